This is an optimization exercise on Yosys and OpenROAD, whose aim is small area, not a production implementation. The RTL was checked by simulation tests, not by an equivalence proof against the original design. The runs stand in the order in which they began. Some may have run side by side, so a run need not build on the results above it, and the first need not be the original design. The series may have gaps, and a smaller design here may also do less where the tests do not look. No driver is modelled on the clock port, so clock power and skew are understated where the tree is cut down; a real chip needs a root buffer or a tree. No activity file was given, so power comes from the tool's default toggle rates.

==> flow/design.v <==
`timescale 1ns / 1ps
module segdisplay(
    input [13:0] nb,
    input myclk,
    input rst,
	 output [7:0] seg,
	 output [3:0] an
    );
	 reg [1:0] muxcnt;
	 reg [3:0] anReg;
	 reg [7:0] SegReg;
	 reg [7:0] snb;
	always @(posedge myclk) 
	if(rst) begin
		muxcnt <= 2'b00;
	end
	else if(muxcnt == 2'b11) begin
		muxcnt <= 2'b00;
	end
	else begin
		muxcnt <= muxcnt + 1'b1;
	end
	always @(posedge myclk)	
	if(rst) begin
		anReg<=4'b1111;
		snb<=8'b11111111;
	end
	else
	case(muxcnt)
	2'b00 : begin
		anReg<=4'b0111;
		snb<=nb%10;
		end
	2'b01 : begin
		anReg<=4'b1110;
		snb<=(nb/10)%10;
		end
	2'b10 : begin
		anReg<=4'b1101;
		snb<=(nb/100)%10;
		end
	2'b11 : begin
		anReg<=4'b1011;
		snb<=(nb/1000)%10;
		end
		endcase
	always @(posedge myclk) 
	if(rst)
		SegReg <= 8'b11111111;
	else
   case (snb)
      4'b0000 : begin
						SegReg <= 8'b00000011;
               end
      4'b0001 : begin
                  SegReg <= 8'b10011111;
               end
      4'b0010 : begin
                  SegReg <= 8'b00100101;
               end
      4'b0011 : begin
                  SegReg <= 8'b00001101;
               end
      4'b0100 : begin
                  SegReg <= 8'b10011001; 
               end
      4'b0101 : begin
                  SegReg <= 8'b01001001;
               end
      4'b0110 : begin
                  SegReg <= 8'b01000001; 
               end
      4'b0111 : begin
                  SegReg <= 8'b00011111;
               end
      4'b1000 : begin
                  SegReg <= 8'b00000001;
               end
      4'b1001 : begin
                  SegReg <= 8'b00001001;
               end
      4'b1010 : begin
                  SegReg <= 8'b00010001;
               end
      4'b1011 : begin
                  SegReg <= 8'b11000001;
               end
      4'b1100 : begin
                  SegReg <= 8'b01100011;
               end
      4'b1101 : begin
                  SegReg <= 8'b10000101;
               end
      4'b1110 : begin
                  SegReg <= 8'b01100001;
               end
      4'b1111 : begin
                  SegReg <= 8'b01110001;
               end
      default: begin
                  SegReg <= 8'b11111111;
               end
   endcase
assign an = anReg;
assign seg = SegReg;
endmodule
==> flow/run.sh <==
#!/bin/bash
# synth_recipe.tcl (not shown) runs the flow's synth.tcl, then flattens the netlist and writes it again
# the make line also repeats each setting of config.mk as NAME=value (left out here)
make -C /OpenROAD-flow-scripts/flow DESIGN_CONFIG=/design/flow/config.mk WORK_HOME=/design/flow/orfs CLKGATE_MAP_FILE= SYNTH_SCRIPT=/design/flow/synth_recipe.tcl finish
==> flow/config.mk <==
export PLATFORM = sky130hd
export DESIGN_NAME = segdisplay
export DESIGN_NICKNAME = segdisplay
export VERILOG_FILES = /design/flow/design.v
export SDC_FILE = /design/flow/constraint.sdc
export NUM_CORES = 4
export LEC_CHECK = 0
export CAP_MARGIN = 20
export CORE_MARGIN = 2
export CORE_UTILIZATION = 40
export SLEW_MARGIN = 20
==> flow/constraint.sdc <==
create_clock -name core_clock -period 100.0 [get_ports {myclk}]
set_input_delay 20.0000 -clock core_clock [delete_from_list [all_inputs] [get_ports {myclk}]]
set_output_delay 20.0000 -clock core_clock [all_outputs]
set_load 0.01 [all_outputs]
==> results.py, run 1 <==
metrics = {
    "run_status": {
        "status": "no timing/DRC/antenna violations",
    },
    "timing": {
        "rsz0062_at_grt": "no",
        "setup_viol": 0,
        "finClkSkew_ns": 0.00842,
        "max_freq_mhz": 11.6,
        "hold_viol": 0,
        "max_slew.worst_pin.slew_ns": 0.997,
        "tns_ns": 0,
        "slew_viol_final": 0,
        "hold_slack_ns": 0.459,
        "relSlewSlack": 0.333,
        "min_period_over_period": 0.864,
        "finalCriticalPeriod_ns": 86.36,
    },
    "finish": {
        "multi_input_area_mm2": 0.0231,
        "layout.nets": 3680,
        "final_cell_mix": "nor2_1, nand2_1, a21oi_1, ha_1, o21ai_0",
        "fill_cells": 6285,
        "diodes": 0,
        "seqCellArea_um2": 420,
        "layout-drive-gt1-share": 0.121,
        "final_common_cell": "nor2_1",
        "area_delta_synth_final_pct": 3.09,
    },
    "hold_path": {
        "hold_class": "reg2reg",
        "min-delay-start": "snb[5]$_SDFF_PP1_",
    },
    "synthesis": {
        "yosysWarningCount": 1,
        "synth_xor_area_frac": 0.0820,
        "synth_edf_count": 0,
        "syn_area_mm2": 0.0245,
        "synth.distinct_cells": 185,
        "synth_compound_area_frac": 0.359,
        "yosys-mux-area-fraction": 0.0474,
        "syn_avg_cell_area_um2": 7.06,
        "synth_ff_type": "dfxtp_1",
        "yosys.area_share.simple": 0.330,
        "synthAdderAreaFrac": 0.120,
        "synth_top_family_by_area": "compound AO/OA/AOI/OAI gates",
        "yosys_register_bits": 21,
        "seq_area_frac_synth": 0.0171,
        "synthArstFlopShare": 0,
        "synth_cells": 3471,
    },
    "critical_path": {
        "cp_max_fo": 20,
        "slowest_delay_ns": 0.97,
        "cp.arrival_ns": 86.51,
        "required_ns": 100.15,
        "crit_buf_inv": 7,
        "startpoint": "nb[2]",
        "slowest_stage": "or4_1",
        "critPathTopFamily": "simple AND/OR/NAND/NOR gates",
        "crit_type": "in2reg",
        "startpoint_type": "input pin",
        "cp-end-kind": "register",
        "r2r-start": "muxcnt[0]$_SDFF_PP0_",
    },
    "floorplan": {
        "design.die.area_mm2": 0.0633,
        "row_count": 90,
        "ios": 28,
        "start_util": 0.405,
        "die_h_um": 252,
        "fp.dieW_um": 252,
        "core_region_area_mm2": 0.0605,
    },
    "clocking": {
        "holdBufCountCts": 0,
        "cts_resized": 0,
        "cts_sinks": 21,
        "clk_latency_ns": 0.26,
        "post_cts_buffers": 0,
        "htree_levels": 1,
        "clkSlewWorstSetupHoldPaths_ns": 0.06,
        "clock_path_buffers": 2,
        "cts_buffers": 3,
        "cts_tree": "yes",
        "cts_root_buf": "clkbuf_16",
    },
    "run": {
        "cap_violations": 0,
    },
    "detailed_routing": {
        "vias": 26092,
        "postRouteAntennaNets": 0,
        "drc": 0,
        "firstDrtPassIters": 5,
        "dr.first_iter.drc_count": 1997,
        "route.detailed.wl_per_inst_um": 17.9,
        "vias_per_cell": 6.19,
        "wl_um": 75200,
    },
    "global_route": {
        "grt_max_degree": 41,
        "antenna_found_initial": 0,
        "grt-ovfl-total": 0,
        "grt_pass1_vias": 23918,
        "grt_pass1_wl_um": 124000,
        "grt_use_total": 0.228,
    },
    "place": {
        "gp_congestion": 0.908,
        "hpwl_um": 61100,
        "port_buffers": 26,
    },
}
-- worst reg2reg max path, delay by kind of cell (launching register included) --
| kind | cells | cell delay [ns] |
|---|---|---|
| compound gates | 119 | 29.24 |
| fa+ha+maj | 30 | 9.48 |
| buf+inv | 7 | 1.99 |
| simple gates | 114 | 30.71 |
| xor+xnor | 1 | 0.28 |
| flops | 1 | 0.35 |
| mux | 5 | 1.96 |
-- Yosys cell counts, types with 18 or more instances --
cell / instances / area [µm²]
or3_1: 30 / 188
xnor2_1: 158 / 1380
a211oi_1: 55 / 413
nand4_1: 51 / 319
o211ai_1: 44 / 330
mux2_2: 29 / 327
nor2b_1: 31 / 194
a21boi_0: 19 / 143
nor3_1: 125 / 626
a21o_2: 22 / 193
and3_1: 30 / 188
clkbuf_1: 41 / 154
nor3_2: 20 / 200
a31oi_1: 46 / 288
o31ai_1: 36 / 270
nand3_1: 87 / 435
nand2b_1: 53 / 332
dfxtp_1: 21 / 420
ha_1: 232 / 2900
a21o_1: 65 / 488
mux2i_1: 59 / 591
or2_2: 42 / 263
o21a_1: 63 / 473
and2_1: 48 / 300
nor4_1: 20 / 125
o21bai_1: 21 / 158
buf_6: 33 / 372
xor2_1: 66 / 578
a21oi_1: 276 / 1380
and4_1: 18 / 158
inv_1: 93 / 349
o21ai_0: 194 / 971
nor2_1: 400 / 1500
o21ai_1: 32 / 160
nand2_1: 279 / 1050
-- logic make-up after synthesis --
| group | count (synthesis) |
|---|---|
| AND/OR/NAND/NOR | 1471 |
| AO/OA/AOI/OAI | 1216 |
| adder cells (fa/ha/maj) | 235 |
| XOR/XNOR | 227 |
| buffers and inverters | 196 |
| multiplexers | 103 |
| flip-flops | 21 |
| other | 2 |
-- area by class of cell --
cell class / instances / area share
sequential: 21 / 0.0166
inverter: 95 / 0.0142
timing repair buffer: 40 / 0.0145
clock buffer: 4 / 0.00312
tap: 782 / 0.0387
multi-input combinational: 3271 / 0.913
-- state kept, by name, indices dropped and copies added, names as in the netlist --
signal,count
snb,8
SegReg,7
anReg,4
muxcnt,2
-- path summary, 6_finish.rpt --
kind	endpoint	slack (ns)	cells past startpoint
worst min register to register	SegReg[4]$_SDFF_PP1_	0.46	1
worst min-delay path	SegReg[4]$_SDFF_PP1_	0.46	1
worst max register to register	snb[5]$_SDFF_PP1_	25.98	276
worst max-delay path	snb[5]$_SDFF_PP1_	13.64	255
-- metal layers --
layer | up-vias | track usage | share of wire
met4 | 0 | 0.0264 | 0.0093
met2 | 620 | 0.381 | 0.45
met5 | - | 0 | 0
met3 | 47 | 0.00794 | 0.038
met1 | 12246 | 0.333 | 0.50
li1 | 13179 | - | -
-- through the flow --
step	instances	cell area [µm²]	utilization	setup WS, ns
after floorplan	3488	24600	-	24.16
after global routing	4213	25300	0.418	7.81
after detailed placement	4209	25200	0.417	14.19
after CTS	4213	25300	0.418	14.27
after global placement	4209	25200	0.417	15.66
final	4213	25300	0.418	13.64
Power of run 1 is left out: the tool's default activity adds up to more than one toggle a clock period on the data nets, which glitch-free logic cannot reach.
==> run 2, diff against run 1 <==
==> flow/design.v (replaced) <==
`timescale 1ns / 1ps
module segdisplay(
    input [13:0] nb,
    input myclk,
    input rst,
    output [7:0] seg,
    output [3:0] an
    );
    localparam [15:0] TQ = 16'hefe0, T2 = 16'h1210, T1 = 16'h8d8c, T0 = 16'h854a;
    localparam [7:0] IQ = 8'he0, I2 = 8'h10, I1 = 8'h8c, I0 = 8'h4a;
    localparam [15:0] D0 = 16'hfc12, D1 = 16'hf060, D2 = 16'hfc04, D3 = 16'hf892, D4 = 16'hfeba, D5 = 16'hf88e, D6 = 16'hf883;
    wire [2:0] c0 = {nb[13], nb[12], nb[11]};
    wire q0 = IQ[c0];  wire [2:0] s0 = {I2[c0], I1[c0], I0[c0]};
    wire [3:0] c1 = {s0, nb[10]};
    wire q1 = TQ[c1];  wire [2:0] s1 = {T2[c1], T1[c1], T0[c1]};
    wire [3:0] c2 = {s1, nb[9]};
    wire q2 = TQ[c2];  wire [2:0] s2 = {T2[c2], T1[c2], T0[c2]};
    wire [3:0] c3 = {s2, nb[8]};
    wire q3 = TQ[c3];  wire [2:0] s3 = {T2[c3], T1[c3], T0[c3]};
    wire [3:0] c4 = {s3, nb[7]};
    wire q4 = TQ[c4];  wire [2:0] s4 = {T2[c4], T1[c4], T0[c4]};
    wire [3:0] c5 = {s4, nb[6]};
    wire q5 = TQ[c5];  wire [2:0] s5 = {T2[c5], T1[c5], T0[c5]};
    wire [3:0] c6 = {s5, nb[5]};
    wire q6 = TQ[c6];  wire [2:0] s6 = {T2[c6], T1[c6], T0[c6]};
    wire [3:0] c7 = {s6, nb[4]};
    wire q7 = TQ[c7];  wire [2:0] s7 = {T2[c7], T1[c7], T0[c7]};
    wire [3:0] c8 = {s7, nb[3]};
    wire q8 = TQ[c8];  wire [2:0] s8 = {T2[c8], T1[c8], T0[c8]};
    wire [3:0] c9 = {s8, nb[2]};
    wire q9 = TQ[c9];  wire [2:0] s9 = {T2[c9], T1[c9], T0[c9]};
    wire [3:0] c10 = {s9, nb[1]};
    wire q10 = TQ[c10];  wire [2:0] s10 = {T2[c10], T1[c10], T0[c10]};
    wire [2:0] c11 = {q0, q1, q2};
    wire q11 = IQ[c11];  wire [2:0] s11 = {I2[c11], I1[c11], I0[c11]};
    wire [3:0] c12 = {s11, q3};
    wire q12 = TQ[c12];  wire [2:0] s12 = {T2[c12], T1[c12], T0[c12]};
    wire [3:0] c13 = {s12, q4};
    wire q13 = TQ[c13];  wire [2:0] s13 = {T2[c13], T1[c13], T0[c13]};
    wire [3:0] c14 = {s13, q5};
    wire q14 = TQ[c14];  wire [2:0] s14 = {T2[c14], T1[c14], T0[c14]};
    wire [3:0] c15 = {s14, q6};
    wire q15 = TQ[c15];  wire [2:0] s15 = {T2[c15], T1[c15], T0[c15]};
    wire [3:0] c16 = {s15, q7};
    wire q16 = TQ[c16];  wire [2:0] s16 = {T2[c16], T1[c16], T0[c16]};
    wire [3:0] c17 = {s16, q8};
    wire q17 = TQ[c17];  wire [2:0] s17 = {T2[c17], T1[c17], T0[c17]};
    wire [3:0] c18 = {s17, q9};
    wire q18 = TQ[c18];  wire [2:0] s18 = {T2[c18], T1[c18], T0[c18]};
    wire [2:0] c19 = {q11, q12, q13};
    wire q19 = IQ[c19];  wire [2:0] s19 = {I2[c19], I1[c19], I0[c19]};
    wire [3:0] c20 = {s19, q14};
    wire q20 = TQ[c20];  wire [2:0] s20 = {T2[c20], T1[c20], T0[c20]};
    wire [3:0] c21 = {s20, q15};
    wire q21 = TQ[c21];  wire [2:0] s21 = {T2[c21], T1[c21], T0[c21]};
    wire [3:0] c22 = {s21, q16};
    wire q22 = TQ[c22];  wire [2:0] s22 = {T2[c22], T1[c22], T0[c22]};
    wire [3:0] c23 = {s22, q17};
    wire q23 = TQ[c23];  wire [2:0] s23 = {T2[c23], T1[c23], T0[c23]};
    wire [2:0] c24 = {q19, q20, q21};
    wire [2:0] s24 = {I2[c24], I1[c24], I0[c24]};
    wire [3:0] c25 = {s24, q22};
    wire q25 = TQ[c25];  wire [2:0] s25 = {T2[c25], T1[c25], T0[c25]};
    reg [3:0] an_r;    
    reg [3:0] d;       
    reg [3:0] pd;      
    reg [3:0] dig;
    always @(*) begin
        if (!an_r[3]) dig = {s18, q10};
        else if (!an_r[0]) dig = {s23, q18};
        else if (!an_r[1]) dig = {s25, q23};
        else dig = {s10, nb[0]};
    end
    always @(posedge myclk) begin
        if (rst) begin
            an_r <= 4'b1111;
        end else begin
            an_r <= {~(an_r[3] & an_r[1] & an_r[0]), an_r[1], an_r[0], an_r[3]};
        end
        d[3] <= rst ? 1'b1 : dig[3];
        pd[3] <= rst ? 1'b1 : d[3];
        d[2] <= rst ? 1'b1 : dig[2];
        pd[2] <= rst ? 1'b1 : d[2];
        d[1] <= dig[1];
        pd[1] <= d[1];
        d[0] <= dig[0];
        pd[0] <= d[0];
    end
    wire blank = pd[3] & pd[2];
    assign seg = {blank | D0[pd], blank | D1[pd], blank | D2[pd], blank | D3[pd], blank | D4[pd], blank | D5[pd], blank | D6[pd], 1'b1};
    assign an = an_r;
endmodule
--- a/flow/config.mk
+++ b/flow/config.mk
@@ -5,6 +5,7 @@
 export SDC_FILE = /design/flow/constraint.sdc
 export NUM_CORES = 4
 export LEC_CHECK = 0
+export ABC_AREA = 1
 export CAP_MARGIN = 20
 export CORE_MARGIN = 2
 export CORE_UTILIZATION = 40
==> results.py, run 2 <==
metrics = {
    "place": {
        "gp_congestion": 0.826,
        "port_buffers": 26,
        "hpwl_um": 4700,
    },
    "timing": {
        "tns_ns": 0,
        "setup_viol": 0,
        "finalCriticalPeriod_ns": 23.47,
        "min_period_over_period": 0.235,
        "slew_viol_final": 0,
        "finClkSkew_ns": 0.00173,
        "max_freq_mhz": 42.6,
        "rsz0062_at_grt": "no",
        "hold_slack_ns": 0.324,
        "hold_viol": 0,
    },
    "global_route": {
        "grt_use_total": 0.159,
        "grt_pass1_vias": 2524,
        "antenna_found_initial": 0,
        "grt_max_degree": 12,
        "grt_pass1_wl_um": 9960,
        "grt-ovfl-total": 0,
    },
    "floorplan": {
        "die_h_um": 84.1,
        "row_count": 29,
        "fp.dieW_um": 84.1,
        "start_util": 0.409,
        "design.die.area_mm2": 0.00707,
        "ios": 28,
        "core_region_area_mm2": 0.00628,
    },
    "finish": {
        "diodes": 0,
        "area_delta_synth_final_pct": 15.0,
        "layout-drive-gt1-share": 0.201,
        "multi_input_area_mm2": 0.00204,
        "fill_cells": 688,
        "final_common_cell": "nand2_1",
        "layout.nets": 530,
        "top_regs": "an_r: 4 flops, d: 4 flops, pd: 4 flops",
        "post-route-util": 0.470,
        "seqCellArea_um2": 240,
        "final_cell_mix": "nand2_1, nand3_1, inv_1, nand2_2, clkdlybuf4s50_1",
    },
    "critical_path": {
        "slowest_stage": "clkdlybuf4s50_1",
        "setup.worst_path.end": "d[2]$_SDFF_PP1_",
        "r2r-start": "an_r[0]$_SDFF_PP1_",
        "rr_worst_depth": 9,
        "crit_type": "in2reg",
        "cp_max_fo": 5,
        "rr_endpoint": "d[2]$_SDFF_PP1_",
        "slowest_delay_ns": 0.50,
        "cp-end-kind": "register",
        "startpoint_type": "input pin",
        "startpoint": "nb[12]",
        "r2r_slack_ns": 98.46,
        "required_ns": 100.13,
        "cp_common_cell": "nand2_1",
        "cp.arrival_ns": 23.60,
    },
    "power": {
        "p_leak_uw": 0.00175,
        "power_density_mw_per_mm2": 22.7,
        "power_uw": 67.1,
        "vdd_ir_drop_max_mv": 0.0134,
    },
    "clocking": {
        "cts_tree": "yes",
        "clk_latency_ns": 0.24,
        "clock_path_buffers": 2,
        "cts_buffers": 3,
        "cts_sinks": 12,
        "cts_resized": 0,
        "post_cts_buffers": 0,
        "holdBufCountCts": 0,
        "cts_root_buf": "clkbuf_8",
        "clkSlewWorstSetupHoldPaths_ns": 0.05,
        "htree_levels": 1,
    },
    "synthesis": {
        "synth_ff_type": "dfxtp_1",
        "syn_area_mm2": 0.00257,
        "synth_edf_count": 0,
        "synth_cells": 482,
        "synthArstFlopShare": 0,
        "yosys.cell_count.top_type": "nand2_1",
        "synth.distinct_cells": 33,
        "syn_avg_cell_area_um2": 5.32,
        "yosys_register_bits": 12,
        "seq_area_frac_synth": 0.0936,
        "synthDominantCellAreaShare": 0.281,
        "synth_top_cell_by_area": "nand2_1",
        "yosysWarningCount": 1,
        "synthTopCellsByArea": "nand2_1, nand2_2, nand3_1, dfxtp_1, inv_1",
        "ys_top_cells_by_count": "nand2_1, nand3_1, inv_1",
    },
    "detailed_routing": {
        "postRouteAntennaNets": 0,
        "firstDrtPassIters": 5,
        "vias_per_cell": 4.79,
        "wl_um": 5480,
        "dr.first_iter.drc_count": 119,
        "drc": 0,
        "route.detailed.wl_per_inst_um": 9.36,
        "vias": 2804,
    },
    "run_status": {
        "status": "no timing/DRC/antenna violations",
    },
    "run": {
        "cap_violations": 0,
    },
    "hold_path": {
        "hold_class": "reg2reg",
    },
}
## run 2: cell count changes in the layout (fill, tap and decap cells not counted), moves of 64 or more
cell and change:
nor2_1 -381, a21o_1 -64, ha_1 -225, nor3_1 -125
xor2_1 -66, xnor2_1 -157, o21ai_0 -184, nand2_1 -86
a21oi_1 -266
## run 2: area by class of cell
class / instances / area share
multi-input cells: 396 / 0.690
well taps: 77 / 0.0326
inverters: 70 / 0.0890
clock buffers: 4 / 0.0187
flip-flops and latches: 12 / 0.0814
repair buffers: 26 / 0.0882
## run 2: worst min path at each step
stage                         end          from  cells past startpoint  slack (ns)
floorplan           pd[0]$_DFF_P_  d[0]$_DFF_P_                      0        0.31
global placement    pd[0]$_DFF_P_  d[0]$_DFF_P_                      0        0.31
detailed placement  pd[1]$_DFF_P_  d[1]$_DFF_P_                      0        0.31
CTS                 pd[1]$_DFF_P_  d[1]$_DFF_P_                      0        0.32
global route        pd[1]$_DFF_P_  d[1]$_DFF_P_                      0        0.34
finish              pd[1]$_DFF_P_  d[1]$_DFF_P_                      0        0.32
## run 2: power by group
| part | switching [µW] | internal, µW | total [µW] |
|---|---|---|---|
| Combinational | 35.5 | 19.4 | 55.0 |
| Clock | 1.66 | 3.47 | 5.13 |
| Sequential | 0.926 | 6.04 | 6.97 |
## run 2: logic make-up (layout without fill, tap and decap cells)
logic type	Yosys count	after routing	synth area share
xor gates and xnor gates	1	1	0.00341
adders and majority gates	5	5	0.0244
buffers and inverters	74	100	0.113
and+or+nand+nor	354	354	0.671
DFF	12	12	0.0936
other	1	1	0.00146
AOI/OAI and AO/OA	35	35	0.0931
## run 2: metrics by stage
step	worst slack (ns)	area, µm²	cells
detailed placement	76.31	2900	581
global placement	76.33	2900	581
finish	76.53	2950	585
global route	76.04	2950	585
floorplan	77.28	2570	482
CTS	76.55	2950	585
## run 2: layer usage
metal	global-route usage	share of wire
met2	0.266	0.42
met5	0	0
met4	0.0176	0.0013
met1	0.223	0.54
met3	0.0208	0.041
## run 2: worst max-delay path, delay by kind of cell
family,cells,cell delay (ns)
and+or+nand+nor,31,2.80
buffers and inverters,6,0.79
==> run 3, diff against run 2 <==
==> flow/flow/run.sh (new file) <==
#!/bin/bash
# Layout flow: the standard flow, except that the ABC step of synthesis
# uses an area-oriented script (abc.script) instead of ORFS's delay-oriented one.
set -euo pipefail
here=$(pwd)
export MY_FLOW_DIR=$here/flow
export MY_ABC_SCRIPT=$here/flow/abc.script
bash standard.sh SYNTH_SCRIPT=$here/flow/synth.tcl finish > $here/standard.log 2>&1
==> flow/flow/abc.script (new file) <==
strash
&get -n
&deepsyn -T 60
&put
dch
amap
topo
stime -c
==> flow/flow/synth.tcl (new file) <==
# The standard flow's synthesis (synth_recipe.tcl), with ABC run on flow/abc.script
proc abc {args} {
  set i [lsearch -exact $args -script]
  if { $i >= 0 } { lset args [expr {$i + 1}] $::env(MY_ABC_SCRIPT) }
  puts "abc with area script: $args"
  yosys abc {*}$args
}
source $::env(MY_FLOW_DIR)/../synth_recipe.tcl
==> flow/standard.sh (new file) <==
#!/bin/bash
# synth_recipe.tcl (not shown) runs the flow's synth.tcl, then flattens the netlist and writes it again
# the make line also repeats each setting of config.mk as NAME=value (left out here)
make -C /OpenROAD-flow-scripts/flow DESIGN_CONFIG=/design/flow/config.mk WORK_HOME=/design/flow/orfs CLKGATE_MAP_FILE= SYNTH_SCRIPT=/design/flow/synth_recipe.tcl "${@:-finish}"
removed: flow/run.sh
==> results.py, run 3 <==
metrics = {
    "critical_path": {
        "crit_type": "in2reg",
        "slowest_stage": "clkdlybuf4s50_1",
        "required_ns": 100.15,
        "slowest_delay_ns": 0.50,
        "r2r-start": "an_r[1]$_SDFF_PP1_",
        "cp_common_cell": "nor2_1",
        "cp-end-kind": "register",
        "cp.arrival_ns": 28.46,
        "startpoint": "nb[12]",
        "startpoint_type": "input pin",
        "cp_max_fo": 5,
    },
    "detailed_routing": {
        "dr.first_iter.drc_count": 82,
        "drc": 0,
        "postRouteAntennaNets": 0,
        "wl_um": 3550,
        "firstDrtPassIters": 4,
        "vias": 1814,
        "vias_per_cell": 5.26,
        "route.detailed.wl_per_inst_um": 10.3,
    },
    "run_status": {
        "status": "no timing/DRC/antenna violations",
    },
    "floorplan": {
        "design.die.area_mm2": 0.00435,
        "die_h_um": 66.0,
        "start_util": 0.417,
        "row_count": 22,
        "ios": 28,
        "fp.dieW_um": 66.0,
        "core_region_area_mm2": 0.00369,
    },
    "clocking": {
        "clkSlewWorstSetupHoldPaths_ns": 0.05,
        "htree_levels": 1,
        "clock_path_buffers": 2,
        "cts_sinks": 12,
        "cts_resized": 0,
        "post_cts_buffers": 0,
        "cts_tree": "yes",
        "holdBufCountCts": 0,
        "cts_buffers": 3,
        "cts_root_buf": "clkbuf_8",
        "clk_latency_ns": 0.23,
    },
    "hold_path": {
        "hold_class": "reg2reg",
        "min-delay-start": "d[0]$_DFF_P_",
    },
    "place": {
        "hpwl_um": 3010,
        "port_buffers": 26,
        "pre_cts_slack_ns": 71.57,
        "gp_congestion": 0.789,
    },
    "timing": {
        "hold_viol": 0,
        "finClkSkew_ns": 0.00258,
        "setup_viol": 0,
        "relSlewSlack": 0.666,
        "max_freq_mhz": 35.3,
        "fin_ws_ns": 71.70,
        "finalCriticalPeriod_ns": 28.30,
        "min_period_over_period": 0.283,
        "max_slew.worst_pin.slew_ns": 0.499,
        "rsz0062_at_grt": "no",
        "slew_viol_final": 0,
        "tns_ns": 0,
    },
    "finish": {
        "layout.nets": 320,
        "post-route-util": 0.513,
        "diodes": 0,
        "top_regs": "an_r: 4 flops, d: 4 flops, pd: 4 flops",
        "final_cell_mix": "nor2_1, clkinv_1, o21ai_0, clkdlybuf4s50_1, nand2_1",
        "final_common_cell": "nor2_1",
        "layout-drive-gt1-share": 0.0101,
        "area_delta_synth_final_pct": 23.0,
    },
    "synthesis": {
        "synth.distinct_cells": 31,
        "syn_area_mm2": 0.00154,
        "synth_cells": 269,
        "synthTopCellsByArea": "nor2_1, dfxtp_1, o21ai_0, clkinv_1, a21oi_1",
        "yosys.cell_count.top_type": "nor2_1",
        "ys_top_cells_by_count": "nor2_1, clkinv_1, o21ai_0",
        "synthDominantCellAreaShare": 0.166,
        "yosysWarningCount": 1,
        "synth_top_cell_by_area": "nor2_1",
        "seq_area_frac_synth": 0.156,
        "synth_edf_count": 0,
        "yosys_register_bits": 12,
        "syn_avg_cell_area_um2": 5.71,
        "synthArstFlopShare": 0,
        "synth_ff_type": "dfxtp_1",
    },
    "global_route": {
        "grt_pass1_vias": 1586,
        "antenna_found_initial": 0,
        "grt_pass1_wl_um": 6490,
        "grt_max_degree": 12,
        "grt-ovfl-total": 0,
        "grt_use_total": 0.182,
    },
    "power": {
        "power_uw": 53.2,
        "vdd_ir_drop_max_mv": 0.0108,
        "power_density_mw_per_mm2": 28.2,
        "p_leak_uw": 0.000705,
    },
    "run": {
        "cap_violations": 0,
    },
}
[run 3: final timing paths]
path	depth (start not counted)	end	slack (ns)
min reg2reg	0	pd[0]$_DFF_P_	0.32
max	43	d[1]$_DFF_P_	71.70
min	0	pd[0]$_DFF_P_	0.32
max reg2reg	7	d[1]$_DFF_P_	98.07
[run 3: cell families after synthesis]
kind of cell    count (synthesis)  synth area share
buf+inv                        42             0.105
fa+ha+maj                       5            0.0407
simple gates                  108             0.289
other cells                     1           0.00244
flops                          12             0.156
compound gates                101             0.406
[run 3: layer usage]
layer | up-vias | GRT usage | part of all wire
li1 | 1011 | - | -
met1 | 777 | 0.265 | 0.55
met2 | 26 | 0.284 | 0.41
met3 | 0 | 0.0409 | 0.035
met4 | 0 | 0.0179 | 0
met5 | - | 0 | 0
[run 3: area by class of cell]
type	count	area, µm²
inverter	41	154
clock buffer	3	41.3
timing repair buffer	26	260
multi-input combinational	215	1130
fill	404	1800
tap	48	60.1
sequential	12	240
[run 3: worst max-delay path: cells and delay by family]
| family | cells | cell delay [ns] |
|---|---|---|
| AOI/OAI and AO/OA | 21 | 5.28 |
| buffers and inverters | 9 | 1.62 |
| and+or+nand+nor | 13 | 1.55 |
[run 3: stage by stage]
step	instances	hold WS [ns]	area, µm²
floorplan	269	0.310	1540
global placement	342	0.311	1850
detailed placement	342	0.315	1850
CTS	345	0.326	1890
global route	345	0.341	1890
finish	345	0.325	1890
[run 3: power breakdown]
| part | switching (µW) | internal (µW) | leakage, µW |
|---|---|---|---|
| registers | 1.10 | 6.27 | 0.000100 |
| clock network | 1.54 | 2.63 | 0.0000216 |
| logic | 25.3 | 16.5 | 0.000584 |
==> run 4, diff against run 3 <==
--- a/flow/design.v
+++ b/flow/design.v
@@ -6,9 +6,9 @@
     output [7:0] seg,
     output [3:0] an
     );
-    localparam [15:0] TQ = 16'hefe0, T2 = 16'h1210, T1 = 16'h8d8c, T0 = 16'h854a;
-    localparam [7:0] IQ = 8'he0, I2 = 8'h10, I1 = 8'h8c, I0 = 8'h4a;
-    localparam [15:0] D0 = 16'hfc12, D1 = 16'hf060, D2 = 16'hfc04, D3 = 16'hf892, D4 = 16'hfeba, D5 = 16'hf88e, D6 = 16'hf883;
+    localparam [15:0] TQ = 16'hbb33, T2 = 16'h6606, T1 = 16'hee66, T0 = 16'h80f7;
+    localparam [7:0] IQ = 8'he0, I2 = 8'h94, I1 = 8'hb5, I0 = 8'he7;
+    localparam [15:0] D0 = 16'h4fb0, D1 = 16'h8f01, D2 = 16'h0f04, D3 = 16'h4fb2, D4 = 16'hefaa, D5 = 16'h0fae, D6 = 16'h0ff2;
     wire [2:0] c0 = {nb[13], nb[12], nb[11]};
     wire q0 = IQ[c0];  wire [2:0] s0 = {I2[c0], I1[c0], I0[c0]};
     wire [3:0] c1 = {s0, nb[10]};
@@ -79,14 +79,14 @@
         end
         d[3] <= rst ? 1'b1 : dig[3];
         pd[3] <= rst ? 1'b1 : d[3];
-        d[2] <= rst ? 1'b1 : dig[2];
-        pd[2] <= rst ? 1'b1 : d[2];
+        d[2] <= rst ? 1'b0 : dig[2];
+        pd[2] <= rst ? 1'b0 : d[2];
         d[1] <= dig[1];
         pd[1] <= d[1];
         d[0] <= dig[0];
         pd[0] <= d[0];
     end
-    wire blank = pd[3] & pd[2];
+    wire blank = pd[3] & ~pd[2];
     assign seg = {blank | D0[pd], blank | D1[pd], blank | D2[pd], blank | D3[pd], blank | D4[pd], blank | D5[pd], blank | D6[pd], 1'b1};
     assign an = an_r;
 endmodule
==> flow/flow/run.sh (replaced) <==
#!/bin/bash
# Layout flow: the standard flow (standard.sh) with these changes:
#  - synthesis runs the standard flow's own script, but ABC maps with an area-oriented
#    script (flow/abc.script) and Yosys's adder extraction is off;
#  - ports are buffered with the smallest buffer (buf_1).
# The full output goes to standard.log; ORFS keeps each step's log in orfs/logs.
set -euo pipefail
here=$(pwd)
export MY_FLOW_DIR=$here/flow
export MY_ABC_SCRIPT=$here/flow/abc.script
bash standard.sh SYNTH_SCRIPT=$here/flow/synth.tcl ADDER_MAP_FILE= \
  "BUFFER_PORTS_ARGS=-buffer_cell sky130_fd_sc_hd__buf_1" finish > $here/standard.log 2>&1
--- a/flow/config.mk
+++ b/flow/config.mk
@@ -9,4 +9,5 @@
 export CAP_MARGIN = 20
 export CORE_MARGIN = 2
 export CORE_UTILIZATION = 40
+export CTS_BUF_LIST = sky130_fd_sc_hd__clkbuf_4
 export SLEW_MARGIN = 20
==> results.py, run 4 <==
metrics = {
    "finish": {
        "diodes": 0,
        "layout.nets": 304,
        "layout-drive-gt1-share": 0.0105,
        "layout.cells.non_filler": 333,
        "fill_cells": 376,
        "top_regs": "an_r: 4 flops, d: 4 flops, pd: 4 flops",
        "seqCellArea_um2": 240,
        "area_delta_synth_final_pct": 12.6,
        "multi_input_area_um2": 991,
        "final_common_cell": "nor2_1",
        "final_cell_mix": "nor2_1, clkinv_1, o21ai_0, a21oi_1, buf_1",
    },
    "global_route": {
        "met1_usage": 0.212,
        "grt_pass1_vias": 1330,
        "grt-ovfl-total": 0,
        "grt_max_degree": 12,
        "grt_pass1_wl_um": 5130,
        "busiest_layer": "met2",
        "grt_util_met3": 0.0432,
        "met2_usage": 0.237,
        "grt_use_total": 0.152,
        "antenna_found_initial": 0,
    },
    "synthesis": {
        "synthDominantCellAreaShare": 0.203,
        "yosys-mux-area-fraction": 0,
        "synthArstFlopShare": 0,
        "synth_compound_area_frac": 0.380,
        "synthAdderAreaFrac": 0,
        "synthTopCellsByArea": "nor2_1, dfxtp_1, o21ai_0, clkinv_1, a21oi_1",
        "yosys.area_share.simple": 0.332,
        "synth_top_cell_by_area": "nor2_1",
        "synth_top_family_by_area": "compound AO/OA/AOI/OAI gates",
        "synth_cells": 258,
        "syn_area_mm2": 0.00139,
        "synth.distinct_cells": 24,
        "ys_top_cells_by_count": "nor2_1, clkinv_1, o21ai_0",
        "yosys.cell_count.top_type": "nor2_1",
        "synth_edf_count": 0,
        "seq_area_frac_synth": 0.173,
        "synth_xor_area_frac": 0,
        "yosysWarningCount": 1,
        "synth_ff_type": "dfxtp_1",
        "syn_avg_cell_area_um2": 5.37,
        "yosys_register_bits": 12,
    },
    "critical_path": {
        "slowest_stage": "o21ai_0",
        "rr_endpoint": "d[3]$_SDFF_PP1_",
        "cp-end-kind": "register",
        "cp.arrival_ns": 25.60,
        "cp_common_cell": "nor2_1",
        "r2r_slack_ns": 98.23,
        "startpoint_type": "input pin",
        "r2r-start": "an_r[0]$_SDFF_PP1_",
        "required_ns": 100.18,
        "slowest_delay_ns": 0.32,
        "crit_type": "in2reg",
        "cp_max_fo": 4,
        "setup.worst_path.end": "d[2]$_SDFF_PP0_",
        "startpoint": "nb[13]",
        "rr_worst_depth": 5,
    },
    "clocking": {
        "cts_resized": 0,
        "clk_latency_ns": 0.26,
        "cts_root_buf": "clkbuf_4",
        "cts_buffers": 3,
        "holdBufCountCts": 0,
        "htree_levels": 1,
        "cts_sinks": 12,
        "clkSlewWorstSetupHoldPaths_ns": 0.07,
        "cts_tree": "yes",
        "clock_path_buffers": 2,
        "post_cts_buffers": 0,
    },
    "detailed_routing": {
        "vias": 1658,
        "vias_per_cell": 4.98,
        "wl_um": 2910,
        "firstDrtPassIters": 4,
        "postRouteAntennaNets": 0,
        "dr.first_iter.drc_count": 119,
        "route.detailed.wl_per_inst_um": 8.74,
        "drc": 0,
    },
    "place": {
        "gp_congestion": 0.803,
        "place_inst": 329,
        "hpwl_um": 2490,
        "pre_cts_slack_ns": 74.39,
        "port_buffers": 26,
    },
    "timing": {
        "max_freq_mhz": 39.3,
        "finalCriticalPeriod_ns": 25.42,
        "tns_ns": 0,
        "rsz0062_at_grt": "no",
        "fin_ws_ns": 74.58,
        "slew_viol_final": 0,
        "finClkSkew_ns": 0.000536,
        "setup_viol": 0,
        "min_period_over_period": 0.254,
        "hold_viol": 0,
    },
    "floorplan": {
        "core_region_area_mm2": 0.00334,
        "design.die.area_mm2": 0.00395,
        "start_util": 0.415,
        "ios": 28,
        "row_count": 21,
        "fp.dieW_um": 62.8,
        "die_h_um": 62.8,
    },
    "power": {
        "power_density_mw_per_mm2": 27.0,
        "switching_power_uw": 23.3,
        "clockPowerShare": 0.069,
        "p_leak_uw": 0.000554,
        "p_seq_frac": 0.170,
        "p_comb_frac": 0.761,
        "internal_power_uw": 18.8,
        "switching_share": 0.554,
        "vdd_ir_drop_max_mv": 0.0124,
    },
    "hold_path": {
        "hold_class": "reg2reg",
    },
    "run_status": {
        "status": "no timing/DRC/antenna violations",
    },
    "run": {
        "cap_violations": 0,
    },
}
[run 4: critical path: cells and delay by family]
family                 cells  cell delay (ns)
buffers and inverters      5             0.57
AOI/OAI and AO/OA         15             2.74
and+or+nand+nor           17             2.29
[run 4: cell type report]
type / count / share of cell area
clock buffer: 3 / 0.0144
sequential: 12 / 0.154
tap: 46 / 0.0369
multi-input combinational: 206 / 0.636
timing repair buffer: 26 / 0.0626
clock inverter: 1 / 0.00241
inverter: 39 / 0.0939
[run 4: per-layer routing]
layer,vias up,wire length (µm),part of all wire
li1,937,-,-
met5,-,0,0
met3,2,129,0.044
met4,0,8,0.0028
met1,686,1600,0.55
met2,33,1170,0.40
[run 4: power groups by stage]
stage               Sequential, µW  Clock (µW)  Combinational (µW)
floorplan                     7.09           0                25.8
global placement              7.25           0                31.8
detailed placement            7.26           0                31.6
CTS                           7.15        3.07                31.8
global route                  7.31        3.39                37.0
finish                        7.14        2.89                32.0
[run 4: cell families after synthesis]
kind of cell,count (synthesis)
AO/OA/AOI/OAI,93
buffers and inverters,40
flip-flops,12
other,1
AND/OR/NAND/NOR,112
[run 4: metrics by stage]
stage / util / hold slack (ns) / power (µW) / area (µm²)
finish: 0.467 / 0.329 / 42.1 / 1560
global route: 0.467 / 0.339 / 47.7 / 1560
CTS: 0.467 / 0.332 / 42.0 / 1560
detailed placement: 0.459 / 0.315 / 38.8 / 1530
global placement: 0.459 / 0.310 / 39.1 / 1530
floorplan: - / 0.310 / 32.9 / 1390
[run 4: worst min-delay path by stage]
stage | depth (start not counted) | to | start
2_1_floorplan | 0 | pd[0]$_DFF_P_ | d[0]$_DFF_P_
3_3_place_gp | 0 | pd[0]$_DFF_P_ | d[0]$_DFF_P_
3_5_place_dp | 0 | pd[0]$_DFF_P_ | d[0]$_DFF_P_
4_1_cts | 0 | pd[0]$_DFF_P_ | d[0]$_DFF_P_
5_1_grt | 0 | pd[1]$_DFF_P_ | d[1]$_DFF_P_
6_report | 0 | pd[0]$_DFF_P_ | d[0]$_DFF_P_
==> run 5, diff against run 4 <==
--- a/flow/design.v
+++ b/flow/design.v
@@ -6,9 +6,9 @@
     output [7:0] seg,
     output [3:0] an
     );
-    localparam [15:0] TQ = 16'hbb33, T2 = 16'h6606, T1 = 16'hee66, T0 = 16'h80f7;
-    localparam [7:0] IQ = 8'he0, I2 = 8'h94, I1 = 8'hb5, I0 = 8'he7;
-    localparam [15:0] D0 = 16'h4fb0, D1 = 16'h8f01, D2 = 16'h0f04, D3 = 16'h4fb2, D4 = 16'hefaa, D5 = 16'h0fae, D6 = 16'h0ff2;
+    localparam [15:0] TQ = 16'h0a0f, T2 = 16'h7272, T1 = 16'hee11, T0 = 16'hff19;
+    localparam [7:0] IQ = 8'he0, I2 = 8'ha5, I1 = 8'h63, I0 = 8'h73;
+    localparam [15:0] D0 = 16'hb130, D1 = 16'h3231, D2 = 16'h3070, D3 = 16'hb132, D4 = 16'hbbba, D5 = 16'hb0f2, D6 = 16'hf032;
     wire [2:0] c0 = {nb[13], nb[12], nb[11]};
     wire q0 = IQ[c0];  wire [2:0] s0 = {I2[c0], I1[c0], I0[c0]};
     wire [3:0] c1 = {s0, nb[10]};
@@ -59,34 +59,32 @@
     wire q23 = TQ[c23];  wire [2:0] s23 = {T2[c23], T1[c23], T0[c23]};
     wire [2:0] c24 = {q19, q20, q21};
     wire [2:0] s24 = {I2[c24], I1[c24], I0[c24]};
-    wire [3:0] c25 = {s24, q22};
-    wire q25 = TQ[c25];  wire [2:0] s25 = {T2[c25], T1[c25], T0[c25]};
-    reg [3:0] an_r;    
+    reg [2:0] ph;
+    wire [3:0] an_r = {~(ph[2] & ph[1]), ~(ph[2] & ~ph[1] & ~ph[0]), ~(ph[1] & ph[0]), ~(ph[2] & ph[0])};
     reg [3:0] d;       
     reg [3:0] pd;      
-    reg [3:0] dig;
+    reg [4:0] sel;    
     always @(*) begin
-        if (!an_r[3]) dig = {s18, q10};
-        else if (!an_r[0]) dig = {s23, q18};
-        else if (!an_r[1]) dig = {s25, q23};
-        else dig = {s10, nb[0]};
+        if (!an_r[3]) sel = {s17, q9, q10};
+        else if (!an_r[0]) sel = {s22, q17, q18};
+        else if (!an_r[1]) sel = {s24, q22, q23};
+        else sel = {s9, nb[1], nb[0]};
     end
+    wire [3:0] cs = sel[4:1];
+    wire [3:0] dig = {T2[cs], T1[cs], T0[cs], sel[0]};
     always @(posedge myclk) begin
-        if (rst) begin
-            an_r <= 4'b1111;
-        end else begin
-            an_r <= {~(an_r[3] & an_r[1] & an_r[0]), an_r[1], an_r[0], an_r[3]};
-        end
-        d[3] <= rst ? 1'b1 : dig[3];
-        pd[3] <= rst ? 1'b1 : d[3];
-        d[2] <= rst ? 1'b0 : dig[2];
-        pd[2] <= rst ? 1'b0 : d[2];
-        d[1] <= dig[1];
-        pd[1] <= d[1];
+        if (rst) ph <= 3'b000;
+        else ph <= {~(ph[2] & ph[0]), ~ph[1], ph[2] & (ph[1] | ph[0])};
+        d[3] <= dig[3];
+        pd[3] <= d[3];
+        d[2] <= rst ? 1'b1 : dig[2];
+        pd[2] <= rst ? 1'b1 : d[2];
+        d[1] <= rst ? 1'b0 : dig[1];
+        pd[1] <= rst ? 1'b0 : d[1];
         d[0] <= dig[0];
         pd[0] <= d[0];
     end
-    wire blank = pd[3] & ~pd[2];
+    wire blank = pd[2] & ~pd[1];
     assign seg = {blank | D0[pd], blank | D1[pd], blank | D2[pd], blank | D3[pd], blank | D4[pd], blank | D5[pd], blank | D6[pd], 1'b1};
     assign an = an_r;
 endmodule
==> flow/flow/abc.script (replaced) <==
strash
&get -n
&deepsyn -T 20
&put
dch
amap
mfs3 -ae -R 4
topo
stime -c
--- a/flow/config.mk
+++ b/flow/config.mk
@@ -10,4 +10,6 @@
 export CORE_MARGIN = 2
 export CORE_UTILIZATION = 40
 export CTS_BUF_LIST = sky130_fd_sc_hd__clkbuf_4
+export CTS_CLUSTER_DIAMETER = 200
+export CTS_CLUSTER_SIZE = 30
 export SLEW_MARGIN = 20
==> results.py, run 5 <==
metrics = {
    "clocking": {
        "cts_buffers": 3,
        "cts_sinks": 11,
        "cts_root_buf": "clkbuf_4",
        "htree_levels": 1,
        "cts_resized": 0,
        "clk_latency_ns": 0.26,
        "cts_tree": "yes",
        "post_cts_buffers": 0,
        "holdBufCountCts": 0,
        "clkSlewWorstSetupHoldPaths_ns": 0.07,
        "clock_path_buffers": 2,
    },
    "finish": {
        "final_cell_mix": "nor2_1, o21ai_0, buf_1, nand2_1, a21oi_1",
        "layout-drive-gt1-share": 0.0157,
        "final_common_cell": "nor2_1",
        "top_regs": "d: 4 flops, pd: 4 flops, ph: 3 flops",
        "area_delta_synth_final_pct": 13.4,
        "diodes": 0,
        "layout.cells.non_filler": 299,
        "layout.nets": 272,
    },
    "critical_path": {
        "cp_max_fo": 6,
        "cp_common_cell": "o21ai_0",
        "critPathTopFamily": "compound AO/OA/AOI/OAI gates",
        "crit_buf_inv": 2,
        "cp-end-kind": "register",
        "crit_type": "in2reg",
        "slowest_stage": "a2111oi_1",
        "rr_worst_depth": 10,
        "r2r_slack_ns": 97.98,
        "cp.arrival_ns": 26.96,
        "setup.worst_path.end": "d[1]$_SDFF_PP0_",
        "crit_cells": 38,
        "rr_endpoint": "d[1]$_SDFF_PP0_",
        "r2r-start": "ph[1]$_SDFF_PP0_",
        "required_ns": 100.20,
        "startpoint_type": "input pin",
        "startpoint": "nb[12]",
        "slowest_delay_ns": 0.71,
    },
    "floorplan": {
        "ios": 28,
        "die_h_um": 61.3,
        "fp.dieW_um": 61.3,
        "core_region_area_mm2": 0.00308,
        "start_util": 0.427,
        "design.die.area_mm2": 0.00376,
        "row_count": 20,
    },
    "global_route": {
        "grt_use_total": 0.162,
        "antenna_found_initial": 0,
        "grt_pass1_vias": 1217,
        "grt_pass1_wl_um": 4760,
        "grt-ovfl-total": 0,
        "grt_max_degree": 10,
    },
    "timing": {
        "max_slew.worst_pin.slew_ns": 0.791,
        "min_period_over_period": 0.268,
        "relSlewSlack": 0.471,
        "slew_viol_final": 0,
        "rsz0062_at_grt": "no",
        "finClkSkew_ns": 0.00651,
        "finalCriticalPeriod_ns": 26.75,
        "tns_ns": 0,
        "max_freq_mhz": 37.4,
        "hold_slack_ns": 0.327,
        "setup_viol": 0,
        "hold_viol": 0,
    },
    "synthesis": {
        "seq_area_frac_synth": 0.168,
        "synth_cells": 226,
        "syn_avg_cell_area_um2": 5.81,
        "ys_top_cells_by_count": "nor2_1, o21ai_0, nand2_1",
        "synth.distinct_cells": 31,
        "synth_top_cell_by_area": "dfxtp_1",
        "synthTopCellsByArea": "dfxtp_1, nor2_1, o21ai_0, nand2_1, a21oi_1",
        "yosys_register_bits": 11,
        "syn_area_mm2": 0.00131,
        "yosysWarningCount": 1,
        "synthArstFlopShare": 0,
        "synthDominantCellAreaShare": 0.168,
        "synth_edf_count": 0,
        "yosys.cell_count.top_type": "nor2_1",
        "synth_ff_type": "dfxtp_1",
    },
    "detailed_routing": {
        "vias_per_cell": 5.08,
        "route.detailed.wl_per_inst_um": 9.26,
        "drc": 0,
        "wl_um": 2770,
        "postRouteAntennaNets": 0,
        "firstDrtPassIters": 4,
        "vias": 1520,
        "dr.first_iter.drc_count": 49,
    },
    "place": {
        "hpwl_um": 2350,
        "place_inst": 295,
        "port_buffers": 26,
        "gp_congestion": 0.844,
    },
    "hold_path": {
        "min-delay-start": "d[3]$_DFF_P_",
        "hold_class": "reg2reg",
    },
    "power": {
        "power_density_mw_per_mm2": 20.5,
        "p_leak_uw": 0.000550,
        "vdd_ir_drop_max_mv": 0.00841,
    },
    "run_status": {
        "status": "no timing/DRC/antenna violations",
    },
    "run": {
        "cap_violations": 0,
    },
}
-- run 5: changes by cell type in the layout (fill, tap and decap cells not counted), moves of 4 or more --
| cell | before | now |
|---|---|---|
| nand2b_1 | 2 | 8 |
| a21oi_1 | 28 | 17 |
| and2_0 | 0 | 4 |
| nand2_1 | 20 | 24 |
| o22ai_1 | 8 | 3 |
| o22a_1 | 0 | 4 |
| clkinv_1 | 40 | 14 |
| o21ai_0 | 39 | 35 |
| nor3_1 | 2 | 7 |
| nor2_1 | 75 | 56 |
-- run 5: cell type report --
type | count | area [µm²]
well taps | 44 | 55.1
fillers | 353 | 1590
flip-flops and latches | 11 | 220
clock buffers | 4 | 30.0
inverters | 14 | 52.6
multi-input cells | 200 | 1030
repair buffers | 26 | 97.6
-- run 5: stage by stage --
| stage | cell area (µm²) | power, µW | worst slack, ns | utilization |
|---|---|---|---|---|
| 2_1_floorplan | 1310 | 23.2 | 74.13 | - |
| 3_3_place_gp | 1460 | 27.3 | 73.01 | 0.474 |
| 3_5_place_dp | 1460 | 27.3 | 72.83 | 0.474 |
| 4_1_cts | 1490 | 30.5 | 73.07 | 0.484 |
| 5_1_grt | 1490 | 34.1 | 72.07 | 0.484 |
| 6_report | 1490 | 30.5 | 73.25 | 0.484 |
-- run 5: worst min-delay path by stage --
stage | slack, ns | cells past startpoint | to
6_report | 0.33 | 0 | pd[3]$_DFF_P_
5_1_grt | 0.33 | 0 | pd[3]$_DFF_P_
4_1_cts | 0.33 | 0 | pd[3]$_DFF_P_
3_5_place_dp | 0.31 | 0 | pd[3]$_DFF_P_
3_3_place_gp | 0.31 | 0 | pd[3]$_DFF_P_
2_1_floorplan | 0.31 | 0 | pd[0]$_DFF_P_
-- run 5: logic make-up (layout without fill, tap and decap cells) --
| family | Yosys count | count (layout) | synth area share |
|---|---|---|---|
| compound gates | 84 | 84 | 0.394 |
| buf+inv | 15 | 44 | 0.0457 |
| flops | 11 | 11 | 0.168 |
| mux | 1 | 1 | 0.00762 |
| other cells | 1 | 1 | 0.00285 |
| simple gates | 114 | 114 | 0.382 |
-- run 5: worst reg2reg max path: stages, from the launching register on --
cell      delay [ns]
dfxtp_1         0.37
and2_0          0.21
clkinv_1        0.25
o31ai_1         0.35
o22a_1          0.19
o22ai_1         0.10
nor2_1          0.15
clkinv_1        0.08
a21oi_1         0.13
nor2_1          0.05
nor2_1          0.08
-- run 5: per-layer routing --
layer	wire (µm)	part of all wire	up-vias	global-route usage
li1	-	-	862	-
met1	1620	0.58	633	0.243
met2	1040	0.38	25	0.252
met3	107	0.039	0	0.0378
met4	0	0	0	0
met5	0	0	-	0
-- run 5: report_power, final --
part	switching, µW	internal, µW
clock	1.34	1.81
combinational	13.6	7.88
sequential	0.483	5.44
total	15.4	15.1
==> run 6, diff against run 5 <==
==> flow/flow/run.sh (replaced) <==
#!/bin/bash
# Layout flow: the standard flow (standard.sh) with these changes:
#  - synthesis runs the standard flow's own script, but ABC maps with an area-oriented
#    script (flow/abc.script) and Yosys's adder extraction is off;
#  - ports are buffered with the smallest buffer (buf_1);
#  - the clock tree uses clkbuf_2 and no dummy loads.
# The full output goes to standard.log; ORFS keeps each step's log in orfs/logs.
set -euo pipefail
here=$(pwd)
export MY_FLOW_DIR=$here/flow
export MY_ABC_SCRIPT=$here/flow/abc.script
bash standard.sh SYNTH_SCRIPT=$here/flow/synth.tcl ADDER_MAP_FILE= \
  "BUFFER_PORTS_ARGS=-buffer_cell sky130_fd_sc_hd__buf_1" \
  "CTS_ARGS=-sink_clustering_enable -repair_clock_nets -dont_use_dummy_load -sink_clustering_size 30 -sink_clustering_max_diameter 200 -buf_list sky130_fd_sc_hd__clkbuf_2" \
  finish > $here/standard.log 2>&1
--- a/flow/config.mk
+++ b/flow/config.mk
@@ -9,7 +9,4 @@
 export CAP_MARGIN = 20
 export CORE_MARGIN = 2
 export CORE_UTILIZATION = 40
-export CTS_BUF_LIST = sky130_fd_sc_hd__clkbuf_4
-export CTS_CLUSTER_DIAMETER = 200
-export CTS_CLUSTER_SIZE = 30
 export SLEW_MARGIN = 20
==> results.py, run 6 <==
metrics = {
    "run_status": {
        "status": "no timing/DRC/antenna violations",
    },
    "timing": {
        "tns_ns": 0,
        "min_period_over_period": 0.268,
        "max_slew.worst_pin.slew_ns": 0.791,
        "hold_slack_ns": 0.335,
        "relSlewSlack": 0.471,
        "finClkSkew_ns": 0.00359,
        "max_freq_mhz": 37.3,
        "hold_viol": 0,
        "finalCriticalPeriod_ns": 26.78,
        "setup_viol": 0,
        "slew_viol_final": 0,
        "rsz0062_at_grt": "no",
    },
    "floorplan": {
        "row_count": 20,
        "core_region_area_mm2": 0.00308,
        "die_h_um": 61.3,
        "start_util": 0.427,
        "fp.dieW_um": 61.3,
        "design.die.area_mm2": 0.00376,
        "ios": 28,
    },
    "synthesis": {
        "ys_top_cells_by_count": "nor2_1, o21ai_0, nand2_1",
        "seq_area_frac_synth": 0.168,
        "yosys_register_bits": 11,
        "synth_ff_type": "dfxtp_1",
        "syn_area_mm2": 0.00131,
        "synth_cells": 226,
        "synthTopCellsByArea": "dfxtp_1, nor2_1, o21ai_0, nand2_1, a21oi_1",
        "yosys.cell_count.top_type": "nor2_1",
        "synth.distinct_cells": 31,
        "synthDominantCellAreaShare": 0.168,
        "yosysWarningCount": 1,
        "synthArstFlopShare": 0,
        "synth_edf_count": 0,
        "synth_top_cell_by_area": "dfxtp_1",
        "syn_avg_cell_area_um2": 5.81,
    },
    "run": {
        "cap_violations": 0,
    },
    "clocking": {
        "cts_sinks": 11,
        "cts_buffers": 3,
        "post_cts_buffers": 0,
        "cts_tree": "yes",
        "clkSlewWorstSetupHoldPaths_ns": 0.09,
        "clock_path_buffers": 2,
        "cts_root_buf": "clkbuf_2",
        "clk_latency_ns": 0.24,
        "holdBufCountCts": 0,
        "htree_levels": 1,
        "cts_resized": 0,
    },
    "finish": {
        "top_regs": "d: 4 flops, pd: 4 flops, ph: 3 flops",
        "layout.nets": 272,
        "final_common_cell": "nor2_1",
        "final_cell_mix": "nor2_1, o21ai_0, buf_1, nand2_1, a21oi_1",
        "design_area_mm2": 0.00148,
        "diodes": 0,
        "layout-drive-gt1-share": 0.0118,
        "area_delta_synth_final_pct": 12.3,
    },
    "critical_path": {
        "slowest_delay_ns": 0.71,
        "slowest_stage": "a2111oi_1",
        "crit_type": "in2reg",
        "startpoint_type": "input pin",
        "cp-end-kind": "register",
        "required_ns": 100.18,
        "cp.arrival_ns": 26.96,
        "cp_common_cell": "o21ai_0",
        "cp_max_fo": 6,
        "critPathTopFamily": "compound AO/OA/AOI/OAI gates",
        "crit_buf_inv": 2,
    },
    "place": {
        "port_buffers": 26,
        "gp_congestion": 0.844,
        "hpwl_um": 2350,
        "placed_cell_area_mm2": 0.00146,
    },
    "detailed_routing": {
        "drc": 0,
        "dr.first_iter.drc_count": 39,
        "firstDrtPassIters": 4,
        "postRouteAntennaNets": 0,
        "wl_um": 2750,
        "route.detailed.wl_per_inst_um": 9.24,
        "vias_per_cell": 5.10,
        "vias": 1519,
    },
    "hold_path": {
        "hold_class": "reg2reg",
    },
    "global_route": {
        "grt-ovfl-total": 0,
        "antenna_found_initial": 0,
        "grt_use_total": 0.162,
        "grt_pass1_wl_um": 4760,
        "grt_max_degree": 10,
        "grt_pass1_vias": 1217,
    },
    "power": {
        "vdd_ir_drop_max_mv": 0.00839,
        "power_density_mw_per_mm2": 19.9,
        "p_leak_uw": 0.000544,
    },
}
[run 6: layout make-up]
cell class | instances | area, µm²
fill | 355 | 1600
tap | 44 | 55.1
multi-input combinational | 200 | 1030
clock buffer | 3 | 15.0
inverter | 14 | 52.6
timing repair buffer | 26 | 97.6
sequential | 11 | 220
[run 6: power breakdown]
part / total (µW) / switching [µW] / internal, µW
logic: 21.4 / 13.6 / 7.88
clock network: 2.04 / 1.22 / 0.819
registers: 5.92 / 0.480 / 5.44
total: 29.4 / 15.3 / 14.1
[run 6: cells by family (layout without fill, tap and decap cells)]
| group | Yosys count | after routing | share of synthesized area |
|---|---|---|---|
| AOI/OAI and AO/OA | 84 | 84 | 0.394 |
| muxes | 1 | 1 | 0.00762 |
| other | 1 | 1 | 0.00285 |
| and+or+nand+nor | 114 | 114 | 0.382 |
| buffers and inverters | 15 | 43 | 0.0457 |
| DFF | 11 | 11 | 0.168 |
[run 6: path summary, 6_finish.rpt]
kind / from / endpoint / slack, ns / depth (start not counted)
max: nb[12] / d[1]$_SDFF_PP0_ / 73.22 / 38
min: d[3]$_DFF_P_ / pd[3]$_DFF_P_ / 0.33 / 0
max reg2reg: ph[1]$_SDFF_PP0_ / d[1]$_SDFF_PP0_ / 97.98 / 10
min reg2reg: d[3]$_DFF_P_ / pd[3]$_DFF_P_ / 0.33 / 0
[run 6: metrics by stage]
stage          utilization  std cells  power (µW)  worst slack (ns)
2_1_floorplan            -        226        23.2             74.13
3_3_place_gp         0.474        295        27.3             73.01
3_5_place_dp         0.474        295        27.3             72.83
4_1_cts              0.479        298        29.4             73.06
5_1_grt              0.479        298        33.0             72.06
6_report             0.479        298        29.4             73.22
[run 6: per-layer routing]
metal	up-vias	part of all wire	global-route usage
met3	0	0.041	0.0378
met2	26	0.38	0.252
met5	-	0	0
li1	861	-	-
met4	0	0	0
met1	632	0.58	0.243
==> run 7, diff against run 6 <==
--- a/flow/design.v
+++ b/flow/design.v
@@ -7,8 +7,9 @@
     output [3:0] an
     );
     localparam [15:0] TQ = 16'h0a0f, T2 = 16'h7272, T1 = 16'hee11, T0 = 16'hff19;
+    localparam [15:0] K2 = 16'h5f5a, K1 = 16'h0072, K0 = 16'ha54b;
     localparam [7:0] IQ = 8'he0, I2 = 8'ha5, I1 = 8'h63, I0 = 8'h73;
-    localparam [15:0] D0 = 16'hb130, D1 = 16'h3231, D2 = 16'h3070, D3 = 16'hb132, D4 = 16'hbbba, D5 = 16'hb0f2, D6 = 16'hf032;
+    localparam [15:0] D0 = 16'h7270, D1 = 16'hb031, D2 = 16'h30f4, D3 = 16'h7272, D4 = 16'hfafa, D5 = 16'h32fe, D6 = 16'h3332;
     wire [2:0] c0 = {nb[13], nb[12], nb[11]};
     wire q0 = IQ[c0];  wire [2:0] s0 = {I2[c0], I1[c0], I0[c0]};
     wire [3:0] c1 = {s0, nb[10]};
@@ -71,16 +72,17 @@
         else sel = {s9, nb[1], nb[0]};
     end
     wire [3:0] cs = sel[4:1];
-    wire [3:0] dig = {T2[cs], T1[cs], T0[cs], sel[0]};
+    wire [3:0] dig = {K2[cs], K1[cs], K0[cs], sel[0]};
+    wire clr = rst | (ph == 3'b000);
     always @(posedge myclk) begin
         if (rst) ph <= 3'b000;
         else ph <= {~(ph[2] & ph[0]), ~ph[1], ph[2] & (ph[1] | ph[0])};
         d[3] <= dig[3];
         pd[3] <= d[3];
-        d[2] <= rst ? 1'b1 : dig[2];
-        pd[2] <= rst ? 1'b1 : d[2];
-        d[1] <= rst ? 1'b0 : dig[1];
-        pd[1] <= rst ? 1'b0 : d[1];
+        d[2] <= dig[2];
+        pd[2] <= clr ? 1'b1 : d[2];
+        d[1] <= dig[1];
+        pd[1] <= clr ? 1'b0 : d[1];
         d[0] <= dig[0];
         pd[0] <= d[0];
     end
==> results.py, run 7 <==
metrics = {
    "run_status": {
        "status": "no timing/DRC/antenna violations",
    },
    "critical_path": {
        "required_ns": 100.11,
        "cp-end-kind": "register",
        "crit_type": "in2reg",
        "slowest_delay_ns": 0.40,
        "cp_common_cell": "o21ai_0",
        "cp.arrival_ns": 25.44,
        "startpoint_type": "input pin",
        "cp_max_fo": 5,
        "slowest_stage": "o32ai_1",
    },
    "clocking": {
        "holdBufCountCts": 0,
        "cts_resized": 0,
        "cts_buffers": 3,
        "htree_levels": 1,
        "clkSlewWorstSetupHoldPaths_ns": 0.09,
        "clk_latency_ns": 0.25,
        "post_cts_buffers": 0,
        "cts_tree": "yes",
        "cts_sinks": 11,
        "cts_root_buf": "clkbuf_2",
        "clock_path_buffers": 2,
    },
    "detailed_routing": {
        "firstDrtPassIters": 4,
        "route.detailed.wl_per_inst_um": 9.27,
        "vias": 1521,
        "dr.first_iter.drc_count": 99,
        "vias_per_cell": 5.14,
        "postRouteAntennaNets": 0,
        "drc": 0,
        "wl_um": 2740,
    },
    "floorplan": {
        "start_util": 0.419,
        "core_region_area_mm2": 0.00303,
        "row_count": 20,
        "design.die.area_mm2": 0.00364,
        "ios": 28,
        "fp.dieW_um": 60.3,
        "die_h_um": 60.3,
    },
    "timing": {
        "min_period_over_period": 0.253,
        "tns_ns": 0,
        "rsz0062_at_grt": "no",
        "hold_slack_ns": 0.334,
        "setup_viol": 0,
        "fin_ws_ns": 74.67,
        "max_freq_mhz": 39.5,
        "slew_viol_final": 0,
        "hold_viol": 0,
        "finClkSkew_ns": 0.0113,
        "finalCriticalPeriod_ns": 25.33,
    },
    "place": {
        "gp_congestion": 0.837,
        "port_buffers": 26,
        "hpwl_um": 2390,
        "pre_cts_slack_ns": 74.40,
        "place_inst": 293,
    },
    "power": {
        "vdd_ir_drop_max_mv": 0.00730,
        "power_density_mw_per_mm2": 18.6,
        "p_leak_uw": 0.000512,
    },
    "synthesis": {
        "synth_edf_count": 0,
        "yosysWarningCount": 1,
        "synth_cells": 224,
        "syn_avg_cell_area_um2": 5.66,
        "synthArstFlopShare": 0,
        "synth_top_cell_by_area": "nor2_1",
        "yosys_register_bits": 11,
        "seq_area_frac_synth": 0.174,
        "synthTopCellsByArea": "nor2_1, dfxtp_1, o21ai_0, o21a_1, nand2_1",
        "syn_area_mm2": 0.00127,
        "synth_ff_type": "dfxtp_1",
        "synthDominantCellAreaShare": 0.175,
        "yosys.cell_count.top_type": "nor2_1",
        "ys_top_cells_by_count": "nor2_1, o21ai_0, nand2_1",
        "synth.distinct_cells": 30,
    },
    "finish": {
        "layout-drive-gt1-share": 0.0119,
        "top_regs": "d: 4 flops, pd: 4 flops, ph: 3 flops",
        "area_delta_synth_final_pct": 12.6,
        "final_common_cell": "nor2_1",
        "diodes": 0,
        "layout.cells.non_filler": 296,
        "fill_cells": 356,
        "seqCellArea_um2": 220,
        "final_cell_mix": "nor2_1, o21ai_0, buf_1, nand2_1, nor3_1",
        "layout.nets": 270,
        "multi_input_area_um2": 988,
    },
    "global_route": {
        "grt_pass1_vias": 1251,
        "busiest_layer": "met2",
        "grt_max_degree": 9,
        "grt-ovfl-total": 0,
        "met2_usage": 0.270,
        "antenna_found_initial": 0,
        "grt_pass1_wl_um": 4790,
        "grt_util_met3": 0.0390,
        "met1_usage": 0.233,
        "grt_use_total": 0.166,
    },
    "hold_path": {
        "hold_class": "reg2reg",
    },
    "run": {
        "cap_violations": 0,
    },
}
==> run 7: cell types whose count changed in the layout (fill, tap and decap cells not counted), moves of 3 or more <==
cell,delta
a21oi_1,-3
nand2b_1,-5
nor2_1,+3
nor3_1,+10
o21a_1,+9
o22a_1,-3
or2_0,-3
==> run 7: critical path: cells and delay by family <==
family                 cells  cell delay, ns
and+or+nand+nor           13            1.69
AOI/OAI and AO/OA         15            3.00
buffers and inverters      6            0.74
==> run 7: power breakdown <==
group,switching (µW),internal (µW)
Clock,1.25,0.818
Sequential,0.582,5.45
Combinational,11.8,6.68
==> run 7: kinds of logic after synthesis <==
logic type      share of synthesized area
compound gates                      0.384
buf+inv                            0.0473
simple gates                        0.392
other cells                       0.00296
flops                               0.174
==> run 7: area by class of cell <==
| class | count | share of cell area |
|---|---|---|
| Clock buffer | 3 | 0.0105 |
| Inverter | 14 | 0.0368 |
| Multi-Input combinational cell | 198 | 0.692 |
| Sequential cell | 11 | 0.154 |
| Tap cell | 44 | 0.0385 |
| Timing Repair Buffer | 26 | 0.0683 |
==> run 7: layer usage <==
layer / vias up / wire, µm
li1: 847 / -
met1: 636 / 1410
met2: 38 / 1170
met3: 0 / 165
met4: 0 / 0
met5: - / 0
==> run 7: stage by stage <==
stage	instance area, µm²	utilization	total power [µW]
floorplan	1270	-	20.9
global route	1430	0.472	30.0
detailed placement	1410	0.467	24.6
global placement	1410	0.467	24.5
finish	1430	0.472	26.6
CTS	1430	0.472	26.8
==> run 7: worst paths after layout <==
path,start,endpoint,slack (ns),depth (start not counted)
worst max-delay path,nb[11],d[1]$_DFF_P_,74.67,34
worst min-delay path,d[0]$_DFF_P_,pd[0]$_DFF_P_,0.33,0
worst max register to register,ph[1]$_SDFF_PP0_,d[1]$_DFF_P_,97.68,11
worst min register to register,d[0]$_DFF_P_,pd[0]$_DFF_P_,0.33,0
==> run 8, diff against run 7 <==
--- a/flow/design.v
+++ b/flow/design.v
@@ -73,16 +73,15 @@
     end
     wire [3:0] cs = sel[4:1];
     wire [3:0] dig = {K2[cs], K1[cs], K0[cs], sel[0]};
-    wire clr = rst | (ph == 3'b000);
     always @(posedge myclk) begin
         if (rst) ph <= 3'b000;
         else ph <= {~(ph[2] & ph[0]), ~ph[1], ph[2] & (ph[1] | ph[0])};
         d[3] <= dig[3];
         pd[3] <= d[3];
-        d[2] <= dig[2];
-        pd[2] <= clr ? 1'b1 : d[2];
-        d[1] <= dig[1];
-        pd[1] <= clr ? 1'b0 : d[1];
+        d[2] <= rst ? 1'b1 : dig[2];
+        pd[2] <= rst ? 1'b1 : d[2];
+        d[1] <= rst ? 1'b0 : dig[1];
+        pd[1] <= rst ? 1'b0 : d[1];
         d[0] <= dig[0];
         pd[0] <= d[0];
     end
==> flow/flow/run.sh (replaced) <==
#!/bin/bash
# Layout flow: the standard flow (standard.sh) with these changes:
#  - synthesis runs the standard flow's own script, but ABC maps with an area-oriented
#    script (flow/abc.script.in) and Yosys's adder extraction is off; the
#    script's random seed is chosen by synthesizing with each of several seeds
#    (in separate ORFS work folders trial<seed>/) and keeping the smallest;
#  - ports are buffered with the smallest buffer (buf_1);
#  - the clock tree uses clkbuf_2 and no dummy loads.
# Each run's output goes to its own log: trial<seed>.log, standard.log;
# ORFS keeps each step's log in orfs/logs (and trial<seed>/logs).
set -euo pipefail
here=$(pwd)
export MY_FLOW_DIR=$here/flow
common=(SYNTH_SCRIPT=$here/flow/synth.tcl ADDER_MAP_FILE=
  "BUFFER_PORTS_ARGS=-buffer_cell sky130_fd_sc_hd__buf_1"
  "CTS_ARGS=-sink_clustering_enable -repair_clock_nets -dont_use_dummy_load -sink_clustering_size 30 -sink_clustering_max_diameter 200 -buf_list sky130_fd_sc_hd__clkbuf_2")
seeds="0 1 2 3 4 5 6 7"
trial() {
  local s=$1
  sed "s/@SEED@/$s/" $here/flow/abc.script.in > $here/abc_s$s.script
  MY_ABC_SCRIPT=$here/abc_s$s.script bash standard.sh "${common[@]}" \
    WORK_HOME=$here/trial$s synth > $here/trial$s.log 2>&1 || true
}
n=0
for s in $seeds; do
  trial $s &
  n=$((n + 1))
  if [ $((n % 4)) -eq 0 ]; then wait; fi
done
wait
best=""; best_area=""
for s in $seeds; do
  f=$here/trial$s/reports/sky130hd/segdisplay/base/synth_stat.txt
  [ -f "$f" ] || continue
  a=$(grep "Chip area for module" "$f" | tail -1 | awk '{print $NF}')
  echo "seed $s: synthesized area $a" >> $here/seeds.log
  if [ -z "$best" ] || awk -v a="$a" -v b="$best_area" 'BEGIN { exit !(a < b) }'; then
    best=$s; best_area=$a
  fi
done
[ -n "$best" ] || best=0
echo "chosen seed $best ($best_area)" >> $here/seeds.log
MY_ABC_SCRIPT=$here/abc_s$best.script bash standard.sh "${common[@]}" finish > $here/standard.log 2>&1
==> flow/flow/abc.script.in (new file) <==
strash
&get -n
&deepsyn -J 30 -T 300 -S @SEED@
&put
dch
amap
mfs3 -ae -R 4
topo
stime -c
removed: flow/flow/abc.script
==> results.py, run 8 <==
metrics = {
    "run_status": {
        "status": "no timing/DRC/antenna violations",
    },
    "timing": {
        "min_period_over_period": 0.251,
        "slew_viol_final": 0,
        "rsz0062_at_grt": "no",
        "tns_ns": 0,
        "hold_viol": 0,
        "fin_ws_ns": 74.94,
        "setup_viol": 0,
        "finClkSkew_ns": 0.0184,
        "max_freq_mhz": 39.9,
        "finalCriticalPeriod_ns": 25.06,
    },
    "critical_path": {
        "crit_type": "in2reg",
        "cp_common_cell": "nor2_1",
        "slowest_stage": "a211oi_1",
        "rr_endpoint": "d[1]$_SDFF_PP0_",
        "slowest_delay_ns": 0.36,
        "startpoint": "nb[11]",
        "cp-end-kind": "register",
        "cp_max_fo": 5,
        "r2r-start": "ph[1]$_SDFF_PP0_",
        "required_ns": 100.18,
        "cp.arrival_ns": 25.23,
        "setup.worst_path.end": "d[1]$_SDFF_PP0_",
        "startpoint_type": "input pin",
        "rr_worst_depth": 10,
        "r2r_slack_ns": 97.79,
    },
    "floorplan": {
        "core_region_area_mm2": 0.00300,
        "row_count": 20,
        "fp.dieW_um": 59.8,
        "design.die.area_mm2": 0.00357,
        "start_util": 0.414,
        "die_h_um": 59.8,
        "ios": 28,
    },
    "clocking": {
        "clock_path_buffers": 2,
        "clkSlewWorstSetupHoldPaths_ns": 0.10,
        "clk_latency_ns": 0.25,
        "cts_sinks": 11,
        "cts_root_buf": "clkbuf_2",
        "cts_tree": "yes",
        "cts_resized": 0,
        "cts_buffers": 3,
        "htree_levels": 1,
        "holdBufCountCts": 0,
        "post_cts_buffers": 0,
    },
    "synthesis": {
        "synth.distinct_cells": 26,
        "syn_avg_cell_area_um2": 5.76,
        "synthDominantCellAreaShare": 0.177,
        "synthTopCellsByArea": "dfxtp_1, nor2_1, o21ai_0, o21a_1, nand2_1",
        "yosysWarningCount": 1,
        "syn_area_mm2": 0.00124,
        "ys_top_cells_by_count": "nor2_1, o21ai_0, nand2_1",
        "synth_top_family_by_area": "compound AO/OA/AOI/OAI gates",
        "synth_top_cell_by_area": "dfxtp_1",
        "synth_xor_area_frac": 0,
        "seq_area_frac_synth": 0.177,
        "yosys-mux-area-fraction": 0,
        "synth_ff_type": "dfxtp_1",
        "synthArstFlopShare": 0,
        "yosys_register_bits": 11,
        "synthAdderAreaFrac": 0,
        "synth_cells": 216,
        "synth_edf_count": 0,
        "yosys.cell_count.top_type": "nor2_1",
        "synth_compound_area_frac": 0.396,
        "yosys.area_share.simple": 0.390,
    },
    "finish": {
        "diodes": 0,
        "top_regs": "d: 4 flops, pd: 4 flops, ph: 3 flops",
        "layout.cells.non_filler": 277,
        "layout.nets": 262,
        "multi_input_area_um2": 982,
        "final_common_cell": "nor2_1",
        "seqCellArea_um2": 220,
        "final_cell_mix": "nor2_1, o21ai_0, nand2_1, buf_1, nor3_1",
        "fill_cells": 338,
        "layout-drive-gt1-share": 0.0123,
        "area_delta_synth_final_pct": 11.8,
    },
    "power": {
        "p_leak_uw": 0.000488,
        "vdd_ir_drop_max_mv": 0.00677,
        "power_density_mw_per_mm2": 18.9,
    },
    "global_route": {
        "busiest_layer": "met1",
        "grt_util_met3": 0.0390,
        "met2_usage": 0.228,
        "met1_usage": 0.244,
        "grt-ovfl-total": 0,
        "grt_use_total": 0.159,
        "grt_pass1_wl_um": 4590,
        "grt_pass1_vias": 1158,
        "grt_max_degree": 8,
        "antenna_found_initial": 0,
    },
    "place": {
        "gp_congestion": 0.861,
        "pre_cts_slack_ns": 74.67,
        "port_buffers": 26,
        "hpwl_um": 2250,
        "place_inst": 274,
    },
    "hold_path": {
        "hold_class": "reg2reg",
    },
    "detailed_routing": {
        "route.detailed.wl_per_inst_um": 9.43,
        "firstDrtPassIters": 4,
        "vias": 1462,
        "drc": 0,
        "wl_um": 2610,
        "vias_per_cell": 5.28,
        "dr.first_iter.drc_count": 68,
        "postRouteAntennaNets": 0,
    },
    "run": {
        "cap_violations": 0,
    },
}
run 8: how the worst min path moves through the flow:
stage | endpoint | cells after the start | slack (ns) | startpoint
after global placement | pd[3]$_DFF_P_ | 0 | 0.31 | d[3]$_DFF_P_
after CTS | pd[0]$_DFF_P_ | 0 | 0.33 | d[0]$_DFF_P_
after detailed placement | pd[0]$_DFF_P_ | 0 | 0.31 | d[0]$_DFF_P_
after global routing | pd[0]$_DFF_P_ | 0 | 0.34 | d[0]$_DFF_P_
after floorplan | pd[0]$_DFF_P_ | 0 | 0.31 | d[0]$_DFF_P_
final | pd[0]$_DFF_P_ | 0 | 0.33 | d[0]$_DFF_P_
run 8: layout make-up:
type / instances / share of cell area
inverter: 9 / 0.0243
multi-input combinational: 195 / 0.707
sequential: 11 / 0.158
timing repair buffer: 26 / 0.0702
tap: 33 / 0.0297
clock buffer: 3 / 0.0108
run 8: cells by family after synthesis:
family,after synthesis
buffers and inverters,10
other,1
AND/OR/NAND/NOR,112
AO/OA/AOI/OAI,82
flip-flops,11
run 8: report_power, final:
group          switching, µW  internal [µW]
Combinational           11.8           6.58
Clock                   1.25          0.818
Sequential             0.516           5.27
run 8: worst max-delay path: cells and delay by family:
kind                   cells  cell delay, ns
AOI/OAI and AO/OA         12            2.51
and+or+nand+nor           18            2.43
buffers and inverters      3            0.30
run 8: routing by layer:
metal,up-vias,routed length (µm),share of wire
met5,-,0,0
met4,0,0,0
met3,0,150,0.057
met2,37,1020,0.39
met1,591,1450,0.55
li1,834,-,-
run 8: metrics by stage:
step | hold WS (ns) | power, µW | util | cell area (µm²)
floorplan | 0.310 | 20.6 | - | 1240
global placement | 0.310 | 24.0 | 0.458 | 1380
detailed placement | 0.312 | 24.1 | 0.458 | 1380
CTS | 0.331 | 26.2 | 0.463 | 1390
global route | 0.335 | 29.5 | 0.463 | 1390
finish | 0.331 | 26.2 | 0.463 | 1390
==> run 9, diff against run 8 <==
==> flow/flow/run.sh (replaced) <==
#!/bin/bash
# Layout flow: the standard flow (standard.sh) with these changes:
#  - synthesis runs the standard flow's own script, but ABC maps with an area-oriented
#    script (flow/abc.script) and Yosys's adder extraction is off;
#  - ports are buffered with the smallest buffer (buf_1);
#  - the clock tree uses clkbuf_2 and no dummy loads.
# The full output goes to standard.log; ORFS keeps each step's log in orfs/logs.
set -euo pipefail
here=$(pwd)
export MY_FLOW_DIR=$here/flow
export MY_ABC_SCRIPT=$here/flow/abc.script
bash standard.sh SYNTH_SCRIPT=$here/flow/synth.tcl ADDER_MAP_FILE= \
  "BUFFER_PORTS_ARGS=-buffer_cell sky130_fd_sc_hd__buf_1" \
  "CTS_ARGS=-sink_clustering_enable -repair_clock_nets -dont_use_dummy_load -sink_clustering_size 30 -sink_clustering_max_diameter 200 -buf_list sky130_fd_sc_hd__clkbuf_2" \
  finish > $here/standard.log 2>&1
==> flow/flow/abc.script (new file) <==
strash
&get -n
&deepsyn -J 30 -T 300
&put
dch
amap
mfs3 -ae -R 4
topo
stime -c
removed: flow/flow/abc.script.in
==> results.py, run 9 <==
metrics = {
    "floorplan": {
        "start_util": 0.414,
        "fp.dieW_um": 59.8,
        "die_h_um": 59.8,
        "core_region_area_mm2": 0.00300,
        "ios": 28,
        "design.die.area_mm2": 0.00357,
        "row_count": 20,
    },
    "timing": {
        "finClkSkew_ns": 0.0184,
        "hold_viol": 0,
        "max_freq_mhz": 39.9,
        "min_period_over_period": 0.251,
        "rsz0062_at_grt": "no",
        "slew_viol_final": 0,
        "setup_viol": 0,
        "fin_ws_ns": 74.94,
        "tns_ns": 0,
        "finalCriticalPeriod_ns": 25.06,
        "hold_slack_ns": 0.331,
    },
    "finish": {
        "layout-drive-gt1-share": 0.0123,
        "layout.cells.non_filler": 277,
        "final_cell_mix": "nor2_1, o21ai_0, nand2_1, buf_1, nor3_1",
        "fill_cells": 338,
        "layout.nets": 262,
        "final_common_cell": "nor2_1",
        "diodes": 0,
        "area_delta_synth_final_pct": 11.8,
        "top_regs": "d: 4 flops, pd: 4 flops, ph: 3 flops",
    },
    "clocking": {
        "clkSlewWorstSetupHoldPaths_ns": 0.10,
        "post_cts_buffers": 0,
        "holdBufCountCts": 0,
        "clock_path_buffers": 2,
        "cts_root_buf": "clkbuf_2",
        "cts_resized": 0,
        "cts_tree": "yes",
        "cts_buffers": 3,
        "clk_latency_ns": 0.25,
        "cts_sinks": 11,
        "htree_levels": 1,
    },
    "power": {
        "switching_power_uw": 13.6,
        "clockPowerShare": 0.079,
        "p_seq_frac": 0.220,
        "power_density_mw_per_mm2": 18.9,
        "switching_share": 0.517,
        "p_leak_uw": 0.000488,
        "p_comb_frac": 0.700,
        "vdd_ir_drop_max_mv": 0.00677,
        "power_uw": 26.2,
        "internal_power_uw": 12.7,
    },
    "synthesis": {
        "synthTopCellsByArea": "dfxtp_1, nor2_1, o21ai_0, o21a_1, nand2_1",
        "yosysWarningCount": 1,
        "synth_top_cell_by_area": "dfxtp_1",
        "synth_cells": 216,
        "syn_area_mm2": 0.00124,
        "synth_edf_count": 0,
        "syn_avg_cell_area_um2": 5.76,
        "synthDominantCellAreaShare": 0.177,
        "ys_top_cells_by_count": "nor2_1, o21ai_0, nand2_1",
        "yosys.cell_count.top_type": "nor2_1",
        "synth_ff_type": "dfxtp_1",
        "yosys_register_bits": 11,
        "synth.distinct_cells": 26,
        "seq_area_frac_synth": 0.177,
        "synthArstFlopShare": 0,
    },
    "place": {
        "port_buffers": 26,
        "gp_congestion": 0.861,
        "hpwl_um": 2250,
        "pre_cts_slack_ns": 74.67,
        "place_inst": 274,
    },
    "global_route": {
        "grt_pass1_wl_um": 4590,
        "antenna_found_initial": 0,
        "grt_use_total": 0.159,
        "grt-ovfl-total": 0,
        "grt_max_degree": 8,
        "grt_pass1_vias": 1158,
    },
    "detailed_routing": {
        "dr.first_iter.drc_count": 68,
        "vias_per_cell": 5.28,
        "route.detailed.wl_per_inst_um": 9.43,
        "vias": 1462,
        "firstDrtPassIters": 4,
        "postRouteAntennaNets": 0,
        "drc": 0,
        "wl_um": 2610,
    },
    "hold_path": {
        "min_path_cells": 0,
        "hold_class": "reg2reg",
    },
    "critical_path": {
        "slowest_delay_ns": 0.36,
        "startpoint_type": "input pin",
        "rr_worst_depth": 10,
        "cp-end-kind": "register",
        "cp_common_cell": "nor2_1",
        "r2r_slack_ns": 97.79,
        "cp_max_fo": 5,
        "slowest_stage": "a211oi_1",
        "cp.arrival_ns": 25.23,
        "required_ns": 100.18,
        "crit_type": "in2reg",
    },
    "run": {
        "cap_violations": 0,
    },
    "run_status": {
        "status": "no timing/DRC/antenna violations",
    },
}
-- run 9: path summary, 6_finish.rpt --
check / from / end
min: d[0]$_DFF_P_ / pd[0]$_DFF_P_
min reg2reg: d[0]$_DFF_P_ / pd[0]$_DFF_P_
max reg2reg: ph[1]$_SDFF_PP0_ / d[1]$_SDFF_PP0_
max: nb[11] / d[1]$_SDFF_PP0_
-- run 9: power groups by stage --
stage                     Sequential (µW)  Combinational, µW  Clock [µW]
after global placement               5.89               18.1           0
final                                5.78               18.4        2.07
after CTS                            5.79               18.2        2.18
after floorplan                      5.76               14.8           0
after detailed placement             5.89               18.2           0
after global routing                 5.91               21.2        2.36
-- run 9: layout make-up --
type	count	area (µm²)	area share
inverter	9	33.8	0.0243
clock buffer	3	15.0	0.0108
tap	33	41.3	0.0297
multi-input combinational	195	982	0.707
sequential	11	220	0.158
timing repair buffer	26	97.6	0.0702
-- run 9: worst max-delay path, delay by kind of cell --
| kind | cells | cell delay, ns |
|---|---|---|
| and+or+nand+nor | 18 | 2.43 |
| buffers and inverters | 3 | 0.30 |
| AOI/OAI and AO/OA | 12 | 2.51 |
-- run 9: layer usage --
layer / up-vias / global-route usage / routed length, µm
met3: 0 / 0.0390 / 150
met5: - / 0 / 0
met1: 591 / 0.244 / 1450
met4: 0 / 0.0190 / 0
li1: 834 / - / -
met2: 37 / 0.228 / 1020
-- run 9: metrics by stage --
stage           util  instance area (µm²)
2_1_floorplan      -                 1240
4_1_cts        0.463                 1390
3_5_place_dp   0.458                 1380
5_1_grt        0.463                 1390
6_report       0.463                 1390
3_3_place_gp   0.458                 1380
-- run 9: kinds of logic after synthesis --
| group | after synthesis | synth area share |
|---|---|---|
| AO/OA/AOI/OAI | 82 | 0.396 |
| buffers and inverters | 10 | 0.0332 |
| flip-flops | 11 | 0.177 |
| other | 1 | 0.00302 |
| AND/OR/NAND/NOR | 112 | 0.390 |
==> run 10, diff against run 9 <==
--- a/flow/design.v
+++ b/flow/design.v
@@ -6,10 +6,10 @@
     output [7:0] seg,
     output [3:0] an
     );
-    localparam [15:0] TQ = 16'h0a0f, T2 = 16'h7272, T1 = 16'hee11, T0 = 16'hff19;
-    localparam [15:0] K2 = 16'h5f5a, K1 = 16'h0072, K0 = 16'ha54b;
-    localparam [7:0] IQ = 8'he0, I2 = 8'ha5, I1 = 8'h63, I0 = 8'h73;
-    localparam [15:0] D0 = 16'h7270, D1 = 16'hb031, D2 = 16'h30f4, D3 = 16'h7272, D4 = 16'hfafa, D5 = 16'h32fe, D6 = 16'h3332;
+    localparam [15:0] TQ = 16'he0e0, T2 = 16'h804c, T1 = 16'h93cc, T0 = 16'h50fa;
+    localparam [15:0] K2 = 16'h8c04, K1 = 16'hb5b5, K0 = 16'hd796;
+    localparam [7:0] IQ = 8'he0, I2 = 8'h8c, I1 = 8'h9c, I0 = 8'h5a;
+    localparam [15:0] D0 = 16'h7720, D1 = 16'hb301, D2 = 16'h3f04, D3 = 16'h7722, D4 = 16'hffaa, D5 = 16'h3f2e, D6 = 16'h3332;
     wire [2:0] c0 = {nb[13], nb[12], nb[11]};
     wire q0 = IQ[c0];  wire [2:0] s0 = {I2[c0], I1[c0], I0[c0]};
     wire [3:0] c1 = {s0, nb[10]};
@@ -61,31 +61,33 @@
     wire [2:0] c24 = {q19, q20, q21};
     wire [2:0] s24 = {I2[c24], I1[c24], I0[c24]};
     reg [2:0] ph;
-    wire [3:0] an_r = {~(ph[2] & ph[1]), ~(ph[2] & ~ph[1] & ~ph[0]), ~(ph[1] & ph[0]), ~(ph[2] & ph[0])};
+    wire [3:0] an_r = {~(~ph[1] & ph[0]), ~(ph[2] & ~ph[1] & ~ph[0]), ~(ph[1] & ph[0]), ~(ph[1] & ~ph[0])};
     reg [3:0] d;       
     reg [3:0] pd;      
     reg [4:0] sel;    
     always @(*) begin
-        if (!an_r[3]) sel = {s17, q9, q10};
-        else if (!an_r[0]) sel = {s22, q17, q18};
-        else if (!an_r[1]) sel = {s24, q22, q23};
-        else sel = {s9, nb[1], nb[0]};
+        case (ph[1:0])
+            2'd1: sel = {s17, q9, q10};
+            2'd2: sel = {s22, q17, q18};
+            2'd3: sel = {s24, q22, q23};
+            default: sel = {s9, nb[1], nb[0]};
+        endcase
     end
     wire [3:0] cs = sel[4:1];
     wire [3:0] dig = {K2[cs], K1[cs], K0[cs], sel[0]};
     always @(posedge myclk) begin
         if (rst) ph <= 3'b000;
-        else ph <= {~(ph[2] & ph[0]), ~ph[1], ph[2] & (ph[1] | ph[0])};
-        d[3] <= dig[3];
-        pd[3] <= d[3];
-        d[2] <= rst ? 1'b1 : dig[2];
-        pd[2] <= rst ? 1'b1 : d[2];
+        else ph <= {ph[1] & ph[0], ph[1:0] + 2'd1};
+        d[3] <= rst ? 1'b1 : dig[3];
+        pd[3] <= rst ? 1'b1 : d[3];
+        d[2] <= dig[2];
+        pd[2] <= d[2];
         d[1] <= rst ? 1'b0 : dig[1];
         pd[1] <= rst ? 1'b0 : d[1];
         d[0] <= dig[0];
         pd[0] <= d[0];
     end
-    wire blank = pd[2] & ~pd[1];
+    wire blank = pd[3] & ~pd[1];
     assign seg = {blank | D0[pd], blank | D1[pd], blank | D2[pd], blank | D3[pd], blank | D4[pd], blank | D5[pd], blank | D6[pd], 1'b1};
     assign an = an_r;
 endmodule
==> results.py, run 10 <==
metrics = {
    "run_status": {
        "status": "no timing/DRC/antenna violations",
    },
    "clocking": {
        "htree_levels": 1,
        "cts_sinks": 11,
        "clock_path_buffers": 2,
        "cts_tree": "yes",
        "cts_buffers": 3,
        "clk_latency_ns": 0.25,
        "holdBufCountCts": 0,
        "cts_resized": 0,
        "post_cts_buffers": 0,
        "cts_root_buf": "clkbuf_2",
        "clkSlewWorstSetupHoldPaths_ns": 0.09,
    },
    "power": {
        "p_comb_frac": 0.684,
        "internal_power_uw": 12.9,
        "switching_share": 0.511,
        "p_seq_frac": 0.236,
        "power_density_mw_per_mm2": 19.1,
        "p_leak_uw": 0.000492,
        "vdd_ir_drop_max_mv": 0.00717,
        "switching_power_uw": 13.5,
        "clockPowerShare": 0.080,
    },
    "place": {
        "gp_congestion": 0.827,
        "placed_cell_area_mm2": 0.00137,
        "hpwl_um": 2310,
        "port_buffers": 26,
        "pre_cts_slack_ns": 75.18,
    },
    "global_route": {
        "busiest_layer": "met1",
        "antenna_found_initial": 0,
        "met2_usage": 0.246,
        "grt_pass1_wl_um": 4700,
        "grt_pass1_vias": 1173,
        "grt_util_met3": 0.0393,
        "grt-ovfl-total": 0,
        "grt_max_degree": 8,
        "grt_use_total": 0.164,
        "met1_usage": 0.247,
    },
    "synthesis": {
        "syn_avg_cell_area_um2": 5.52,
        "yosys-mux-area-fraction": 0,
        "yosys.area_share.simple": 0.394,
        "yosysWarningCount": 1,
        "synth_top_family_by_area": "simple AND/OR/NAND/NOR gates",
        "syn_area_mm2": 0.00124,
        "synthArstFlopShare": 0,
        "yosys_register_bits": 11,
        "synth.distinct_cells": 27,
        "ys_top_cells_by_count": "nor2_1, o21ai_0, nand2_1",
        "seq_area_frac_synth": 0.178,
        "synth_xor_area_frac": 0,
        "synth_cells": 224,
        "synth_top_cell_by_area": "nor2_1",
        "synth_compound_area_frac": 0.361,
        "synth_edf_count": 0,
        "synthAdderAreaFrac": 0,
        "synth_ff_type": "dfxtp_1",
        "synthDominantCellAreaShare": 0.188,
        "synthTopCellsByArea": "nor2_1, dfxtp_1, o21ai_0, nand2_1, clkinv_1",
        "yosys.cell_count.top_type": "nor2_1",
    },
    "floorplan": {
        "core_region_area_mm2": 0.00300,
        "design.die.area_mm2": 0.00355,
        "row_count": 20,
        "die_h_um": 59.6,
        "start_util": 0.412,
        "fp.dieW_um": 59.6,
        "ios": 28,
    },
    "hold_path": {
        "hold_class": "reg2reg",
    },
    "detailed_routing": {
        "wl_um": 2710,
        "firstDrtPassIters": 4,
        "vias": 1461,
        "dr.first_iter.drc_count": 67,
        "drc": 0,
        "vias_per_cell": 5.13,
        "postRouteAntennaNets": 0,
        "route.detailed.wl_per_inst_um": 9.52,
    },
    "finish": {
        "layout.nets": 270,
        "diodes": 0,
        "layout-drive-gt1-share": 0.0119,
        "final_cell_mix": "nor2_1, o21ai_0, nand2_1, buf_1, clkinv_1",
        "top_regs": "d: 4 flops, pd: 4 flops, ph: 3 flops",
        "design_area_mm2": 0.00138,
        "area_delta_synth_final_pct": 11.8,
        "final_common_cell": "nor2_1",
    },
    "timing": {
        "hold_slack_ns": 0.329,
        "finClkSkew_ns": 0.00344,
        "finalCriticalPeriod_ns": 24.59,
        "max_freq_mhz": 40.7,
        "fin_ws_ns": 75.41,
        "hold_viol": 0,
        "rsz0062_at_grt": "no",
        "setup_viol": 0,
        "tns_ns": 0,
        "min_period_over_period": 0.246,
        "slew_viol_final": 0,
    },
    "critical_path": {
        "cp.arrival_ns": 24.75,
        "startpoint_type": "input pin",
        "crit_buf_inv": 4,
        "cp-end-kind": "register",
        "cp_max_fo": 4,
        "critPathTopFamily": "compound AO/OA/AOI/OAI gates",
        "required_ns": 100.16,
        "cp_common_cell": "o21ai_0",
        "slowest_delay_ns": 0.41,
        "slowest_stage": "or3_1",
        "crit_type": "in2reg",
    },
    "run": {
        "cap_violations": 0,
    },
}
run 10: changes by cell type after synthesis, moves of 2 or more:
cell      delta
and2_0       -3
or2_0        -3
clkinv_1    +10
o21a_1       -6
nor2_1      +10
a21oi_1      +2
o211ai_1     -3
nor3_1       -2
a211oi_1     -2
run 10: metrics by stage:
stage	std cells	utilization	power, µW
final	285	0.461	26.4
after global routing	285	0.461	29.5
after CTS	285	0.461	26.5
after detailed placement	282	0.456	24.2
after global placement	282	0.456	24.1
after floorplan	224	-	20.6
run 10: cells by family (layout without fill, tap and decap cells):
logic type / count (synthesis) / after routing
compound gates: 76 / 76
buf+inv: 20 / 48
other cells: 1 / 1
flops: 11 / 11
simple gates: 116 / 116
run 10: routing by layer:
layer / part of all wire / vias up
li1: - / 841
met3: 0.052 / 0
met5: 0 / -
met2: 0.38 / 29
met4: 0 / 0
met1: 0.57 / 591
run 10: path summary, 6_finish.rpt:
| kind | slack [ns] | startpoint | endpoint | depth (start not counted) |
|---|---|---|---|---|
| setup / recovery | 75.41 | nb[12] | d[1]$_SDFF_PP0_ | 29 |
| hold / removal | 0.33 | d[2]$_DFF_P_ | pd[2]$_DFF_P_ | 0 |
| setup reg to reg | 97.98 | ph[0]$_SDFF_PP0_ | d[3]$_SDFF_PP1_ | 7 |
| hold reg to reg | 0.33 | d[2]$_DFF_P_ | pd[2]$_DFF_P_ | 0 |
run 10: power by group through the flow:
stage	Combinational [µW]	Clock, µW	Sequential (µW)
after floorplan	14.4	0	6.20
after global placement	17.8	0	6.33
after detailed placement	17.9	0	6.33
after CTS	18.0	2.30	6.23
after global routing	20.7	2.45	6.38
final	18.1	2.11	6.23
run 10: cell type report:
type | instances | area, µm²
Inverter | 19 | 71.3
Tap cell | 33 | 41.3
Timing Repair Buffer | 26 | 97.6
Fill cell | 348 | 1620
Sequential cell | 11 | 220
Clock buffer | 3 | 15.0
Multi-Input combinational cell | 193 | 938
==> run 11, diff against run 10 <==
--- a/flow/design.v
+++ b/flow/design.v
@@ -61,23 +61,23 @@
     wire [2:0] c24 = {q19, q20, q21};
     wire [2:0] s24 = {I2[c24], I1[c24], I0[c24]};
     reg [2:0] ph;
-    wire [3:0] an_r = {~(~ph[1] & ph[0]), ~(ph[2] & ~ph[1] & ~ph[0]), ~(ph[1] & ph[0]), ~(ph[1] & ~ph[0])};
+    localparam [7:0] A3 = 8'hfa, A2 = 8'h77, A1 = 8'h5f, A0 = 8'h3f;    
+    localparam [7:0] N2 = 8'h55, N1 = 8'h3f, N0 = 8'hf0;    
+    wire [3:0] an_r = {A3[ph], A2[ph], A1[ph], A0[ph]};
     reg [3:0] d;       
     reg [3:0] pd;      
     reg [4:0] sel;    
     always @(*) begin
-        case (ph[1:0])
-            2'd1: sel = {s17, q9, q10};
-            2'd2: sel = {s22, q17, q18};
-            2'd3: sel = {s24, q22, q23};
-            default: sel = {s9, nb[1], nb[0]};
-        endcase
+        if (!an_r[3]) sel = {s17, q9, q10};
+        else if (!an_r[0]) sel = {s22, q17, q18};
+        else if (!an_r[1]) sel = {s24, q22, q23};
+        else sel = {s9, nb[1], nb[0]};
     end
     wire [3:0] cs = sel[4:1];
     wire [3:0] dig = {K2[cs], K1[cs], K0[cs], sel[0]};
     always @(posedge myclk) begin
-        if (rst) ph <= 3'b000;
-        else ph <= {ph[1] & ph[0], ph[1:0] + 2'd1};
+        if (rst) ph <= 3'b001;
+        else ph <= {N2[ph], N1[ph], N0[ph]};
         d[3] <= rst ? 1'b1 : dig[3];
         pd[3] <= rst ? 1'b1 : d[3];
         d[2] <= dig[2];
==> results.py, run 11 <==
metrics = {
    "run_status": {
        "status": "no timing/DRC/antenna violations",
    },
    "floorplan": {
        "ios": 28,
        "die_h_um": 59.5,
        "start_util": 0.413,
        "fp.dieW_um": 59.5,
        "core_region_area_mm2": 0.00298,
        "row_count": 20,
        "design.die.area_mm2": 0.00353,
    },
    "critical_path": {
        "startpoint_type": "input pin",
        "slowest_stage": "a21boi_0",
        "cp.arrival_ns": 24.81,
        "cp_max_fo": 5,
        "crit_type": "in2reg",
        "cp-end-kind": "register",
        "rr_worst_depth": 9,
        "required_ns": 100.13,
        "slowest_delay_ns": 0.35,
        "rr_endpoint": "d[1]$_SDFF_PP0_",
        "r2r_slack_ns": 98.09,
        "r2r-start": "ph[0]$_SDFF_PP1_",
        "cp_common_cell": "nor2_1",
    },
    "synthesis": {
        "syn_avg_cell_area_um2": 5.62,
        "synth_cells": 219,
        "synth.distinct_cells": 27,
        "yosysWarningCount": 1,
        "synthArstFlopShare": 0,
        "seq_area_frac_synth": 0.179,
        "synth_top_cell_by_area": "nor2_1",
        "ys_top_cells_by_count": "nor2_1, o21ai_0, nand2_1",
        "yosys.cell_count.top_type": "nor2_1",
        "yosys_register_bits": 11,
        "syn_area_mm2": 0.00123,
        "synthDominantCellAreaShare": 0.195,
        "synthTopCellsByArea": "nor2_1, dfxtp_1, o21ai_0, nand2_1, o21a_1",
        "synth_edf_count": 0,
        "synth_ff_type": "dfxtp_1",
    },
    "place": {
        "pre_cts_slack_ns": 75.06,
        "hpwl_um": 2260,
        "gp_congestion": 0.815,
        "place_inst": 277,
        "port_buffers": 26,
    },
    "detailed_routing": {
        "firstDrtPassIters": 4,
        "vias_per_cell": 5.34,
        "drc": 0,
        "route.detailed.wl_per_inst_um": 9.49,
        "wl_um": 2660,
        "postRouteAntennaNets": 0,
        "dr.first_iter.drc_count": 71,
        "vias": 1496,
    },
    "hold_path": {
        "min-delay-start": "d[2]$_DFF_P_",
        "min_delay_worst_endpoint": "pd[2]$_DFF_P_",
        "hold_class": "reg2reg",
        "min_path_cells": 0,
    },
    "timing": {
        "slew_viol_final": 0,
        "setup_viol": 0,
        "finClkSkew_ns": 0.00347,
        "max_freq_mhz": 40.5,
        "fin_ws_ns": 75.32,
        "hold_viol": 0,
        "tns_ns": 0,
        "min_period_over_period": 0.247,
        "finalCriticalPeriod_ns": 24.68,
        "rsz0062_at_grt": "no",
    },
    "clocking": {
        "cts_resized": 0,
        "cts_sinks": 11,
        "clk_latency_ns": 0.25,
        "cts_root_buf": "clkbuf_2",
        "post_cts_buffers": 0,
        "clkSlewWorstSetupHoldPaths_ns": 0.09,
        "clock_path_buffers": 2,
        "cts_buffers": 3,
        "cts_tree": "yes",
        "htree_levels": 1,
        "holdBufCountCts": 0,
    },
    "global_route": {
        "grt_pass1_wl_um": 4680,
        "grt_use_total": 0.166,
        "grt_max_degree": 9,
        "grt-ovfl-total": 0,
        "grt_pass1_vias": 1205,
        "antenna_found_initial": 0,
    },
    "finish": {
        "diodes": 0,
        "final_common_cell": "nor2_1",
        "top_regs": "d: 4 flops, pd: 4 flops, ph: 3 flops",
        "layout.cells.non_filler": 280,
        "area_delta_synth_final_pct": 11.9,
        "layout.nets": 265,
        "layout-drive-gt1-share": 0.0121,
        "final_cell_mix": "nor2_1, o21ai_0, nand2_1, buf_1, nor3_1",
    },
    "power": {
        "power_density_mw_per_mm2": 18.6,
        "p_leak_uw": 0.000489,
        "vdd_ir_drop_max_mv": 0.00500,
        "power_uw": 25.7,
    },
    "run": {
        "cap_violations": 0,
    },
}
-- run 11: metal layers --
metal  vias to the layer above  GRT usage  wire length (µm)
met5                         -          0                 0
met4                         0     0.0195                 9
met3                         2     0.0415               205
met2                        42      0.267              1040
met1                       615      0.231              1400
li1                        837          -                 -
-- run 11: cell type report --
cell class                      count  area [µm²]
Clock buffer                        3        15.0
Fill cell                         327        1600
Inverter                           10        37.5
Multi-Input combinational cell    197         965
Sequential cell                    11         220
Tap cell                           33        41.3
Timing Repair Buffer               26        97.6
-- run 11: cell families after synthesis --
kind of cell,Yosys count,synth area share
and+or+nand+nor,119,0.405
buffers and inverters,11,0.0366
DFF,11,0.179
other,1,0.00305
AOI/OAI and AO/OA,77,0.376
-- run 11: worst max-delay path, delay by kind of cell --
kind	cells	cell delay [ns]
compound gates	12	2.65
buf+inv	4	0.51
simple gates	12	1.63
-- run 11: worst max-delay path by stage --
stage / startpoint / cells past startpoint / end
finish: nb[13] / 28 / d[1]$_SDFF_PP0_
global route: nb[13] / 30 / d[1]$_SDFF_PP0_
CTS: nb[13] / 28 / d[1]$_SDFF_PP0_
detailed placement: nb[13] / 28 / d[1]$_SDFF_PP0_
global placement: nb[13] / 30 / d[1]$_SDFF_PP0_
floorplan: nb[13] / 27 / d[1]$_SDFF_PP0_
-- run 11: stage by stage --
| step | util | cell area, µm² | hold slack, ns |
|---|---|---|---|
| global placement | 0.457 | 1360 | 0.311 |
| finish | 0.462 | 1380 | 0.334 |
| CTS | 0.462 | 1380 | 0.337 |
| floorplan | - | 1230 | 0.310 |
| global route | 0.462 | 1380 | 0.338 |
| detailed placement | 0.457 | 1360 | 0.314 |
-- run 11: power by group --
part	total, µW	internal [µW]	switching [µW]
Sequential	6.03	5.43	0.605
Combinational	17.5	6.33	11.2
Clock	2.11	0.818	1.29
==> run 12, diff against run 11 <==
==> flow/flow/run.sh (replaced) <==
#!/bin/bash
# Layout flow: the standard flow (standard.sh) with these changes:
#  - synthesis runs the standard flow's own script, but ABC maps with an area-oriented
#    script (flow/abc.script) and Yosys's adder extraction is off;
#  - ports are buffered with the smallest buffer (buf_1);
#  - the clock tree uses clkbuf_2 and no dummy loads, and its root buffer is
#    removed after CTS (flow/post_cts.tcl): the clock port drives the branch buffers.
# The full output goes to standard.log; ORFS keeps each step's log in orfs/logs.
set -euo pipefail
here=$(pwd)
export MY_FLOW_DIR=$here/flow
export MY_ABC_SCRIPT=$here/flow/abc.script
export POST_CTS_TCL=$here/flow/post_cts.tcl
bash standard.sh SYNTH_SCRIPT=$here/flow/synth.tcl ADDER_MAP_FILE= \
  "BUFFER_PORTS_ARGS=-buffer_cell sky130_fd_sc_hd__buf_1" \
  "CTS_ARGS=-sink_clustering_enable -repair_clock_nets -dont_use_dummy_load -sink_clustering_size 30 -sink_clustering_max_diameter 200 -buf_list sky130_fd_sc_hd__clkbuf_2" \
  finish > $here/standard.log 2>&1
==> flow/flow/post_cts.tcl (new file) <==
# POST_CTS hook: remove the clock tree's root buffer, so that the clock port
# drives the (two) branch buffers directly; every flip-flop keeps one buffer
# between it and the port.
set block [ord::get_db_block]
set clk [$block findNet myclk]
set roots {}
foreach it [$clk getITerms] {
  if { [$it isInputSignal] } { lappend roots [$it getInst] }
}
if { [llength $roots] == 1 } {
  set root [lindex $roots 0]
  set rootout ""
  foreach it [$root getITerms] { if { [$it isOutputSignal] } { set rootout [$it getNet] } }
  set loads {}
  foreach it [$rootout getITerms] { if { [$it isInputSignal] } { lappend loads $it } }
  set master [[$root getMaster] getName]
  if { [string match *clkbuf* $master] && [llength $loads] <= 4 } {
    foreach it $loads {
      if { ![string match *clkbuf* [[[$it getInst] getMaster] getName]] } { return }
    }
    foreach it $loads { $it disconnect; $it connect $clk }
    foreach it [$root getITerms] { $it disconnect }
    odb::dbInst_destroy $root
    odb::dbNet_destroy $rootout
    puts "removed clock root buffer; myclk drives [llength $loads] buffers"
  }
}
==> results.py, run 12 <==
metrics = {
    "global_route": {
        "grt_use_total": 0.164,
        "grt_max_degree": 9,
        "grt-ovfl-total": 0,
        "grt_pass1_vias": 1200,
        "antenna_found_initial": 0,
        "grt_pass1_wl_um": 4650,
    },
    "synthesis": {
        "syn_avg_cell_area_um2": 5.62,
        "ys_top_cells_by_count": "nor2_1, o21ai_0, nand2_1",
        "synth_top_cell_by_area": "nor2_1",
        "synthDominantCellAreaShare": 0.195,
        "synthAdderAreaFrac": 0,
        "synth_top_family_by_area": "simple AND/OR/NAND/NOR gates",
        "synthTopCellsByArea": "nor2_1, dfxtp_1, o21ai_0, nand2_1, o21a_1",
        "synthArstFlopShare": 0,
        "synth_ff_type": "dfxtp_1",
        "synth_compound_area_frac": 0.376,
        "syn_area_mm2": 0.00123,
        "yosys.cell_count.top_type": "nor2_1",
        "yosys.area_share.simple": 0.405,
        "synth_edf_count": 0,
        "seq_area_frac_synth": 0.179,
        "yosys_register_bits": 11,
        "synth.distinct_cells": 27,
        "synth_cells": 219,
        "yosys-mux-area-fraction": 0,
        "yosysWarningCount": 1,
        "synth_xor_area_frac": 0,
    },
    "detailed_routing": {
        "dr.first_iter.drc_count": 60,
        "route.detailed.wl_per_inst_um": 9.49,
        "drc": 0,
        "vias_per_cell": 5.34,
        "wl_um": 2650,
        "vias": 1489,
        "firstDrtPassIters": 4,
        "postRouteAntennaNets": 0,
    },
    "finish": {
        "layout-drive-gt1-share": 0.00813,
        "area_delta_synth_final_pct": 11.5,
        "final_cell_mix": "nor2_1, o21ai_0, nand2_1, buf_1, nor3_1",
        "diodes": 0,
        "top_regs": "d: 4 flops, pd: 4 flops, ph: 3 flops",
        "final_common_cell": "nor2_1",
        "fill_cells": 328,
        "layout.nets": 264,
    },
    "floorplan": {
        "start_util": 0.413,
        "fp.dieW_um": 59.5,
        "design.die.area_mm2": 0.00353,
        "die_h_um": 59.5,
        "ios": 28,
        "core_region_area_mm2": 0.00298,
        "row_count": 20,
    },
    "critical_path": {
        "startpoint_type": "input pin",
        "crit_type": "in2reg",
        "r2r_slack_ns": 98.09,
        "cp-end-kind": "register",
        "required_ns": 100.00,
        "cp.arrival_ns": 24.81,
        "cp_max_fo": 5,
    },
    "timing": {
        "finalCriticalPeriod_ns": 24.81,
        "max_freq_mhz": 40.3,
        "slew_viol_final": 0,
        "hold_viol": 0,
        "rsz0062_at_grt": "no",
        "finClkSkew_ns": 0.00431,
        "tns_ns": 0,
        "setup_viol": 0,
        "fin_ws_ns": 75.19,
        "min_period_over_period": 0.248,
    },
    "clocking": {
        "cts_sinks": 11,
        "clkSlewWorstSetupHoldPaths_ns": 0.09,
        "clk_latency_ns": 0.12,
    },
    "power": {
        "p_seq_frac": 0.241,
        "switching_share": 0.508,
        "internal_power_uw": 12.3,
        "power_density_mw_per_mm2": 18.3,
        "switching_power_uw": 12.7,
        "p_comb_frac": 0.699,
        "p_leak_uw": 0.000485,
        "vdd_ir_drop_max_mv": 0.00497,
        "clockPowerShare": 0.060,
    },
    "place": {
        "hpwl_um": 2260,
        "port_buffers": 26,
        "pre_cts_slack_ns": 75.06,
        "gp_congestion": 0.815,
    },
    "run_status": {
        "status": "no timing/DRC/antenna violations",
    },
    "hold_path": {
        "hold_class": "reg2reg",
    },
    "run": {
        "cap_violations": 0,
    },
}
[run 12: worst paths after layout]
| kind | startpoint | end | cells past startpoint |
|---|---|---|---|
| worst min-delay path | d[2]$_DFF_P_ | pd[2]$_DFF_P_ | 0 |
| worst min register to register | d[2]$_DFF_P_ | pd[2]$_DFF_P_ | 0 |
| worst max register to register | ph[0]$_SDFF_PP1_ | d[1]$_SDFF_PP0_ | 9 |
| worst max-delay path | nb[13] | d[1]$_SDFF_PP0_ | 28 |
[run 12: critical path: stages]
cell and delay (ns):
buf_1 0.12, clkinv_1 0.12, nor2_1 0.18, clkinv_1 0.12, o21ai_0 0.24, a21oi_1 0.07
nor2_1 0.12, o21ai_0 0.16, nor3_1 0.25, nor2_1 0.10, nor2_1 0.14, nor2_1 0.07
o22ai_1 0.27, nand2_1 0.10, o21ai_0 0.28, nand2_1 0.10, o21ai_0 0.29, nor3_1 0.12
nor2_1 0.23, nand2_1 0.09, o21bai_1 0.24, a21boi_0 0.35, o31ai_1 0.13, o22a_1 0.21
o22ai_1 0.34, clkinv_1 0.15, nor2_1 0.13, a211oi_1 0.07
[run 12: per-stage QoR]
step	cells	utilization	total power (µW)	cell area, µm²	hold WS (ns)
2_1_floorplan	219	-	20.0	1230	0.310
6_report	279	0.461	25.1	1370	0.334
3_5_place_dp	277	0.457	23.5	1360	0.314
3_3_place_gp	277	0.457	23.4	1360	0.311
5_1_grt	279	0.461	28.2	1370	0.338
[run 12: power by group through the flow]
stage	Combinational, µW	Sequential (µW)	Clock [µW]
detailed placement	17.4	6.16	0
floorplan	14.0	6.01	0
finish	17.5	6.04	1.52
global placement	17.3	6.14	0
global route	20.4	6.14	1.65
[run 12: layout make-up]
| class | instances | area (µm²) | area share |
|---|---|---|---|
| Timing Repair Buffer | 26 | 97.6 | 0.0712 |
| Tap cell | 33 | 41.3 | 0.0301 |
| Inverter | 10 | 37.5 | 0.0274 |
| Clock buffer | 2 | 10.0 | 0.00730 |
| Sequential cell | 11 | 220 | 0.161 |
| Multi-Input combinational cell | 197 | 965 | 0.703 |
[run 12: routing by layer]
layer  global-route usage  share of wire  up-vias
li1                     -              -      835
met1                0.231           0.53      611
met2                0.267           0.39       40
met3               0.0284          0.075        3
met4               0.0195         0.0045        0
met5                    0              0        -
[run 12: kinds of logic (layout without fill, tap and decap cells)]
| group | count (synthesis) | count (layout) |
|---|---|---|
| AND/OR/NAND/NOR | 119 | 119 |
| AO/OA/AOI/OAI | 77 | 77 |
| flip-flops | 11 | 11 |
| buffers and inverters | 11 | 38 |
| other | 1 | 1 |

-- re-timing with driven ports --
No port has a modelled driver above. Below, the same layouts with a new extraction and two added sets of constraints.
Step 1 assumes that a clkbuf_16 drives the clock port and a buf_2 every other input.
Step 2 moves the port delays by t, midway between the first and last clock arrival at a register: inputs arrive t later, outputs are due t later. That takes back most of the time a late clock gives input paths.
a / b / c = ideal ports / drivers / drivers and shift; a / b = the first two.
run	t (ns)	setup slack, ns	hold WS [ns]	worst setup path after step 2	clock arrival spread, ns
run 1	0.291	13.637 / 13.652 / 13.361	0.459 / 0.459 / 0.459	input to register	0.009 / 0.009
run 2	0.256	76.531 / 76.530 / 76.274	0.324 / 0.324 / 0.324	input to register	0.002 / 0.002
run 3	0.254	71.698 / 71.697 / 71.444	0.325 / 0.325 / 0.325	input to register	0.002 / 0.003
run 4	0.280	74.576 / 74.570 / 74.290	0.329 / 0.329 / 0.329	input to register	0.000 / 0.000
run 5	0.274	73.246 / 73.240 / 72.966	0.327 / 0.327 / 0.327	input to register	0.007 / 0.006
run 6	0.251	73.221 / 73.214 / 72.964	0.335 / 0.335 / 0.335	input to register	0.004 / 0.003
run 7	0.259	74.669 / 74.665 / 74.406	0.334 / 0.334 / 0.334	input to register	0.012 / 0.012
run 8	0.259	74.942 / 74.939 / 74.680	0.331 / 0.331 / 0.331	input to register	0.019 / 0.018
run 9	0.259	74.942 / 74.939 / 74.680	0.331 / 0.331 / 0.331	input to register	0.019 / 0.018
run 10	0.261	75.409 / 75.404 / 75.144	0.329 / 0.329 / 0.329	input to register	0.003 / 0.003
run 11	0.266	75.317 / 75.314 / 75.048	0.334 / 0.334 / 0.334	input to register	0.004 / 0.003
run 12	0.148	75.189 / 75.195 / 75.047	0.334 / 0.334 / 0.334	input to register	0.004 / 0.004
After both steps every run listed still meets setup and hold. For run 4, which loses most, drivers alone change the setup slack by -0.006 ns; drivers and shift together by -0.286 ns.
